This design comes from an exercise in tuning for small area, a short achievable clock period and few clock cycles on the open sky130 flow, not from production work.
The RTL was checked by simulation tests, not by an equivalence proof against the original design.
Order is by start time. A run may have started before the one above it ended, and the first run may already hold edits.
The series may have gaps, and a smaller design here may also do less where the tests do not look.

--- flow/run.sh ---
#!/bin/bash
# synth_recipe.tcl (not shown) runs the flow's synth.tcl, then flattens the netlist and writes it again
# the make line also repeats each setting of config.mk as NAME=value (left out here)
make -C /OpenROAD-flow-scripts/flow DESIGN_CONFIG=/design/flow/config.mk WORK_HOME=/design/flow/orfs CLKGATE_MAP_FILE= SYNTH_SCRIPT=/design/flow/synth_recipe.tcl finish
--- flow/config.mk ---
export PLATFORM = sky130hd
export DESIGN_NAME = GSIM
export DESIGN_NICKNAME = GSIM
export VERILOG_FILES = /design/flow/design.v
export SDC_FILE = /design/flow/constraint.sdc
export NUM_CORES = 4
export LEC_CHECK = 0
export CAP_MARGIN = 20
export CORE_MARGIN = 2
export CORE_UTILIZATION = 25
export PLACE_DENSITY = 0.3
export SLEW_MARGIN = 20
--- flow/constraint.sdc ---
create_clock -name core_clock -period 20.0 [get_ports {clk}]
set_input_delay 4.0000 -clock core_clock [delete_from_list [all_inputs] [get_ports {clk}]]
set_output_delay 4.0000 -clock core_clock [all_outputs]
set_load 0.01 [all_outputs]
--- flow/design.v ---
`timescale 1ns/10ps
module calvalue(in_0, in_1, in_2, in_3, in_4, in_5, in_b, out_ans);
input  [63:0] in_0;
input  [63:0] in_1; 
input  [63:0] in_2; 
input  [63:0] in_3; 
input  [63:0] in_4; 
input  [63:0] in_5; 
input  [15:0] in_b; 
output [63:0] out_ans;
wire   [63:0] comb_0;
wire   [63:0] comb_1;
wire   [63:0] comb_2;
wire   [63:0] comb_3;
wire   [63:0] shi_11;
wire   [63:0] shi_12;
wire   [63:0] shi_22;
wire   [63:0] shi_23;
wire   [63:0] add_tmp;
wire   [95:0] add_ext;
wire   [95:0] tmp_ans;
assign comb_0 = in_0 + in_5;  
assign comb_1 = in_1 + in_4;  
assign comb_2 = in_2 + in_3;  
assign comb_3 = (in_b[15])? {16'hffff, in_b, 32'b0} : {16'h0, in_b, 32'b0};  
assign shi_11 = {comb_1[63], comb_1[61:0], 1'b0};
assign shi_12 = {comb_1[63], comb_1[60:0], 2'b0};
assign shi_22 = {comb_2[63], comb_2[60:0], 2'b0};
assign shi_23 = {comb_2[63], comb_2[59:0], 3'b0};
assign add_tmp = ((comb_0 + comb_2) + (shi_22 + shi_23)) + (comb_3 - (shi_11 + shi_12));
assign add_ext = (add_tmp[63])? {32'hffffffff, add_tmp} : {32'h0, add_tmp};
assign tmp_ans = add_ext * {64'b0, 32'h0CCCCCCD};  
assign out_ans = tmp_ans[95:32];
endmodule
module GSIM ( clk, reset, in_en, b_in, out_valid, x_out, iter_cnt);
input   clk ;
input   reset;
input   in_en;
output  out_valid;
input   [15:0]  b_in;
output  [31:0]  x_out;
output  [9:0]   iter_cnt;
reg   [3:0] count;
reg   [9:0] loop;
reg   [3:0] next_count;
reg   [9:0] next_loop;
reg         out_valid;
reg  [31:0] x_out;
reg         chg;
reg         next_chg;
reg         done;
reg         next_done;
wire        hold;
wire        row_chg;
assign hold     = done | loop[9];
assign iter_cnt = loop;
reg  [15:0] inb_0;
reg  [15:0] inb_1;
reg  [15:0] inb_2;
reg  [15:0] inb_3;
reg  [15:0] inb_4;
reg  [15:0] inb_5;
reg  [15:0] inb_6;
reg  [15:0] inb_7;
reg  [15:0] inb_8;
reg  [15:0] inb_9;
reg  [15:0] inb_10;
reg  [15:0] inb_11;
reg  [15:0] inb_12;
reg  [15:0] inb_13;
reg  [15:0] inb_14;
reg  [15:0] inb_15;
reg  [15:0] next_inb_0;
reg  [15:0] next_inb_1;
reg  [15:0] next_inb_2;
reg  [15:0] next_inb_3;
reg  [15:0] next_inb_4;
reg  [15:0] next_inb_5;
reg  [15:0] next_inb_6;
reg  [15:0] next_inb_7;
reg  [15:0] next_inb_8;
reg  [15:0] next_inb_9;
reg  [15:0] next_inb_10;
reg  [15:0] next_inb_11;
reg  [15:0] next_inb_12;
reg  [15:0] next_inb_13;
reg  [15:0] next_inb_14;
reg  [15:0] next_inb_15;
reg  [63:0] out_0;
reg  [63:0] out_1;
reg  [63:0] out_2;
reg  [63:0] out_3;
reg  [63:0] out_4;
reg  [63:0] out_5;
reg  [63:0] out_6;
reg  [63:0] out_7;
reg  [63:0] out_8;
reg  [63:0] out_9;
reg  [63:0] out_10;
reg  [63:0] out_11;
reg  [63:0] out_12;
reg  [63:0] out_13;
reg  [63:0] out_14;
reg  [63:0] out_15;
reg  [63:0] next_out_0;
reg  [63:0] next_out_1;
reg  [63:0] next_out_2;
reg  [63:0] next_out_3;
reg  [63:0] next_out_4;
reg  [63:0] next_out_5;
reg  [63:0] next_out_6;
reg  [63:0] next_out_7;
reg  [63:0] next_out_8;
reg  [63:0] next_out_9;
reg  [63:0] next_out_10;
reg  [63:0] next_out_11;
reg  [63:0] next_out_12;
reg  [63:0] next_out_13;
reg  [63:0] next_out_14;
reg  [63:0] next_out_15;
reg  [63:0] par_0;
reg  [63:0] par_1;
reg  [63:0] par_2;
reg  [63:0] par_3;
reg  [63:0] par_4;
reg  [63:0] par_5;
reg  [15:0] par_b;
wire [63:0] tmp_out;
reg  [63:0] cur_out;
assign row_chg = (tmp_out != cur_out);
calvalue cal0( .in_0(par_0),  .in_1(par_1),  .in_2(par_2),  .in_3(par_3),  .in_4(par_4),  .in_5(par_5),  .in_b(par_b),  .out_ans(tmp_out));
always @ (*) begin
    if (reset) begin
        next_count  =  4'b0;
        next_loop   = 10'b0;
        next_chg    =  1'b0;
        next_done   =  1'b0;
        cur_out     = 64'b0;
        next_inb_0  = 16'b0;
        next_inb_1  = 16'b0;
        next_inb_2  = 16'b0;
        next_inb_3  = 16'b0;
        next_inb_4  = 16'b0;
        next_inb_5  = 16'b0;
        next_inb_6  = 16'b0;
        next_inb_7  = 16'b0;
        next_inb_8  = 16'b0;
        next_inb_9  = 16'b0;
        next_inb_10 = 16'b0;
        next_inb_11 = 16'b0;
        next_inb_12 = 16'b0;
        next_inb_13 = 16'b0;
        next_inb_14 = 16'b0;
        next_inb_15 = 16'b0;
        next_out_0  = 64'b0;
        next_out_1  = 64'b0;
        next_out_2  = 64'b0;
        next_out_3  = 64'b0;
        next_out_4  = 64'b0;
        next_out_5  = 64'b0;
        next_out_6  = 64'b0;
        next_out_7  = 64'b0;
        next_out_8  = 64'b0;
        next_out_9  = 64'b0;
        next_out_10 = 64'b0;
        next_out_11 = 64'b0;
        next_out_12 = 64'b0;
        next_out_13 = 64'b0;
        next_out_14 = 64'b0;
        next_out_15 = 64'b0;
        par_0       = 64'b0;
        par_1       = 64'b0;
        par_2       = 64'b0;
        par_3       = 64'b0;
        par_4       = 64'b0;
        par_5       = 64'b0;
        par_b       = 16'b0;
        out_valid   =  1'b0;
        x_out       = 32'b0;
    end
    else begin
        next_count  = (in_en)? 4'b0   : count+4'b1;
        next_loop   = (in_en | hold)? loop : ((count == 4'hf)?  loop+10'b1: loop);
        next_chg    = (in_en | hold | (count == 4'hf))? 1'b0 : (chg | row_chg);
        next_done   = done | ((~in_en) & (~loop[9]) & (count == 4'hf) & (~chg) & (~row_chg));
        next_inb_0  = (in_en)? inb_1  : inb_0;
        next_inb_1  = (in_en)? inb_2  : inb_1;
        next_inb_2  = (in_en)? inb_3  : inb_2;
        next_inb_3  = (in_en)? inb_4  : inb_3;
        next_inb_4  = (in_en)? inb_5  : inb_4;
        next_inb_5  = (in_en)? inb_6  : inb_5;
        next_inb_6  = (in_en)? inb_7  : inb_6;
        next_inb_7  = (in_en)? inb_8  : inb_7;
        next_inb_8  = (in_en)? inb_9  : inb_8;
        next_inb_9  = (in_en)? inb_10 : inb_9;
        next_inb_10 = (in_en)? inb_11 : inb_10;
        next_inb_11 = (in_en)? inb_12 : inb_11;
        next_inb_12 = (in_en)? inb_13 : inb_12;
        next_inb_13 = (in_en)? inb_14 : inb_13;
        next_inb_14 = (in_en)? inb_15 : inb_14;
        next_inb_15 = (in_en)? b_in   : inb_15;
        next_out_0  = (in_en)? out_1  : ((~hold && count == 4'h0)? tmp_out : out_0);
        next_out_1  = (in_en)? out_2  : ((~hold && count == 4'h1)? tmp_out : out_1);
        next_out_2  = (in_en)? out_3  : ((~hold && count == 4'h2)? tmp_out : out_2);
        next_out_3  = (in_en)? out_4  : ((~hold && count == 4'h3)? tmp_out : out_3);
        next_out_4  = (in_en)? out_5  : ((~hold && count == 4'h4)? tmp_out : out_4);
        next_out_5  = (in_en)? out_6  : ((~hold && count == 4'h5)? tmp_out : out_5);
        next_out_6  = (in_en)? out_7  : ((~hold && count == 4'h6)? tmp_out : out_6);
        next_out_7  = (in_en)? out_8  : ((~hold && count == 4'h7)? tmp_out : out_7);
        next_out_8  = (in_en)? out_9  : ((~hold && count == 4'h8)? tmp_out : out_8);
        next_out_9  = (in_en)? out_10 : ((~hold && count == 4'h9)? tmp_out : out_9);
        next_out_10 = (in_en)? out_11 : ((~hold && count == 4'ha)? tmp_out : out_10);
        next_out_11 = (in_en)? out_12 : ((~hold && count == 4'hb)? tmp_out : out_11);
        next_out_12 = (in_en)? out_13 : ((~hold && count == 4'hc)? tmp_out : out_12);
        next_out_13 = (in_en)? out_14 : ((~hold && count == 4'hd)? tmp_out : out_13);
        next_out_14 = (in_en)? out_15 : ((~hold && count == 4'he)? tmp_out : out_14);
        next_out_15 = (in_en)? (b_in[15]? {20'hfffff, b_in[15:4], 32'b0} : {20'b0, b_in[15:4], 32'b0}) :
                     ((~hold && count == 4'hf)? tmp_out : out_15);
        case (count)
            4'h0: begin par_0 = 64'b0;  par_1 = 64'b0;  par_2 = 64'b0;  par_3 = out_1;  par_4 = out_2;  par_5 = out_3;  par_b = inb_0;  x_out = out_0[47:16]; cur_out = out_0;  end
            4'h1: begin par_0 = 64'b0;  par_1 = 64'b0;  par_2 = out_0;  par_3 = out_2;  par_4 = out_3;  par_5 = out_4;  par_b = inb_1;  x_out = out_1[47:16]; cur_out = out_1;  end
            4'h2: begin par_0 = 64'b0;  par_1 = out_0;  par_2 = out_1;  par_3 = out_3;  par_4 = out_4;  par_5 = out_5;  par_b = inb_2;  x_out = out_2[47:16]; cur_out = out_2;  end
            4'h3: begin par_0 = out_0;  par_1 = out_1;  par_2 = out_2;  par_3 = out_4;  par_4 = out_5;  par_5 = out_6;  par_b = inb_3;  x_out = out_3[47:16]; cur_out = out_3;  end
            4'h4: begin par_0 = out_1;  par_1 = out_2;  par_2 = out_3;  par_3 = out_5;  par_4 = out_6;  par_5 = out_7;  par_b = inb_4;  x_out = out_4[47:16]; cur_out = out_4;  end
            4'h5: begin par_0 = out_2;  par_1 = out_3;  par_2 = out_4;  par_3 = out_6;  par_4 = out_7;  par_5 = out_8;  par_b = inb_5;  x_out = out_5[47:16]; cur_out = out_5;  end
            4'h6: begin par_0 = out_3;  par_1 = out_4;  par_2 = out_5;  par_3 = out_7;  par_4 = out_8;  par_5 = out_9;  par_b = inb_6;  x_out = out_6[47:16]; cur_out = out_6;  end
            4'h7: begin par_0 = out_4;  par_1 = out_5;  par_2 = out_6;  par_3 = out_8;  par_4 = out_9;  par_5 = out_10; par_b = inb_7;  x_out = out_7[47:16]; cur_out = out_7;  end
            4'h8: begin par_0 = out_5;  par_1 = out_6;  par_2 = out_7;  par_3 = out_9;  par_4 = out_10; par_5 = out_11; par_b = inb_8;  x_out = out_8[47:16]; cur_out = out_8;  end
            4'h9: begin par_0 = out_6;  par_1 = out_7;  par_2 = out_8;  par_3 = out_10; par_4 = out_11; par_5 = out_12; par_b = inb_9;  x_out = out_9[47:16]; cur_out = out_9;  end
            4'ha: begin par_0 = out_7;  par_1 = out_8;  par_2 = out_9;  par_3 = out_11; par_4 = out_12; par_5 = out_13; par_b = inb_10; x_out = out_10[47:16]; cur_out = out_10; end
            4'hb: begin par_0 = out_8;  par_1 = out_9;  par_2 = out_10; par_3 = out_12; par_4 = out_13; par_5 = out_14; par_b = inb_11; x_out = out_11[47:16]; cur_out = out_11; end
            4'hc: begin par_0 = out_9;  par_1 = out_10; par_2 = out_11; par_3 = out_13; par_4 = out_14; par_5 = out_15; par_b = inb_12; x_out = out_12[47:16]; cur_out = out_12; end
            4'hd: begin par_0 = out_10; par_1 = out_11; par_2 = out_12; par_3 = out_14; par_4 = out_15; par_5 = 64'b0;  par_b = inb_13; x_out = out_13[47:16]; cur_out = out_13; end
            4'he: begin par_0 = out_11; par_1 = out_12; par_2 = out_13; par_3 = out_15; par_4 = 64'b0;  par_5 = 64'b0;  par_b = inb_14; x_out = out_14[47:16]; cur_out = out_14; end
            4'hf: begin par_0 = out_12; par_1 = out_13; par_2 = out_14; par_3 = 64'b0;  par_4 = 64'b0;  par_5 = 64'b0;  par_b = inb_15; x_out = out_15[47:16]; cur_out = out_15; end
        endcase
        out_valid = hold;
    end
end
always @ (posedge clk) begin
    if (reset) begin
        count  <=  4'b0;
        loop   <= 10'b0;
        chg    <=  1'b0;
        done   <=  1'b0;
        inb_0  <= 16'b0;
        inb_1  <= 16'b0;
        inb_2  <= 16'b0;
        inb_3  <= 16'b0;
        inb_4  <= 16'b0;
        inb_5  <= 16'b0;
        inb_6  <= 16'b0;
        inb_7  <= 16'b0;
        inb_8  <= 16'b0;
        inb_9  <= 16'b0;
        inb_10 <= 16'b0;
        inb_11 <= 16'b0;
        inb_12 <= 16'b0;
        inb_13 <= 16'b0;
        inb_14 <= 16'b0;
        inb_15 <= 16'b0;
        out_0  <= 64'b0;
        out_1  <= 64'b0;
        out_2  <= 64'b0;
        out_3  <= 64'b0;
        out_4  <= 64'b0;
        out_5  <= 64'b0;
        out_6  <= 64'b0;
        out_7  <= 64'b0;
        out_8  <= 64'b0;
        out_9  <= 64'b0;
        out_10 <= 64'b0;
        out_11 <= 64'b0;
        out_12 <= 64'b0;
        out_13 <= 64'b0;
        out_14 <= 64'b0;
        out_15 <= 64'b0;
    end
    else begin
        count  <= next_count;
        loop   <= next_loop;
        chg    <= next_chg;
        done   <= next_done;
        inb_0  <= next_inb_0;
        inb_1  <= next_inb_1;
        inb_2  <= next_inb_2;
        inb_3  <= next_inb_3;
        inb_4  <= next_inb_4;
        inb_5  <= next_inb_5;
        inb_6  <= next_inb_6;
        inb_7  <= next_inb_7;
        inb_8  <= next_inb_8;
        inb_9  <= next_inb_9;
        inb_10 <= next_inb_10;
        inb_11 <= next_inb_11;
        inb_12 <= next_inb_12;
        inb_13 <= next_inb_13;
        inb_14 <= next_inb_14;
        inb_15 <= next_inb_15;
        out_0  <= next_out_0;
        out_1  <= next_out_1;
        out_2  <= next_out_2;
        out_3  <= next_out_3;
        out_4  <= next_out_4;
        out_5  <= next_out_5;
        out_6  <= next_out_6;
        out_7  <= next_out_7;
        out_8  <= next_out_8;
        out_9  <= next_out_9;
        out_10 <= next_out_10;
        out_11 <= next_out_11;
        out_12 <= next_out_12;
        out_13 <= next_out_13;
        out_14 <= next_out_14;
        out_15 <= next_out_15;
    end
end
endmodule
==> results of run 1 <==
## tightest hold or removal path, cell delays in order (launching register included)
cell	delay, ns
dfxtp_1	0.32
mux2i_1	0.06
nor2_1	0.07
## worst max-delay path by stage
stage | startpoint | to
2_1_floorplan | reset | done$_SDFF_PP0_
3_3_place_gp | reset | chg$_SDFF_PP0_
3_5_place_dp | reset | chg$_SDFF_PP0_
4_1_cts | reset | chg$_SDFF_PP0_
5_1_grt | reset | chg$_SDFF_PP0_
6_report | reset | chg$_SDFF_PP0_
## flip-flops by register name (all words and copies together) (netlist names), 64 cells and up
register	count
out_1	64
out_11	64
out_10	64
out_12	64
out_4	64
out_14	64
out_0	64
out_9	64
out_7	64
out_15	64
out_8	64
out_2	64
out_13	64
out_5	64
out_6	64
out_3	64
## cells in the final DEF, fill, tap and decap left out, types with 189 or more instances in the layout
| cell | Yosys | final |
|---|---|---|
| a222oi_1 | 222 | 222 |
| a31oi_1 | 244 | 221 |
| nor3_1 | 253 | 231 |
| ha_1 | 666 | 647 |
| dfxtp_1 | 1296 | 1294 |
| fa_1 | 1133 | 1129 |
| clkbuf_16 | 0 | 189 |
| inv_1 | 1511 | 1506 |
| a21oi_1 | 2095 | 2064 |
| nor2_1 | 1060 | 1040 |
| a22oi_1 | 1061 | 1061 |
| mux2i_1 | 501 | 500 |
| nand2_1 | 913 | 898 |
| nand4_1 | 233 | 233 |
| a221oi_1 | 777 | 775 |
| a22o_1 | 518 | 518 |
| o21ai_0 | 1348 | 1313 |
| buf_4 | 10 | 2256 |
| xnor2_1 | 238 | 214 |
| nand3_1 | 256 | 255 |
## cells by family after synthesis
kind of cell               after synthesis  share of synthesized area [%]
buffers and inverters                 3705                           9.96
other                                    1                        0.00265
muxes                                  547                           3.93
xor gates and xnor gates               383                           2.38
adders and majority gates             1799                           22.0
AOI/OAI and AO/OA                     7159                           33.6
DFF                                   1296                           18.4
and+or+nand+nor                       3071                           9.77
## layer usage
layer  vias to the layer above  global-route usage [%]
met5                         -                       0
met3                      1966                    8.31
met2                      9126                    50.1
met4                        46                    15.2
li1                      66459                       -
met1                     79771                    45.9
## final cells by class
type	instances	area, sq um
timing repair buffer	2497	21100
clock inverter	75	1200
multi-input combinational	12960	103000
sequential	1296	26000
inverter	1515	5720
clock buffer	267	5450
fill	60432	392000
tap	7506	9390
antenna	47	118
## cells in the mapped netlist (all sizes together) (454+ instances only)
cell type	instances	area, sq um
clkbuf	1736	6520
o21ai	1368	6850
mux2i	501	5010
a22o	518	4540
nor2	1060	3980
fa	1133	22700
a221oi	778	6820
a22oi	1061	7970
dfxtp	1296	25900
buf	454	1870
inv	1513	5680
nand2	915	3440
a21oi	2097	10500
ha	666	8330
## per-stage QoR
stage,cell area (sq um),worst slack (ns),utilization [%],cells
global placement,164000,-1.76,29.1,25762
detailed placement,164000,-1.67,29.1,25764
finish,172000,0.441,30.5,26163
CTS,171000,0.00547,30.3,26108
global route,172000,-0.0241,30.5,26122
floorplan,141000,0.0135,-,17961
## repair_timing
action / 4_1_cts / 5_1_grt
hold buffers: 0 / 0
endpoints found under the hold margin: 0 / 0
buffers inserted: 2 / 8
resized for setup: 20 / 164
pin swaps: 1 / 31
setup endpoints to repair: 63 / 344
==> flow_metrics.env, run 1 <==
export IMPL_ys_ff_latch=1296
export IMPL_cpPeakStageDelay_ns=0.62
export IMPL_syn_avg_cell_area_sq_um=7.87
export IMPL_fp_dieW_um=756
export IMPL_grt_overflow=0
export IMPL_clk_pin_slew_ns=0.06
export IMPL_synthArstFlopShare_pct=0
export IMPL_first_iter_violations=22695
export IMPL_status="finished clean"
export IMPL_worst_r2r_startpoint="count[0]$_SDFF_PP0_"
export IMPL_dr_total_vias=157368
export IMPL_hold_viol_final=0
export IMPL_rr_endpoint="chg$_SDFF_PP0_"
export IMPL_drc=0
export IMPL_wl_um=1000000
export IMPL_routed_top_layer="met5"
export IMPL_critPathSlowestCell="fa_1"
export IMPL_slew_headroom_pct=15.5
export IMPL_ys_warn_count=1
export IMPL_grt_max_degree=155
export IMPL_worst_setup_path_type="input pin to flop"
export IMPL_hold_path_depth=2
export IMPL_syn_area_sq_um=141000
export IMPL_die_area_sq_um=571000
export IMPL_drv_cap=0
export IMPL_synth_edf_count=0
export IMPL_first_pass_iters=10
export IMPL_root_buffer="clkbuf_16"
export IMPL_grt_pass1_wl_um=1370000
export IMPL_critPathTopFamily="adder cells"
export IMPL_synthCells=17961
export IMPL_final_layout_size_suffix_gt1_share_pct=16.7
export IMPL_worstSkewPairLatency_ns=1.03
export IMPL_ant_nets=0
export IMPL_cp_num_buf_inv=24
export IMPL_crit_cells=68
export IMPL_finalNetCount=20277
export IMPL_h_tree_depth=4
export IMPL_routabilityCongestion=0.918
export IMPL_cts_tree="built"
export IMPL_synth_main_ff_cell="dfxtp_1"
export IMPL_reg2reg_depth=78
export IMPL_core_sq_um=564000
export IMPL_worst_pin_slew_ns=1.25
export IMPL_cp_arrival_ns=20.38
export IMPL_dr_wl_met3_um=91900
export IMPL_portBuffers=61
export IMPL_grt_pass1_vias=153214
export IMPL_slew_violations=0
export IMPL_start_kind="input pin"
export IMPL_wl_met2_um=423000
export IMPL_viasPerCell=6.01
export IMPL_num_rows=276
export IMPL_hold_end="inb_0[0]$_SDFFE_PP0P_"
export IMPL_wl_met1_um=434000
export IMPL_antenna_found_initial=100
export IMPL_numCtsBuffers=189
export IMPL_start_util_pct=25.1
export IMPL_setup_tns_ns=0
export IMPL_top_level_ports=62
export IMPL_hp_start="inb_0[0]$_SDFFE_PP0P_"
export IMPL_clock_sinks=1296
export IMPL_rrSetupSlack_ns=0.54
export IMPL_post_route_period_util_pct=97.8
export IMPL_clock_skew_ns=0.145
export IMPL_holdWs_ns=0.487
export IMPL_dp_hpwl_um=704000
export IMPL_end_kind="flop"
export IMPL_setup_viol=0
export IMPL_wire_per_inst_um=38.3
export IMPL_cp_max_fo=13
export IMPL_synth_distinct_cells=106
export IMPL_timing_critical_path_mode_cell="buf_4"
export IMPL_fmaxAchievable_mhz=51.1
export IMPL_required_ns=20.82
export IMPL_hp_class="flop to flop"
export IMPL_die_h_um=756
export IMPL_grt_usage_pct=33.7
export IMPL_areaGrowthSynthToFinish_pct=21.7
export IMPL_syn_nets=19779
export IMPL_fin_crit_ns=19.56
export IMPL_ys_seq_area_share_pct=18.4
export IMPL_clockBufferDepth=4
Testbench counts, summed over its fixed seeds: cycles 123,528.
Power of run 1 is not shown: default switching activity piles up to over one toggle a cycle in this logic, so the estimate is an artifact.
==> run 2, diff against run 1 <==
==> flow/design.v (replaced) <==
`timescale 1ns/10ps
module gs_csa #(parameter W = 8) (x, y, z, s, c);
input  [W-1:0] x, y, z;
output [W-1:0] s, c;
assign s = x ^ y ^ z;
assign c = {(x[W-2:0] & y[W-2:0]) | (x[W-2:0] & z[W-2:0]) | (y[W-2:0] & z[W-2:0]), 1'b0};
endmodule
module gs_pre (m3, m2, p1, p2, b, rs, rc);
input  [48:0] m3, m2, p1, p2;
input  [15:0] b;
output [54:0] rs, rc;
wire [54:0] e3 = {{6{m3[48]}}, m3};
wire [54:0] e1 = {{6{p1[48]}}, p1};
wire [54:0] f2 = {{6{m2[48]}}, m2};
wire [54:0] g2 = {{6{p2[48]}}, p2};
wire [54:0] q0 = e3;
wire [54:0] q1 = e1 << 3;
wire [54:0] q2 = e1 << 2;
wire [54:0] q3 = e1;
wire [54:0] q4 = {{7{b[15]}}, b, 32'b0} + {55'h1 << 52} + 55'd16;
wire [54:0] q5 = f2 << 1;
wire [54:0] q6 = {~f2[51:0], 3'b000};                  
wire [54:0] q7 = g2 << 1;
wire [54:0] q8 = {~g2[51:0], 3'b000};                  
wire [54:0] s1, c1, s2, c2, s3, c3, s4, c4, s5, c5, s6, c6, s7, c7;
gs_csa #(55) k1 (q0, q1, q2, s1, c1);
gs_csa #(55) k2 (q3, q4, q5, s2, c2);
gs_csa #(55) k3 (q6, q7, q8, s3, c3);
gs_csa #(55) k4 (s1, c1, s2, s4, c4);
gs_csa #(55) k5 (c2, s3, c3, s5, c5);
gs_csa #(55) k6 (s4, c4, s5, s6, c6);
gs_csa #(55) k7 (s6, c6, c5, s7, c7);
assign rs = s7;
assign rc = c7;
endmodule
module gs_row (rs, rc, m1, p3, v);
input  [54:0] rs, rc;
input  [48:0] m1, p3;
output [48:0] v;
wire [54:0] e1 = {{6{m1[48]}}, m1};
wire [54:0] e3 = {{6{p3[48]}}, p3};
wire [54:0] s1, c1, s2, c2, s3, c3, s4, c4, s5, c5, s6, c6;
gs_csa #(55) k1 (rs, rc, e1 << 3, s1, c1);
gs_csa #(55) k2 (e1 << 2, e1, e3, s2, c2);
gs_csa #(55) k3 (s1, c1, s2, s3, c3);
gs_csa #(55) k4 (s3, c3, c2, s4, c4);       
gs_csa #(55) k5 (s4, c4, s4 << 1, s5, c5);
gs_csa #(55) k6 (s5, c5, c4 << 1, s6, c6);  
wire [52:0] ab = s4[52:0] + c4[52:0];
wire [54:0] u  = s6 + c6;
wire [80:0] w0 = {28'b0, ab};
wire [80:0] w1 = {24'b0, u, 2'b0};
wire [80:0] w2 = {20'b0, u, 6'b0};
wire [80:0] w3 = {16'b0, u, 10'b0};
wire [80:0] w4 = {12'b0, u, 14'b0};
wire [80:0] w5 = { 8'b0, u, 18'b0};
wire [80:0] w6 = { 4'b0, u, 22'b0};
wire [80:0] w7 = {u, 26'b0};
wire [80:0] w8 = {29'h0 - 29'h0CCCCCCD, 52'b0};      
wire [80:0] t1, d1, t2, d2, t3, d3, t4, d4, t5, d5, t6, d6, t7, d7;
gs_csa #(81) m1_ (w0, w1, w2, t1, d1);
gs_csa #(81) m2_ (w3, w4, w5, t2, d2);
gs_csa #(81) m3_ (w6, w7, w8, t3, d3);
gs_csa #(81) m4_ (t1, d1, t2, t4, d4);
gs_csa #(81) m5_ (d2, t3, d3, t5, d5);
gs_csa #(81) m6_ (t4, d4, t5, t6, d6);
gs_csa #(81) m7_ (t6, d6, d5, t7, d7);
wire [80:0] pr = t7 + d7;
assign v = pr[80:32];
endmodule
module GSIM ( clk, reset, in_en, b_in, out_valid, x_out, iter_cnt);
input   clk ;
input   reset;
input   in_en;
output  out_valid;
input   [15:0]  b_in;
output  [31:0]  x_out;
output  [9:0]   iter_cnt;
localparam WS = 49;      
localparam WA = 55;      
reg  [WS*16-1:0] S;      
reg  [16*16-1:0] B;      
reg  [3:0]       ph;     
reg  [9:0]       nst;    
reg  [9:0]       ndone;  
reg              done;
reg  [1:0]       osel;   
reg  [3:0]       act;    
reg  [3:0]       fq;     
reg  [3:0]       acc;    
reg  [WA*4-1:0]  RS, RC; 
reg  [6*4-1:0]   msk;    
reg  [7*4-1:0]   grp;    
assign out_valid = done;
assign iter_cnt  = ndone;
wire gs = (ph[1:0] == 2'd0) && (ph[3:2] == nst[1:0] + 2'd1) && !nst[9] && !done;
wire [3:0] phn = reset ? 4'd0 : ph + 4'd1;
wire [WS*4-1:0] nv;
wire [WA*4-1:0] RS_n, RC_n;
wire [6*4-1:0]  msk_n;
wire [7*4-1:0]  grp_n;
wire [3:0] now_v, row15, row1, cq;
genvar g;
generate for (g = 0; g < 4; g = g + 1) begin : u
    wire [3:0] row = ph + 4*g;           
    wire [3:0] rn  = phn + 4*g;          
    wire [3:0] rnn = rn + 4'd1;          
    assign msk_n[6*g +: 6] = {rn >= 4'd1, rn <= 4'd12,
                              rnn >= 4'd3, rnn >= 4'd2, rnn <= 4'd14, rnn <= 4'd13};
    wire [WS-1:0] cur = S[WS*(4*g)             +: WS];
    wire [WS-1:0] sm2 = S[WS*((4*g + 14) % 16) +: WS];
    wire [WS-1:0] sm1 = S[WS*((4*g + 15) % 16) +: WS];
    wire [WS-1:0] sp2 = S[WS*((4*g + 2) % 16)  +: WS];
    wire [WS-1:0] sp3 = S[WS*((4*g + 3) % 16)  +: WS];
    wire [15:0]   bn  = B[16*((4*g + 1) % 16)  +: 16];
    wire [WS-1:0] m1  = sm1 & {WS{msk[6*g + 5]}};
    wire [WS-1:0] p3  = sp3 & {WS{msk[6*g + 4]}};
    gs_row ur (RS[WA*g +: WA], RC[WA*g +: WA], m1, p3, nv[WS*g +: WS]);
    wire [WS-1:0] m3n = sm2 & {WS{msk[6*g + 3]}};
    wire [WS-1:0] m2n = sm1 & {WS{msk[6*g + 2]}};
    wire [WS-1:0] p1n = sp2 & {WS{msk[6*g + 1]}};
    wire [WS-1:0] p2n = sp3 & {WS{msk[6*g + 0]}};
    gs_pre up (m3n, m2n, p1n, p2n, bn, RS_n[WA*g +: WA], RC_n[WA*g +: WA]);
    assign now_v[g] = act[g] | (gs & (row == 4'd0));
    assign row15[g] = (row == 4'd15);
    assign row1[g]  = (row == 4'd1);
    wire [WS-1:0] dif = nv[WS*g +: WS] ^ cur;
    genvar k;
    for (k = 0; k < 7; k = k + 1) begin : gr
        assign grp_n[7*g + k] = now_v[g] & (|dif[7*k +: 7]);
    end
    assign cq[g] = |grp[7*g +: 7];
end endgenerate
reg  [WS*16-1:0] S_n;
reg  [16*16-1:0] B_n;
integer p;
always @(*) begin
    for (p = 0; p < 15; p = p + 1) begin
        S_n[WS*p +: WS] = S[WS*(p + 1) +: WS];
        B_n[16*p +: 16] = B[16*(p + 1) +: 16];
    end
    S_n[WS*15 +: WS] = in_en  ? {{(WS-44){b_in[15]}}, b_in[15:4], 32'b0} :
                       now_v[0] ? nv[0 +: WS] : S[0 +: WS];
    B_n[16*15 +: 16] = in_en ? b_in : B[0 +: 16];
    if (now_v[1]) S_n[WS*3  +: WS] = nv[WS*1 +: WS];
    if (now_v[2]) S_n[WS*7  +: WS] = nv[WS*2 +: WS];
    if (now_v[3]) S_n[WS*11 +: WS] = nv[WS*3 +: WS];
end
wire       fin    = |fq;
wire       finchg = |(fq & (acc | cq));
wire [1:0] fint   = {fq[3] | fq[2], fq[3] | fq[1]};
always @(posedge clk) begin
    S   <= S_n;
    B   <= B_n;
    RS  <= RS_n;
    RC  <= RC_n;
    msk <= msk_n;
    grp <= grp_n;
    ph  <= phn;
    if (reset) begin
        nst   <= 10'd0;
        ndone <= 10'd0;
        done  <= 1'b0;
        osel  <= 2'd0;
        act   <= 4'd0;
        fq    <= 4'd0;
        acc   <= 4'd0;
    end else begin
        nst   <= nst + {9'd0, gs};
        act   <= now_v & ~row15;
        fq    <= now_v & row15;
        acc   <= (acc & ~row1) | cq;
        if (fin & !done) begin
            ndone <= ndone + 10'd1;
            if (!finchg || ndone == 10'd511) begin
                done <= 1'b1;
                osel <= fint;
            end
        end
    end
end
reg [31:0] xo;
always @(*) begin
    case (osel)
        2'd0: xo = S[WS*15 + 16 +: 32];
        2'd1: xo = S[WS*3  + 16 +: 32];
        2'd2: xo = S[WS*7  + 16 +: 32];
        default: xo = S[WS*11 + 16 +: 32];
    endcase
end
assign x_out = xo;
endmodule
--- a/flow/config.mk
+++ b/flow/config.mk
@@ -7,6 +7,6 @@
 export LEC_CHECK = 0
 export CAP_MARGIN = 20
 export CORE_MARGIN = 2
-export CORE_UTILIZATION = 25
-export PLACE_DENSITY = 0.3
+export CORE_UTILIZATION = 40
+export PLACE_DENSITY = 0.5
 export SLEW_MARGIN = 20
==> run 2 against run 1 <==
Effect of this change:
- still clean
- sequential share of layout area up 1.3 points
- sequential cell count up 263
- via count down 26%
- clock skew shrank 0.060 ns
- first-iteration DRC count decreased by 67%
- core utilization rose by 13 points
- critical path type is now flop to flop
==> flow_metrics.env, run 2 <==
export IMPL_status="finished clean"
export IMPL_h_tree_depth=4
export IMPL_first_iter_violations=7479
export IMPL_ys_ff_latch=1559
export IMPL_hold_viol_final=0
export IMPL_portBuffers=61
export IMPL_clk_pin_slew_ns=0.06
export IMPL_syn_area_sq_um=175000
export IMPL_num_rows=242
export IMPL_viasPerCell=4.96
export IMPL_fp_dieW_um=666
export IMPL_hp_class="flop to flop"
export IMPL_wl_um=571000
export IMPL_postLayoutCoreUtil_pct=43.9
export IMPL_clockBufferDepth=4
export IMPL_design_area_sq_um=191000
export IMPL_fillCellCount=42133
export IMPL_largest_reg_flops=784
export IMPL_rrSetupSlack_ns=5.22
export IMPL_worstSkewPairLatency_ns=0.94
export IMPL_fmaxAchievable_mhz=67.7
export IMPL_worst_pin_slew_ns=1.18
export IMPL_post_cts_setup_buffers=0
export IMPL_synth_edf_count=0
export IMPL_drv_cap=0
export IMPL_ant_nets=0
export IMPL_syn_nets=22170
export IMPL_final_common_cell="inv_1"
export IMPL_worst_setup_path_type="flop to flop"
export IMPL_synthTopCellsByArea="fa_1 41%, dfxtp_1 18%, ha_1 10%"
export IMPL_dr_wl_met3_um=30100
export IMPL_required_ns=20.79
export IMPL_routed_top_layer="met5"
export IMPL_ys_seq_area_share_pct=17.8
export IMPL_dr_total_vias=115970
export IMPL_cp_max_fo=36
export IMPL_grt_overflow=0
export IMPL_syn_avg_cell_area_sq_um=10.2
export IMPL_reg2reg_depth=46
export IMPL_grt_pass1_vias=127081
export IMPL_timing_critical_path_mode_cell="fa_1"
export IMPL_areaGrowthSynthToFinish_pct=9.00
export IMPL_yosysMostFrequentCell="inv_1"
export IMPL_finalNetCount=22427
export IMPL_rr_endpoint="grp[27]$_DFF_P_"
export IMPL_hold_end="B[16]$_DFF_P_"
export IMPL_setup_tns_ns=0
export IMPL_critPathSlowestCell="a2111oi_0"
export IMPL_placed_area_sq_um=184000
export IMPL_synth_distinct_cells=95
export IMPL_synthArstFlopShare_pct=0
export IMPL_hold_path_depth=0
export IMPL_synthTopCellsByCount="4403 x inv_1, 3564 x fa_1, 1559 x dfxtp_1"
export IMPL_cts_tree="built"
export IMPL_ys_warn_count=1
export IMPL_clock_sinks=1559
export IMPL_final_cell_mix="4403 x inv_1, 3564 x fa_1, 1538 x dfxtp_1, 1439 x ha_1, 1102 x nand2_1"
export IMPL_grt_usage_pct=26.2
export IMPL_synth_main_ff_cell="dfxtp_1"
export IMPL_yosys_area_top_type="fa_1"
export IMPL_hold_buffers=0
export IMPL_grt_setup_unrepaired="false"
export IMPL_routabilityCongestion=0.973
export IMPL_synth_top_cell_area_share_pct=40.7
export IMPL_wl_met1_um=255000
export IMPL_post_route_period_util_pct=73.9
export IMPL_synthCells=17148
export IMPL_die_area_sq_um=443000
export IMPL_worst_r2r_startpoint="msk[23]$_DFF_P_"
export IMPL_cpPeakStageDelay_ns=0.84
export IMPL_start_util_pct=40.2
export IMPL_core_sq_um=435000
export IMPL_reg_largest_list="S: 784 flops, B: 256 flops, RS: 220 flops"
export IMPL_cp_arrival_ns=15.57
export IMPL_grt_max_degree=55
export IMPL_die_h_um=666
export IMPL_top_level_ports=62
export IMPL_cts_resized=0
export IMPL_grt_pass1_wl_um=848000
export IMPL_clock_skew_ns=0.0851
export IMPL_wire_per_inst_um=24.4
export IMPL_numCtsBuffers=192
export IMPL_fin_crit_ns=14.78
export IMPL_wl_met2_um=264000
export IMPL_root_buffer="clkbuf_16"
export IMPL_slew_headroom_pct=21.1
export IMPL_start_kind="flop"
export IMPL_hp_start="B[32]$_DFF_P_"
export IMPL_slew_violations=0
export IMPL_regMostFlops="S"
export IMPL_first_pass_iters=8
export IMPL_dp_hpwl_um=503000
export IMPL_setup_viol=0
export IMPL_end_kind="flop"
export IMPL_drc=0
export IMPL_final_layout_size_suffix_gt1_share_pct=4.56
export IMPL_antenna_found_initial=76
==> run 2: per-layer routing <==
layer / up-vias / GRT usage (%)
met4: 2 / 8.19
met3: 602 / 3.43
met5: - / 0
li1: 52930 / -
met1: 59790 / 36.3
met2: 2646 / 42.5
==> run 2: how the worst max path moves through the flow <==
stage / endpoint / slack, ns / cells past startpoint / start
global route: grp[27]$_DFF_P_ / 4.64 / 46 / msk[23]$_DFF_P_
CTS: grp[27]$_DFF_P_ / 5.20 / 46 / msk[23]$_DFF_P_
floorplan: grp[27]$_DFF_P_ / 8.08 / 45 / msk[23]$_DFF_P_
detailed placement: grp[27]$_DFF_P_ / 5.24 / 46 / msk[23]$_DFF_P_
global placement: grp[20]$_DFF_P_ / 5.00 / 44 / msk[16]$_DFF_P_
finish: grp[27]$_DFF_P_ / 5.22 / 46 / msk[23]$_DFF_P_
==> run 2: critical path, delay by kind of cell (launching register included) <==
kind | cells | cell delay [ns]
buf+inv | 7 | 1.11
simple gates | 10 | 2.82
compound gates | 15 | 4.28
fa+ha+maj | 11 | 5.29
flops | 1 | 0.32
xor+xnor | 3 | 0.74
==> run 2: layout make-up <==
cell class                 instances  area (sq um)  area share (%)
antenna                           88           220           0.115
clock buffer                     241          5290            2.77
clock inverter                   110          1240           0.651
inverter                        4403         16500            8.66
multi-input combinational      10949        127000            66.4
sequential                      1559         31200            16.4
tap                             5734          7170            3.76
timing repair buffer             300          2390            1.25
==> run 2: per-stage QoR <==
stage | hold slack (ns) | instances | worst slack, ns
after global routing | 0.276 | 23341 | 4.64
after floorplan | 0.310 | 17148 | 8.08
final | 0.266 | 23384 | 5.22
after detailed placement | 0.312 | 22945 | 5.24
after CTS | 0.259 | 23296 | 5.20
after global placement | 0.310 | 22943 | 5.00
==> run 2: cells by family after synthesis <==
logic type / share of synthesized area, %
simple gates: 7.77
buf+inv: 9.95
mux: 0.993
fa+ha+maj: 51.1
compound gates: 7.67
xor+xnor: 4.69
flops: 17.8
Testbench counts for the RTL of run 2, summed over its fixed seeds: cycles 32,524.
Power of run 2 is left out for the same reason.
==> run 3, diff against run 2 <==
--- a/flow/design.v
+++ b/flow/design.v
@@ -81,6 +81,8 @@
 reg  [WS*16-1:0] S;      
 reg  [16*16-1:0] B;      
 reg  [3:0]       ph;     
+reg  [3:0]       phb, phc;  
+reg  [3*2*4-1:0] mkc;    
 reg  [9:0]       nst;    
 reg  [9:0]       ndone;  
 reg              done;
@@ -95,6 +97,9 @@
 assign iter_cnt  = ndone;
 wire gs = (ph[1:0] == 2'd0) && (ph[3:2] == nst[1:0] + 2'd1) && !nst[9] && !done;
 wire [3:0] phn = reset ? 4'd0 : ph + 4'd1;
+wire [3:0] phbn = reset ? 4'd0 : phb + 4'd1;
+wire [3:0] phcn = reset ? 4'd0 : phc + 4'd1;
+wire [3*2*4-1:0] mkc_n;
 wire [WS*4-1:0] nv;
 wire [WA*4-1:0] RS_n, RC_n;
 wire [6*4-1:0]  msk_n;
@@ -105,16 +110,20 @@
     wire [3:0] row = ph + 4*g;           
     wire [3:0] rn  = phn + 4*g;          
     wire [3:0] rnn = rn + 4'd1;          
-    assign msk_n[6*g +: 6] = {rn >= 4'd1, rn <= 4'd12,
-                              rnn >= 4'd3, rnn >= 4'd2, rnn <= 4'd14, rnn <= 4'd13};
+    assign msk_n[6*g +: 6] = {2'b00, rnn >= 4'd3, rnn >= 4'd2, rnn <= 4'd14, rnn <= 4'd13};
     wire [WS-1:0] cur = S[WS*(4*g)             +: WS];
     wire [WS-1:0] sm2 = S[WS*((4*g + 14) % 16) +: WS];
     wire [WS-1:0] sm1 = S[WS*((4*g + 15) % 16) +: WS];
     wire [WS-1:0] sp2 = S[WS*((4*g + 2) % 16)  +: WS];
     wire [WS-1:0] sp3 = S[WS*((4*g + 3) % 16)  +: WS];
     wire [15:0]   bn  = B[16*((4*g + 1) % 16)  +: 16];
-    wire [WS-1:0] m1  = sm1 & {WS{msk[6*g + 5]}};
-    wire [WS-1:0] p3  = sp3 & {WS{msk[6*g + 4]}};
+    wire [3:0] rnb = phbn + 4*g;
+    wire [3:0] rnc = phcn + 4*g;
+    assign mkc_n[6*g +: 6] = {rnc >= 4'd1, rnc <= 4'd12, rnb >= 4'd1, rnb <= 4'd12, rn >= 4'd1, rn <= 4'd12};
+    wire [WS-1:0] e1  = {{17{mkc[6*g + 5]}}, {16{mkc[6*g + 3]}}, {16{mkc[6*g + 1]}}};
+    wire [WS-1:0] e3  = {{17{mkc[6*g + 4]}}, {16{mkc[6*g + 2]}}, {16{mkc[6*g + 0]}}};
+    wire [WS-1:0] m1  = sm1 & e1;
+    wire [WS-1:0] p3  = sp3 & e3;
     gs_row ur (RS[WA*g +: WA], RC[WA*g +: WA], m1, p3, nv[WS*g +: WS]);
     wire [WS-1:0] m3n = sm2 & {WS{msk[6*g + 3]}};
     wire [WS-1:0] m2n = sm1 & {WS{msk[6*g + 2]}};
@@ -155,6 +164,9 @@
     RS  <= RS_n;
     RC  <= RC_n;
     msk <= msk_n;
+    mkc <= mkc_n;
+    phb <= phbn;
+    phc <= phcn;
     grp <= grp_n;
     ph  <= phn;
     if (reset) begin
==> flow/flow/run.sh (new file) <==
#!/bin/bash
# Layout flow: the standard synthesis and layout, with two changes.
# 1. After the standard synthesis, fixinv.py flips the polarity of full-adder
#    cells where that removes inverters (a full adder is self-dual); the logic
#    function and every register stay as they are.
# 2. The layout's timing repair aims for extra setup slack (SETUP_SLACK_MARGIN 8)
#    so that the achieved period shrinks; constraints are unchanged.
# Each tool's output goes to a log file of its own in this folder.
set -euo pipefail
R=orfs/results/${FLOW_PLATFORM:-sky130hd}/GSIM/base
bash standard.sh synth > synth.log 2>&1
python3 flow/fixinv.py $R/1_2_yosys.v $R/1_2_yosys_fixinv.v > fixinv.log 2>&1
cp $R/1_2_yosys.v $R/1_2_yosys_orig.v
cp $R/1_2_yosys_fixinv.v $R/1_2_yosys.v
touch $R/1_2_yosys.v
bash standard.sh finish SETUP_SLACK_MARGIN=8 > layout.log 2>&1
==> flow/flow/fixinv.py (new file) <==
#!/usr/bin/env python3
"""Remove inverters around full adders in a flat sky130 netlist.

A full adder is self-dual: FA(~a, ~b, ~c) = (~sum, ~cout).  Synthesis maps
carry-save trees onto fa cells with arbitrary polarity and puts inverters
between them.  This flips the polarity of a full adder whenever that lowers
the inverter count, repeating until nothing improves.  The logic function of
the netlist does not change; registers and ports are left as they are.

usage: fixinv.py IN.v OUT.v
"""
import re, sys

src = open(sys.argv[1]).read()
m = re.search(r'^\s*sky130_fd_sc_hd__\w+\s+\S+\s*\(', src, re.M)
head = src[:m.start()]
tail_i = src.rindex('endmodule')
body = src[m.start():tail_i]
tail = src[tail_i:]

cell_re = re.compile(r'\s*(sky130_fd_sc_hd__\w+)\s+(\S+)\s*\((.*?)\);', re.S)
pin_re = re.compile(r'\.(\w+)\(\s*(.*?)\s*\)\s*(?:,|$)', re.S)
OUTS = {'X', 'Y', 'Q', 'Q_N', 'SUM', 'COUT'}

cells = {}      # name -> [type, {pin: net}]
order = []
pos = 0
for cm in cell_re.finditer(body):
    assert body[pos:cm.start()].strip() == '', body[pos:cm.start()][:200]
    pos = cm.end()
    typ, name, pins = cm.group(1), cm.group(2), cm.group(3)
    pd = {}
    for pm in pin_re.finditer(pins.strip()):
        pd[pm.group(1)] = pm.group(2).strip()
    cells[name] = [typ, pd]
    order.append(name)
assert body[pos:].strip() == ''

# port nets (anything named in the port list) count as fixed loads/drivers
ports = set()
for pm in re.finditer(r'^\s*(input|output)\s+(\[[^\]]*\]\s*)?(\S+);', head, re.M):
    ports.add(pm.group(3))
def is_port(net):
    return net.split('[')[0].lstrip('\\').strip() in {p.lstrip('\\') for p in ports} and not net.startswith('_')

drv = {}
loads = {}
def add_load(net, c, p):
    loads.setdefault(net, set()).add((c, p))
def rm_load(net, c, p):
    loads[net].discard((c, p))
for c in order:
    typ, pd = cells[c]
    for p, n in pd.items():
        if p in OUTS:
            drv[n] = (c, p)
        else:
            add_load(n, c, p)

def is_inv(c):
    return c in cells and cells[c][0].startswith('sky130_fd_sc_hd__inv_')
def is_fa(c):
    return c in cells and cells[c][0].startswith('sky130_fd_sc_hd__fa_')

inv_of = {}     # net -> an inverter whose input is net
for c in order:
    if is_inv(c):
        inv_of.setdefault(cells[c][1]['A'], set()).add(c)

cnt = [0]
newwires = []
def newnet():
    cnt[0] += 1
    n = '_fixinv_n%d_' % cnt[0]
    newwires.append(n)
    return n
def newinv(a):
    cnt[0] += 1
    c = '_fixinv_c%d_' % cnt[0]
    y = newnet()
    cells[c] = ['sky130_fd_sc_hd__inv_1', {'A': a, 'Y': y}]
    order.append(c)
    drv[y] = (c, 'Y')
    add_load(a, c, 'A')
    inv_of.setdefault(a, set()).add(c)
    return c, y
def delcell(c):
    typ, pd = cells.pop(c)
    for p, n in pd.items():
        if p in OUTS:
            del drv[n]
        else:
            rm_load(n, c, p)
    if typ.startswith('sky130_fd_sc_hd__inv_'):
        inv_of[pd['A']].discard(c)

def inv_out_ok(j):
    # an inverter on an FA output can be bypassed if its output is not a port
    return not is_port(cells[j][1]['Y'])

def gain(f):
    pd = cells[f][1]
    g = 0
    seen = {}
    for p in ('A', 'B', 'CIN'):
        n = pd[p]
        d = drv.get(n)
        if d and is_inv(d[0]):
            seen[d[0]] = seen.get(d[0], 0) + 1
        else:
            if not inv_of.get(n):
                g -= 1
    for i, k in seen.items():
        if len(loads[cells[i][1]['Y']]) == k:
            g += 1
    for p in ('SUM', 'COUT'):
        n = pd[p]
        other = is_port(n)
        for (c, q) in loads.get(n, ()):
            if is_inv(c) and inv_out_ok(c):
                g += 1
            else:
                other = True
        if other:
            g -= 1
    return g

def flip(f):
    pd = cells[f][1]
    for p in ('A', 'B', 'CIN'):
        n = pd[p]
        d = drv.get(n)
        if d and is_inv(d[0]):
            i = d[0]
            m_ = cells[i][1]['A']
            rm_load(n, f, p)
            pd[p] = m_
            add_load(m_, f, p)
            if not loads[n]:
                delcell(i)
        else:
            js = inv_of.get(n)
            if js:
                y = cells[next(iter(js))][1]['Y']
            else:
                _, y = newinv(n)
            rm_load(n, f, p)
            pd[p] = y
            add_load(y, f, p)
    for p in ('SUM', 'COUT'):
        n = pd[p]
        o2 = newnet()
        del drv[n]
        pd[p] = o2
        drv[o2] = (f, p)
        other = is_port(n)
        for (c, q) in list(loads.get(n, ())):
            if is_inv(c) and inv_out_ok(c):
                k = cells[c][1]['Y']
                for (c2, q2) in list(loads.get(k, ())):
                    rm_load(k, c2, q2)
                    cells[c2][1][q2] = o2
                    add_load(o2, c2, q2)
                delcell(c)
            else:
                other = True
        if other:
            # regenerate n = ~o2 with a new inverter driving n itself
            cnt[0] += 1
            c = '_fixinv_c%d_' % cnt[0]
            cells[c] = ['sky130_fd_sc_hd__inv_1', {'A': o2, 'Y': n}]
            order.append(c)
            drv[n] = (c, 'Y')
            add_load(o2, c, 'A')
            inv_of.setdefault(o2, set()).add(c)

before = sum(1 for c in cells if is_inv(c))
for it in range(50):
    changed = 0
    for f in list(order):
        if is_fa(f) and gain(f) > 0:
            flip(f)
            changed += 1
    if not changed:
        break
after = sum(1 for c in cells if is_inv(c))
sys.stderr.write('fixinv: inverters %d -> %d after %d passes\n' % (before, after, it + 1))

out = [head.rstrip('\n') + '\n']
for n in newwires:
    out.append('  wire %s;\n' % n)
for c in order:
    if c not in cells:
        continue
    typ, pd = cells[c]
    out.append('  %s %s (\n' % (typ, c))
    out.append(',\n'.join('    .%s(%s)' % (p, n if not n.startswith('\\') else n + ' ') for p, n in pd.items()))
    out.append('\n  );\n')
out.append(tail)
open(sys.argv[2], 'w').write(''.join(out))
==> flow/standard.sh (new file) <==
#!/bin/bash
# synth_recipe.tcl (not shown) runs the flow's synth.tcl, then flattens the netlist and writes it again
# the make line also repeats each setting of config.mk as NAME=value (left out here)
make -C /OpenROAD-flow-scripts/flow DESIGN_CONFIG=/design/flow/config.mk WORK_HOME=/design/flow/orfs CLKGATE_MAP_FILE= SYNTH_SCRIPT=/design/flow/synth_recipe.tcl "${@:-finish}"
removed: flow/run.sh
==> run 3 against run 2 <==
Effect of this change:
- global-route usage increased by 0.27 points
- via count decreased by 7.7%
- final area decreased by 1.8%
- fmax increased by 23%
- cell count decreased by 13%
- synthesized cell count decreased by 17%
- register-to-register slack improved by 2.8 ns
- core utilization increased by 1.6 points
- highest routed layer unchanged
- still clean
- die area decreased by 5.6%
==> flow_metrics.env, run 3 <==
export IMPL_fmaxAchievable_mhz=83.6
export IMPL_hold_viol_final=0
export IMPL_grt_max_degree=88
export IMPL_antenna_found_initial=10
export IMPL_grt_pass1_vias=116191
export IMPL_largest_reg_flops=784
export IMPL_root_buffer="clkbuf_16"
export IMPL_regMostFlops="S"
export IMPL_worst_setup_path_type="flop to flop"
export IMPL_final_common_cell="fa_1"
export IMPL_clock_sinks=1583
export IMPL_ys_warn_count=1
export IMPL_final_layout_size_suffix_gt1_share_pct=12.9
export IMPL_timing_critical_path_mode_cell="fa_1"
export IMPL_start_util_pct=40.1
export IMPL_required_ns=20.78
export IMPL_top_level_ports=62
export IMPL_h_tree_depth=4
export IMPL_first_pass_iters=6
export IMPL_start_kind="flop"
export IMPL_syn_avg_cell_area_sq_um=11.6
export IMPL_drc=0
export IMPL_worstSkewPairLatency_ns=0.96
export IMPL_cts_tree="built"
export IMPL_setup_slack_ns=8.03
export IMPL_grt_overflow=0
export IMPL_wire_per_inst_um=26.4
export IMPL_areaGrowthSynthToFinish_pct=13.5
export IMPL_dp_hpwl_um=471000
export IMPL_status="finished clean"
export IMPL_core_sq_um=412000
export IMPL_end_kind="flop"
export IMPL_die_h_um=647
export IMPL_post_route_period_util_pct=59.8
export IMPL_grt_usage_pct=26.4
export IMPL_slew_headroom_pct=20.8
export IMPL_worst_pin_slew_ns=1.18
export IMPL_fillCellCount=38828
export IMPL_setup_viol=0
export IMPL_portBuffers=61
export IMPL_cp_arrival_ns=12.74
export IMPL_setup_tns_ns=0
export IMPL_ant_nets=0
export IMPL_num_rows=236
export IMPL_hold_buffers=0
export IMPL_die_area_sq_um=418000
export IMPL_cp_max_fo=11
export IMPL_final_cell_mix="3476 x fa_1, 1476 x dfxtp_1, 1322 x inv_1, 1314 x ha_1, 1112 x nand2_1"
export IMPL_slew_violations=0
export IMPL_synthCells=14300
export IMPL_syn_nets=19324
export IMPL_wl_um=540000
export IMPL_fp_dieW_um=647
export IMPL_reg_largest_list="S: 784 flops, B: 256 flops, RS: 220 flops"
export IMPL_cpPeakStageDelay_ns=0.59
export IMPL_viasPerCell=5.24
export IMPL_finalNetCount=19824
export IMPL_postLayoutCoreUtil_pct=45.5
export IMPL_critPathSlowestCell="fa_1"
export IMPL_clk_pin_slew_ns=0.07
export IMPL_dr_total_vias=106997
export IMPL_clockBufferDepth=4
export IMPL_first_iter_violations=7424
export IMPL_fin_crit_ns=11.97
export IMPL_routabilityCongestion=0.952
export IMPL_grt_pass1_wl_um=803000
export IMPL_clock_skew_ns=0.111
export IMPL_syn_area_sq_um=165000
export IMPL_place_ws_ns=5.06
export IMPL_drv_cap=0
export IMPL_hp_class="flop to flop"
export IMPL_numCtsBuffers=182
export IMPL_grt_setup_unrepaired="true"
run 3: cell types whose count changed in the layout (fill, tap and decap cells not counted), moves of 62 or more:
cell / previous run / this run
buf_4: 237 / 471
dfxtp_1: 1538 / 1476
diode_2: 88 / 14
fa_1: 3564 / 3476
fa_2: 0 / 88
ha_1: 1439 / 1314
ha_4: 0 / 71
inv_1: 4403 / 1322
o21ai_0: 408 / 344
xnor2_1: 548 / 465
xnor2_2: 18 / 85
run 3: repair_timing:
item | 4_1_cts | 5_1_grt
resized for setup | 556 | 592
buffers inserted | 87 | 163
cloned | 0 | 1
pin swaps | 91 | 276
setup endpoints to repair | 207 | 133
run 3: cell type report:
| type | instances | area, sq um | area share [%] |
|---|---|---|---|
| well taps | 5474 | 6850 | 3.65 |
| inverters | 1393 | 5260 | 2.81 |
| clock buffers | 230 | 5040 | 2.69 |
| multi-input cells | 11068 | 132000 | 70.6 |
| flip-flops and latches | 1583 | 31900 | 17.0 |
| clock inverters | 103 | 1310 | 0.700 |
| repair buffers | 572 | 4710 | 2.51 |
| diodes | 14 | 35.0 | 0.0187 |
run 3: final timing paths:
kind,from,endpoint,slack [ns],cells past startpoint
worst min register to register,B[126]$_DFF_P_,B[110]$_DFF_P_,0.27,0
worst max-delay path,mkc[19]$_DFF_P_,grp[25]$_DFF_P_,8.03,42
worst min-delay path,B[126]$_DFF_P_,B[110]$_DFF_P_,0.27,0
worst max register to register,mkc[19]$_DFF_P_,grp[25]$_DFF_P_,8.03,42
run 3: through the flow:
step / instance area (sq um) / std cells / hold slack (ns)
3_3_place_gp: 174000 / 19838 / 0.310
2_1_floorplan: 165000 / 14300 / 0.310
4_1_cts: 183000 / 20258 / 0.271
5_1_grt: 187000 / 20424 / 0.277
6_report: 188000 / 20437 / 0.268
3_5_place_dp: 174000 / 19838 / 0.312
run 3: layer usage:
| metal | up-vias | part of all wire, % | GRT usage (%) |
|---|---|---|---|
| met4 | 2 | 4.7 | 9.58 |
| met3 | 564 | 4.3 | 2.84 |
| met5 | - | 0.0024 | 0 |
| met2 | 2495 | 47 | 43.2 |
| li1 | 47912 | - | - |
| met1 | 56024 | 44 | 36.4 |
run 3: worst max-delay path: cells and delay by family (launching register included):
family                   cells  cell delay (ns)
XOR/XNOR                     3             0.94
buffers and inverters        6             0.96
AO/OA/AOI/OAI               18             3.74
adder cells (fa/ha/maj)     11             5.27
AND/OR/NAND/NOR              4             0.54
flip-flops                   1             0.35
Testbench counts for the RTL of run 3, summed over its fixed seeds: cycles 32,524.
Power of run 3 is left out for the same reason.
==> run 4, diff against run 3 <==
--- a/flow/design.v
+++ b/flow/design.v
@@ -33,10 +33,12 @@
 assign rs = s7;
 assign rc = c7;
 endmodule
-module gs_row (rs, rc, m1, p3, v);
+module gs_row (rs, rc, m1, p3, old, v, ne);
 input  [54:0] rs, rc;
 input  [48:0] m1, p3;
+input  [48:0] old;
 output [48:0] v;
+output [6:0]  ne;    
 wire [54:0] e1 = {{6{m1[48]}}, m1};
 wire [54:0] e3 = {{6{p3[48]}}, p3};
 wire [54:0] s1, c1, s2, c2, s3, c3, s4, c4, s5, c5, s6, c6;
@@ -67,6 +69,15 @@
 gs_csa #(81) m7_ (t6, d6, d5, t7, d7);
 wire [80:0] pr = t7 + d7;
 assign v = pr[80:32];
+wire [32:0] lo = {1'b0, t7[31:0]} + {1'b0, d7[31:0]};
+wire [48:0] ht = t7[80:32];
+wire [48:0] hd = d7[80:32];
+wire [48:0] kc = {(ht[47:0] & hd[47:0]) | ((ht[47:0] ^ hd[47:0]) & ~old[47:0]), lo[32]};
+wire [48:0] df = ht ^ hd ^ old ^ kc;
+genvar k;
+generate for (k = 0; k < 7; k = k + 1) begin : gr
+    assign ne[k] = |df[7*k +: 7];
+end endgenerate
 endmodule
 module GSIM ( clk, reset, in_en, b_in, out_valid, x_out, iter_cnt);
 input   clk ;
@@ -124,7 +135,8 @@
     wire [WS-1:0] e3  = {{17{mkc[6*g + 4]}}, {16{mkc[6*g + 2]}}, {16{mkc[6*g + 0]}}};
     wire [WS-1:0] m1  = sm1 & e1;
     wire [WS-1:0] p3  = sp3 & e3;
-    gs_row ur (RS[WA*g +: WA], RC[WA*g +: WA], m1, p3, nv[WS*g +: WS]);
+    wire [6:0] ne;
+    gs_row ur (RS[WA*g +: WA], RC[WA*g +: WA], m1, p3, cur, nv[WS*g +: WS], ne);
     wire [WS-1:0] m3n = sm2 & {WS{msk[6*g + 3]}};
     wire [WS-1:0] m2n = sm1 & {WS{msk[6*g + 2]}};
     wire [WS-1:0] p1n = sp2 & {WS{msk[6*g + 1]}};
@@ -133,11 +145,7 @@
     assign now_v[g] = act[g] | (gs & (row == 4'd0));
     assign row15[g] = (row == 4'd15);
     assign row1[g]  = (row == 4'd1);
-    wire [WS-1:0] dif = nv[WS*g +: WS] ^ cur;
-    genvar k;
-    for (k = 0; k < 7; k = k + 1) begin : gr
-        assign grp_n[7*g + k] = now_v[g] & (|dif[7*k +: 7]);
-    end
+    assign grp_n[7*g +: 7] = ne & {7{now_v[g]}};
     assign cq[g] = |grp[7*g +: 7];
 end endgenerate
 reg  [WS*16-1:0] S_n;
--- a/flow/flow/run.sh
+++ b/flow/flow/run.sh
@@ -3,7 +3,7 @@
 # 1. After the standard synthesis, fixinv.py flips the polarity of full-adder
 #    cells where that removes inverters (a full adder is self-dual); the logic
 #    function and every register stay as they are.
-# 2. The layout's timing repair aims for extra setup slack (SETUP_SLACK_MARGIN 8)
+# 2. The layout's timing repair aims for extra setup slack (SETUP_SLACK_MARGIN 10)
 #    so that the achieved period shrinks; constraints are unchanged.
 # Each tool's output goes to a log file of its own in this folder.
 set -euo pipefail
@@ -13,4 +13,4 @@
 cp $R/1_2_yosys.v $R/1_2_yosys_orig.v
 cp $R/1_2_yosys_fixinv.v $R/1_2_yosys.v
 touch $R/1_2_yosys.v
-bash standard.sh finish SETUP_SLACK_MARGIN=8 > layout.log 2>&1
+bash standard.sh finish SETUP_SLACK_MARGIN=10 > layout.log 2>&1
==> run 4 against run 3 <==
Effect of this change:
- cell count rose by 5.6%
- synthesized cell count up 4.0%
- hold slack lost 0.042 ns
==> flow_metrics.env, run 4 <==
export IMPL_status="finished clean"
export IMPL_grt_usage_pct=28.4
export IMPL_num_rows=239
export IMPL_slew_violations=0
export IMPL_wire_per_inst_um=28.0
export IMPL_die_area_sq_um=432000
export IMPL_drc=0
export IMPL_use_met3_pct=4.29
export IMPL_numCtsBuffers=190
export IMPL_use_met2_pct=45.0
export IMPL_multi_input_area_sq_um=142000
export IMPL_portBuffers=61
export IMPL_synthCells=14879
export IMPL_fillCellCount=39172
export IMPL_largest_reg_flops=784
export IMPL_clk_pin_slew_ns=0.06
export IMPL_critPathLaunch="mkc[13]$_DFF_P_"
export IMPL_worst_r2r_startpoint="mkc[13]$_DFF_P_"
export IMPL_syn_nets=20126
export IMPL_first_iter_violations=8290
export IMPL_worst_pin_slew_ns=1.26
export IMPL_grt_setup_unrepaired="true"
export IMPL_final_cell_mix="3558 x fa_1, 1686 x inv_1, 1452 x dfxtp_1, 1218 x ha_1, 965 x nand2_1"
export IMPL_top_usage_layer="met2"
export IMPL_core_sq_um=424000
export IMPL_critPathSlowestCell="fa_2"
export IMPL_dr_total_vias=114329
export IMPL_timing_critical_path_mode_cell="fa_2"
export IMPL_fmaxAchievable_mhz=89.0
export IMPL_final_common_cell="fa_1"
export IMPL_cts_tree="built"
export IMPL_drv_cap=0
export IMPL_worstSkewPairLatency_ns=0.94
export IMPL_hold_end="S[24]$_DFF_P_"
export IMPL_worst_setup_path_type="flop to flop"
export IMPL_rr_endpoint="S[375]$_DFF_P_"
export IMPL_hold_viol_final=0
export IMPL_ys_warn_count=1
export IMPL_grt_met1_usage_pct=39.9
export IMPL_final_layout_size_suffix_gt1_share_pct=19.3
export IMPL_grt_max_degree=55
export IMPL_grt_pass1_vias=123382
export IMPL_root_buffer="clkbuf_16"
export IMPL_required_ns=20.75
export IMPL_clock_skew_ns=0.134
export IMPL_setup_tns_ns=0
export IMPL_hp_class="flop to flop"
export IMPL_clockBufferDepth=4
export IMPL_slew_headroom_pct=16.0
export IMPL_antenna_found_initial=33
export IMPL_cpPeakStageDelay_ns=0.60
export IMPL_h_tree_depth=4
export IMPL_start_kind="flop"
export IMPL_finalNetCount=20994
export IMPL_grt_pass1_wl_um=886000
export IMPL_dp_hpwl_um=519000
export IMPL_post_route_period_util_pct=56.2
export IMPL_cp_arrival_ns=11.99
export IMPL_rrSetupSlack_ns=8.76
export IMPL_wl_um=604000
export IMPL_hold_path_depth=0
export IMPL_setup_viol=0
export IMPL_hp_start="S[73]$_DFF_P_"
export IMPL_regArea_sq_um=32000
export IMPL_start_util_pct=40.2
export IMPL_hold_buffers=0
export IMPL_viasPerCell=5.30
export IMPL_reg2reg_depth=44
export IMPL_first_pass_iters=9
export IMPL_ant_nets=0
export IMPL_fp_dieW_um=657
export IMPL_regMostFlops="S"
export IMPL_syn_avg_cell_area_sq_um=11.5
export IMPL_die_h_um=657
export IMPL_routabilityCongestion=0.968
export IMPL_cp_max_fo=4
export IMPL_clock_sinks=1583
export IMPL_end_kind="flop"
export IMPL_grt_overflow=0
export IMPL_top_level_ports=62
export IMPL_fin_crit_ns=11.24
export IMPL_syn_area_sq_um=171000
export IMPL_reg_largest_list="S: 784 flops, B: 256 flops, RS: 220 flops"
export IMPL_areaGrowthSynthToFinish_pct=18.9
## run 4: how the worst max path moves through the flow
stage / endpoint / slack, ns
floorplan: S[391]$_DFF_P_ / 9.60
global placement: S[391]$_DFF_P_ / 6.43
detailed placement: S[391]$_DFF_P_ / 6.66
CTS: S[375]$_DFF_P_ / 8.84
global route: S[391]$_DFF_P_ / 8.50
finish: S[375]$_DFF_P_ / 8.76
## run 4: critical path: cells and delay by family (launching register included)
kind / cells / cell delay [ns]
buffers and inverters: 7 / 0.91
xor gates and xnor gates: 1 / 0.27
adders and majority gates: 12 / 5.17
DFF: 1 / 0.36
and+or+nand+nor: 5 / 1.08
AOI/OAI and AO/OA: 19 / 3.28
## run 4: per-stage QoR
stage / area [sq um] / setup slack, ns / std cells / utilization [%] / hold slack (ns)
floorplan: 172000 / 9.60 / 14879 / - / 0.310
global placement: 180000 / 6.43 / 20546 / 42.5 / 0.310
detailed placement: 180000 / 6.66 / 20550 / 42.5 / 0.312
CTS: 198000 / 8.84 / 21322 / 46.6 / 0.219
global route: 203000 / 8.50 / 21560 / 47.8 / 0.236
finish: 203000 / 8.76 / 21576 / 47.8 / 0.225
## run 4: layout make-up
type / count / share of cell area, %
Antenna cell: 19 / 0.0235
Clock buffer: 250 / 2.67
Clock inverter: 89 / 0.675
Inverter: 1814 / 3.42
Multi-Input combinational cell: 11221 / 69.9
Sequential cell: 1583 / 15.8
Tap cell: 5663 / 3.50
Timing Repair Buffer: 937 / 4.07
## run 4: routing by layer
layer	wire [um]	vias to the layer above	part of all wire (%)
met2	278000	3212	46
li1	-	50027	-
met1	264000	60356	44
met5	126	-	0.021
met4	26300	18	4.4
met3	35600	716	5.9
## run 4: what timing repair did
item / CTS / global route
endpoints found under the setup margin: 223 / 210
resized for setup: 1671 / 688
pin swaps: 578 / 542
cloned: 0 / 0
setup buffers: 433 / 235
Testbench counts for the RTL of run 4, summed over its fixed seeds: cycles 32,524.
Power of run 4 is left out for the same reason.
==> run 5, diff against run 4 <==
--- a/flow/design.v
+++ b/flow/design.v
@@ -4,6 +4,40 @@
 output [W-1:0] s, c;
 assign s = x ^ y ^ z;
 assign c = {(x[W-2:0] & y[W-2:0]) | (x[W-2:0] & z[W-2:0]) | (y[W-2:0] & z[W-2:0]), 1'b0};
+endmodule
+module gs_bk #(parameter W = 8, parameter L = 3) (x, y, s);
+input  [W-1:0] x, y;
+output [W-1:0] s;
+wire [W-1:0] gu [0:L];
+wire [W-1:0] pu [0:L];
+wire [W-1:0] gd [0:L];
+assign gu[0] = x & y;
+assign pu[0] = x ^ y;
+genvar l, i;
+generate
+    for (l = 1; l <= L; l = l + 1) begin : up
+        for (i = 0; i < W; i = i + 1) begin : b
+            if ((i + 1) % (1 << l) == 0) begin : n
+                assign gu[l][i] = gu[l-1][i] | (pu[l-1][i] & gu[l-1][i - (1 << (l-1))]);
+                assign pu[l][i] = pu[l-1][i] & pu[l-1][i - (1 << (l-1))];
+            end else begin : w
+                assign gu[l][i] = gu[l-1][i];
+                assign pu[l][i] = pu[l-1][i];
+            end
+        end
+    end
+    assign gd[L] = gu[L];
+    for (l = L; l >= 1; l = l - 1) begin : dn
+        for (i = 0; i < W; i = i + 1) begin : b
+            if ((i + 1) % (1 << l) == (1 << (l-1)) && i >= (1 << l)) begin : n
+                assign gd[l-1][i] = gd[l][i] | (pu[l-1][i] & gd[l][i - (1 << (l-1))]);
+            end else begin : w
+                assign gd[l-1][i] = gd[l][i];
+            end
+        end
+    end
+endgenerate
+assign s = pu[0] ^ {gd[0][W-2:0], 1'b0};
 endmodule
 module gs_pre (m3, m2, p1, p2, b, rs, rc);
 input  [48:0] m3, m2, p1, p2;
@@ -48,7 +82,8 @@
 gs_csa #(55) k4 (s3, c3, c2, s4, c4);       
 gs_csa #(55) k5 (s4, c4, s4 << 1, s5, c5);
 gs_csa #(55) k6 (s5, c5, c4 << 1, s6, c6);  
-wire [52:0] ab = s4[52:0] + c4[52:0];
+wire [52:0] ab;
+gs_bk #(53, 6) kab (s4[52:0], c4[52:0], ab);
 wire [54:0] u  = s6 + c6;
 wire [80:0] w0 = {28'b0, ab};
 wire [80:0] w1 = {24'b0, u, 2'b0};
--- a/flow/flow/run.sh
+++ b/flow/flow/run.sh
@@ -3,7 +3,7 @@
 # 1. After the standard synthesis, fixinv.py flips the polarity of full-adder
 #    cells where that removes inverters (a full adder is self-dual); the logic
 #    function and every register stay as they are.
-# 2. The layout's timing repair aims for extra setup slack (SETUP_SLACK_MARGIN 10)
+# 2. The layout's timing repair aims for extra setup slack (SETUP_SLACK_MARGIN 9)
 #    so that the achieved period shrinks; constraints are unchanged.
 # Each tool's output goes to a log file of its own in this folder.
 set -euo pipefail
@@ -13,4 +13,4 @@
 cp $R/1_2_yosys.v $R/1_2_yosys_orig.v
 cp $R/1_2_yosys_fixinv.v $R/1_2_yosys.v
 touch $R/1_2_yosys.v
-bash standard.sh finish SETUP_SLACK_MARGIN=10 > layout.log 2>&1
+bash standard.sh finish SETUP_SLACK_MARGIN=9 > layout.log 2>&1
--- a/flow/config.mk
+++ b/flow/config.mk
@@ -8,5 +8,6 @@
 export CAP_MARGIN = 20
 export CORE_MARGIN = 2
 export CORE_UTILIZATION = 40
+export CTS_BUF_LIST = sky130_fd_sc_hd__clkbuf_8
 export PLACE_DENSITY = 0.5
 export SLEW_MARGIN = 20
==> run 5 against run 4 <==
Effect of this change:
- still clean
- clock skew is 0.018 ns higher
- first-iteration DRC count is 11% lower
- register-to-register slack worse by 0.10 ns
- hold slack better by 0.058 ns
- synthesized cell count is 3.9% lower
- cell count is 2.0% lower
- wire length is 1.2% higher
- die area is 1.1% lower
- highest routed layer unchanged
==> flow_metrics.env, run 5 <==
export IMPL_fp_dieW_um=653
export IMPL_start_util_pct=40.2
export IMPL_numCtsBuffers=312
export IMPL_grt_setup_unrepaired="true"
export IMPL_areaGrowthSynthToFinish_pct=17.1
export IMPL_grt_pass1_wl_um=884000
export IMPL_die_h_um=653
export IMPL_grt_max_degree=105
export IMPL_dp_hpwl_um=526000
export IMPL_timing_critical_path_mode_cell="fa_1"
export IMPL_synthCells=14304
export IMPL_wire_per_inst_um=28.9
export IMPL_hold_path_depth=0
export IMPL_final_cell_mix="3628 x fa_1, 1624 x inv_1, 1427 x dfxtp_1, 1233 x ha_1, 977 x nand2_1"
export IMPL_critPathSlowestCell="fa_2"
export IMPL_syn_avg_cell_area_sq_um=11.8
export IMPL_slew_violations=0
export IMPL_start_kind="flop"
export IMPL_setup_tns_ns=0
export IMPL_ant_nets=0
export IMPL_ys_warn_count=2
export IMPL_required_ns=20.84
export IMPL_reg_largest_list="S: 784 flops, B: 256 flops, RS: 220 flops"
export IMPL_final_layout_size_suffix_gt1_share_pct=18.4
export IMPL_dr_total_vias=111421
export IMPL_h_tree_depth=5
export IMPL_worstSkewPairLatency_ns=1.12
export IMPL_drv_cap=0
export IMPL_end_kind="flop"
export IMPL_hp_class="flop to flop"
export IMPL_cts_tree="built"
export IMPL_fmaxAchievable_mhz=88.2
export IMPL_die_area_sq_um=427000
export IMPL_core_sq_um=420000
export IMPL_top_level_ports=62
export IMPL_hold_viol_final=0
export IMPL_finalNetCount=20620
export IMPL_cp_max_fo=6
export IMPL_viasPerCell=5.27
export IMPL_final_common_cell="fa_1"
export IMPL_routabilityCongestion=0.968
export IMPL_post_route_period_util_pct=56.7
export IMPL_syn_nets=19640
export IMPL_grt_usage_pct=29.0
export IMPL_grt_pass1_vias=124194
export IMPL_setup_viol=0
export IMPL_syn_area_sq_um=169000
export IMPL_first_pass_iters=6
export IMPL_slew_headroom_pct=17.4
export IMPL_fin_crit_ns=11.34
export IMPL_antenna_found_initial=101
export IMPL_drc=0
export IMPL_regMostFlops="S"
export IMPL_wl_um=611000
export IMPL_placed_area_sq_um=177000
export IMPL_num_rows=238
export IMPL_cpPeakStageDelay_ns=0.61
export IMPL_largest_reg_flops=784
export IMPL_first_iter_violations=7393
export IMPL_portBuffers=61
export IMPL_clock_skew_ns=0.152
export IMPL_cp_arrival_ns=12.18
export IMPL_design_area_sq_um=197000
export IMPL_root_buffer="clkbuf_8"
export IMPL_clock_sinks=1583
export IMPL_grt_overflow=0
export IMPL_status="finished clean"
export IMPL_clockBufferDepth=4
export IMPL_worst_pin_slew_ns=1.23
export IMPL_reg2reg_depth=41
export IMPL_worst_setup_path_type="flop to flop"
export IMPL_clk_pin_slew_ns=0.06
## run 5: path summary, 6_finish.rpt
kind                    endpoint  slack (ns)      startpoint
hold reg to reg    S[41]$_DFF_P_        0.28   S[90]$_DFF_P_
setup reg to reg  S[587]$_DFF_P_        8.66  S[562]$_DFF_P_
setup / recovery  S[587]$_DFF_P_        8.66  S[562]$_DFF_P_
hold / removal     S[41]$_DFF_P_        0.28   S[90]$_DFF_P_
## run 5: repair_timing
item                                    4_1_cts  5_1_grt
gates cloned                                  0        1
buffers inserted                            295      318
hold buffers                                  0        0
endpoints found under the setup margin      216      158
resized for setup                          1240      757
pin swaps                                   309      590
## run 5: layer usage
metal / wire length (um) / up-vias / share of wire (%) / global-route usage, %
li1: - / 48353 / - / -
met2: 279000 / 3188 / 46 / 45.9
met3: 37300 / 918 / 6.1 / 4.78
met4: 29700 / 10 / 4.9 / 11.4
met5: 72 / - / 0.012 / 0
met1: 265000 / 58952 / 43 / 39.8
## run 5: worst max-delay path, delay by kind of cell, from the launching register on
family / cells / cell delay [ns]
buf+inv: 7 / 0.94
fa+ha+maj: 11 / 5.11
xor+xnor: 1 / 0.14
flops: 1 / 0.29
compound gates: 17 / 3.20
simple gates: 5 / 1.44
## run 5: layout make-up
cell class	count	area (sq um)
Antenna cell	83	208
Clock buffer	375	5160
Clock inverter	192	1780
Fill cell	38656	222000
Inverter	1644	6270
Multi-Input combinational cell	10828	137000
Sequential cell	1583	32100
Tap cell	5520	6910
Timing Repair Buffer	915	7790
## run 5: stage by stage
| step | setup WS, ns | utilization (%) | hold slack [ns] | cells |
|---|---|---|---|---|
| detailed placement | 6.16 | 42.2 | 0.312 | 19876 |
| floorplan | 9.13 | - | 0.310 | 14304 |
| CTS | 8.59 | 45.6 | 0.263 | 20738 |
| global route | 8.36 | 47.0 | 0.282 | 21107 |
| global placement | 5.85 | 42.2 | 0.310 | 19874 |
| finish | 8.66 | 47.0 | 0.283 | 21140 |
Testbench counts for the RTL of run 5, summed over its fixed seeds: cycles 32,524.
Power of run 5 is left out for the same reason.
==> run 6, diff against run 5 <==
--- a/flow/flow/run.sh
+++ b/flow/flow/run.sh
@@ -3,7 +3,7 @@
 # 1. After the standard synthesis, fixinv.py flips the polarity of full-adder
 #    cells where that removes inverters (a full adder is self-dual); the logic
 #    function and every register stay as they are.
-# 2. The layout's timing repair aims for extra setup slack (SETUP_SLACK_MARGIN 9)
+# 2. The layout's timing repair aims for extra setup slack (SETUP_SLACK_MARGIN 8)
 #    so that the achieved period shrinks; constraints are unchanged.
 # Each tool's output goes to a log file of its own in this folder.
 set -euo pipefail
@@ -13,4 +13,4 @@
 cp $R/1_2_yosys.v $R/1_2_yosys_orig.v
 cp $R/1_2_yosys_fixinv.v $R/1_2_yosys.v
 touch $R/1_2_yosys.v
-bash standard.sh finish SETUP_SLACK_MARGIN=9 > layout.log 2>&1
+bash standard.sh finish SETUP_SLACK_MARGIN=8 > layout.log 2>&1
--- a/flow/config.mk
+++ b/flow/config.mk
@@ -8,6 +8,5 @@
 export CAP_MARGIN = 20
 export CORE_MARGIN = 2
 export CORE_UTILIZATION = 40
-export CTS_BUF_LIST = sky130_fd_sc_hd__clkbuf_8
 export PLACE_DENSITY = 0.5
 export SLEW_MARGIN = 20
==> run 6 against run 5 <==
Effect of this change:
- register-to-register slack worse by 0.42 ns
- fmax is 3.6% lower
- die area stayed put
- synthesized cell count stayed put
- critical path type unchanged
==> flow_metrics.env, run 6 <==
export IMPL_grt_setup_unrepaired="true"
export IMPL_dr_total_vias=107864
export IMPL_rr_endpoint="S[162]$_DFF_P_"
export IMPL_worst_pin_slew_ns=1.10
export IMPL_fp_dieW_um=653
export IMPL_start_kind="flop"
export IMPL_drc=0
export IMPL_rrSetupSlack_ns=8.24
export IMPL_grt_max_degree=84
export IMPL_cts_tree="built"
export IMPL_core_sq_um=420000
export IMPL_required_ns=20.65
export IMPL_grt_overflow=0
export IMPL_regArea_sq_um=31900
export IMPL_regMostFlops="S"
export IMPL_setup_tns_ns=0
export IMPL_viasPerCell=5.29
export IMPL_grt_pass1_vias=120951
export IMPL_worst_r2r_startpoint="S[151]$_DFF_P_"
export IMPL_antenna_found_initial=114
export IMPL_synthCells=14304
export IMPL_final_cell_mix="3854 x fa_1, 1634 x inv_1, 1469 x dfxtp_1, 1427 x ha_1, 993 x nand2_1"
export IMPL_largest_reg_flops=784
export IMPL_cpPeakStageDelay_ns=0.79
export IMPL_hold_path_depth=0
export IMPL_clockBufferDepth=4
export IMPL_num_rows=238
export IMPL_fin_crit_ns=11.76
export IMPL_areaGrowthSynthToFinish_pct=10.4
export IMPL_hold_viol_final=0
export IMPL_post_route_period_util_pct=58.8
export IMPL_drv_cap=0
export IMPL_critPathSlowestCell="xnor2_1"
export IMPL_syn_nets=19640
export IMPL_portBuffers=61
export IMPL_start_util_pct=40.2
export IMPL_slew_headroom_pct=26.0
export IMPL_routabilityCongestion=0.980
export IMPL_clock_skew_ns=0.0820
export IMPL_ys_warn_count=2
export IMPL_numCtsBuffers=194
export IMPL_die_area_sq_um=427000
export IMPL_holdWs_ns=0.311
export IMPL_slew_violations=0
export IMPL_worst_setup_path_type="flop to flop"
export IMPL_first_iter_violations=7895
export IMPL_status="finished clean"
export IMPL_fillCellCount=39299
export IMPL_syn_area_sq_um=169000
export IMPL_dp_hpwl_um=513000
export IMPL_grt_usage_pct=27.8
export IMPL_root_buffer="clkbuf_16"
export IMPL_reg_largest_list="S: 784 flops, B: 256 flops, RS: 220 flops"
export IMPL_clk_pin_slew_ns=0.06
export IMPL_timing_critical_path_mode_cell="fa_1"
export IMPL_final_layout_size_suffix_gt1_share_pct=7.70
export IMPL_end_kind="flop"
export IMPL_h_tree_depth=4
export IMPL_finalNetCount=19963
export IMPL_multi_input_area_sq_um=131000
export IMPL_final_common_cell="fa_1"
export IMPL_critPathLaunch="S[151]$_DFF_P_"
export IMPL_reg2reg_depth=34
export IMPL_grt_pass1_wl_um=850000
export IMPL_hold_buffers=0
export IMPL_clock_sinks=1583
export IMPL_cp_arrival_ns=12.41
export IMPL_wl_um=580000
export IMPL_top_level_ports=62
export IMPL_hp_class="flop to flop"
export IMPL_ant_nets=0
export IMPL_die_h_um=653
export IMPL_fmaxAchievable_mhz=85.0
export IMPL_cp_max_fo=7
export IMPL_syn_avg_cell_area_sq_um=11.8
export IMPL_worstSetupEndpoint="S[162]$_DFF_P_"
export IMPL_first_pass_iters=5
export IMPL_wire_per_inst_um=28.5
export IMPL_setup_viol=0
export IMPL_worstSkewPairLatency_ns=0.93
-- run 6: changes by cell type in the layout (fill, tap and decap cells not counted), sizes merged, moves of 3 or more --
cell / change
buf: -539
clkbuf: -126
inv: -66
diode: -13
bufinv: -10
clkinvlp: -9
clkinv: -3
-- run 6: cell type report --
type	count	share of cell area, %
Clock buffer	250	2.89
Sequential cell	1583	17.1
Timing Repair Buffer	376	1.62
Multi-Input combinational cell	10828	70.6
Clock inverter	104	0.677
Antenna cell	70	0.0941
Inverter	1644	3.32
Tap cell	5520	3.71
-- run 6: through the flow --
step	cell area, sq um	utilization (%)	worst slack (ns)	instances
2_1_floorplan	169000	-	8.99	14304
3_3_place_gp	177000	42.2	6.23	19892
3_5_place_dp	177000	42.2	6.21	19893
4_1_cts	185000	44.1	8.01	20269
5_1_grt	186000	44.3	7.94	20327
6_report	186000	44.3	8.24	20375
-- run 6: how the worst min path moves through the flow --
stage                   start              to
6_report        B[66]$_DFF_P_   B[50]$_DFF_P_
4_1_cts         B[66]$_DFF_P_   B[50]$_DFF_P_
3_5_place_dp   S[454]$_DFF_P_  S[405]$_DFF_P_
3_3_place_gp   B[251]$_DFF_P_  B[235]$_DFF_P_
2_1_floorplan  B[116]$_DFF_P_  B[100]$_DFF_P_
5_1_grt        B[178]$_DFF_P_  B[162]$_DFF_P_
-- run 6: critical path: cells and delay by family, from the launching register on --
family          cells  cell delay [ns]
fa+ha+maj          11             5.48
compound gates     10             2.36
simple gates        8             1.52
xor+xnor            2             1.05
buf+inv             3             0.67
flops               1             0.46
-- run 6: layer usage --
metal | vias up | track usage [%] | share of wire [%]
met4 | 2 | 9.84 | 4.3
met3 | 741 | 4.98 | 6.7
li1 | 47010 | - | -
met1 | 56804 | 38.2 | 43
met2 | 3307 | 43.9 | 46
met5 | - | 0.374 | 0.0016
-- run 6: repair_timing --
item,4_1_cts,5_1_grt
setup buffers,22,36
resized for setup,186,234
setup endpoints to repair,168,117
pin swaps,15,32
Power of run 6 is left out for the same reason.
==> run 7, diff against run 6 <==
--- a/flow/config.mk
+++ b/flow/config.mk
@@ -7,6 +7,6 @@
 export LEC_CHECK = 0
 export CAP_MARGIN = 20
 export CORE_MARGIN = 2
-export CORE_UTILIZATION = 40
-export PLACE_DENSITY = 0.5
+export CORE_UTILIZATION = 50
+export PLACE_DENSITY = 0.6
 export SLEW_MARGIN = 20
==> run 7 against run 6 <==
Effect of this change:
- critical path depth grew 2
- clock-buffer cell count shrank 16
- synthesized cell count is the same
- cell count shrank 4.8%
==> flow_metrics.env, run 7 <==
export IMPL_status="finished clean"
export IMPL_core_sq_um=336000
export IMPL_hold_buffers=0
export IMPL_fin_crit_ns=11.71
export IMPL_grt_usage_pct=33.0
export IMPL_grt_overflow=0
export IMPL_cp_max_fo=6
export IMPL_placed_area_sq_um=176000
export IMPL_place_ws_ns=6.75
export IMPL_dr_wl_met3_um=43800
export IMPL_ys_warn_count=2
export IMPL_wl_met1_um=232000
export IMPL_worst_pin_slew_ns=1.14
export IMPL_slew_violations=0
export IMPL_worstSkewPairLatency_ns=0.91
export IMPL_numCtsBuffers=183
export IMPL_slew_headroom_pct=23.6
export IMPL_end_kind="flop"
export IMPL_wire_per_inst_um=28.2
export IMPL_routed_top_layer="met5"
export IMPL_dp_hpwl_um=477000
export IMPL_first_pass_iters=6
export IMPL_post_route_period_util_pct=58.6
export IMPL_start_util_pct=50.2
export IMPL_num_rows=213
export IMPL_ant_nets=0
export IMPL_h_tree_depth=4
export IMPL_grt_pass1_wl_um=810000
export IMPL_cpPeakStageDelay_ns=0.59
export IMPL_clock_sinks=1583
export IMPL_largest_reg_flops=784
export IMPL_routabilityCongestion=0.999
export IMPL_timing_critical_path_mode_cell="fa_1"
export IMPL_portBuffers=61
export IMPL_synthCells=14304
export IMPL_wl_met2_um=239000
export IMPL_syn_avg_cell_area_sq_um=11.8
export IMPL_die_h_um=585
export IMPL_finalNetCount=19983
export IMPL_syn_nets=19640
export IMPL_fp_dieW_um=585
export IMPL_regMostFlops="S"
export IMPL_root_buffer="clkbuf_16"
export IMPL_final_layout_size_suffix_gt1_share_pct=7.14
export IMPL_antenna_found_initial=108
export IMPL_syn_area_sq_um=169000
export IMPL_hold_viol_final=0
export IMPL_die_area_sq_um=342000
export IMPL_drc=0
export IMPL_clock_skew_ns=0.0741
export IMPL_viasPerCell=5.62
export IMPL_setup_slack_ns=8.29
export IMPL_first_iter_violations=9137
export IMPL_setup_tns_ns=0
export IMPL_drv_cap=0
export IMPL_final_cell_mix="3863 x fa_1, 1636 x inv_1, 1513 x dfxtp_1, 1432 x ha_1, 995 x nand2_1"
export IMPL_required_ns=20.74
export IMPL_cp_arrival_ns=12.46
export IMPL_clk_pin_slew_ns=0.08
export IMPL_grt_pass1_vias=117570
export IMPL_start_kind="flop"
export IMPL_grt_setup_unrepaired="true"
export IMPL_fmaxAchievable_mhz=85.4
export IMPL_cts_tree="built"
export IMPL_final_common_cell="fa_1"
export IMPL_setup_viol=0
export IMPL_clockBufferDepth=4
export IMPL_top_level_ports=62
export IMPL_critPathSlowestCell="fa_1"
export IMPL_grt_max_degree=66
export IMPL_hp_class="flop to flop"
export IMPL_areaGrowthSynthToFinish_pct=9.53
export IMPL_reg_largest_list="S: 784 flops, B: 256 flops, RS: 220 flops"
export IMPL_wl_um=547000
export IMPL_worst_setup_path_type="flop to flop"
export IMPL_dr_total_vias=108945
export IMPL_design_area_sq_um=185000
## run 7: changes by cell type in the layout (fill, tap and decap cells not counted), sizes merged
cell,delta
buf,+31
bufinv,+7
clkbuf,-16
clkinv,-19
clkinvlp,+2
diode,+15
inv,+4
## run 7: layout make-up
type	count	area, sq um
antenna	85	213
clock buffer	234	5030
clock inverter	98	1380
fill	28933	151000
inverter	1644	6190
multi-input combinational	10828	131000
sequential	1583	31800
tap	4515	5650
timing repair buffer	407	3270
## run 7: repair_timing
item / 4_1_cts / 5_1_grt
buffers inserted: 6 / 54
setup endpoints to repair: 139 / 136
pin swaps: 8 / 30
endpoints found under the hold margin: 0 / 0
resized for setup: 106 / 226
## run 7: worst paths after layout
kind / from / end / slack, ns / cells after the start
min reg2reg: S[66]$_DFF_P_ / S[17]$_DFF_P_ / 0.30 / 0
min: S[66]$_DFF_P_ / S[17]$_DFF_P_ / 0.30 / 0
max reg2reg: S[556]$_DFF_P_ / S[587]$_DFF_P_ / 8.29 / 36
max: S[556]$_DFF_P_ / S[587]$_DFF_P_ / 8.29 / 36
## run 7: layer usage
layer | up-vias | GRT usage (%)
li1 | 47043 | -
met1 | 57037 | 46.8
met2 | 3958 | 48.7
met3 | 887 | 6.69
met4 | 20 | 15.8
met5 | - | 0
## run 7: per-stage QoR
stage                     hold slack (ns)  util, %  instances
after global routing                0.320     54.9      19313
after floorplan                     0.310        -      14304
after global placement              0.310     52.4      18917
after CTS                           0.309     54.5      19255
after detailed placement            0.312     52.4      18917
final                               0.302     55.0      19394
## run 7: critical path: cells and delay by family (launching register included)
kind,cells,cell delay [ns]
buffers and inverters,2,0.31
flip-flops,1,0.32
XOR/XNOR,2,0.52
AND/OR/NAND/NOR,4,1.48
adder cells (fa/ha/maj),11,5.19
AO/OA/AOI/OAI,17,3.69
Power of run 7 is left out for the same reason.
==> run 8, diff against run 7 <==
--- a/flow/config.mk
+++ b/flow/config.mk
@@ -7,6 +7,6 @@
 export LEC_CHECK = 0
 export CAP_MARGIN = 20
 export CORE_MARGIN = 2
-export CORE_UTILIZATION = 50
-export PLACE_DENSITY = 0.6
+export CORE_UTILIZATION = 55
+export PLACE_DENSITY = 0.65
 export SLEW_MARGIN = 20
==> run 8 against run 7 <==
Effect of this change:
- still clean on timing, DRC and antenna
- hold slack got worse by 0.0094 ns
- global-route usage up 3.4 points
- synthesized cell count unchanged
- critical path depth increased by 1
- clock-buffer cell count rose by 13
- core utilization up 5.5 points
- setup slack lost 0.026 ns
- non-clock buffer count shrank 53
- clock skew down 0.0050 ns
- critical endpoint unchanged
==> flow_metrics.env, run 8 <==
export IMPL_holdWs_ns=0.292
export IMPL_clockBufferDepth=4
export IMPL_place_ws_ns=6.20
export IMPL_first_iter_violations=7809
export IMPL_crit_cells=37
export IMPL_drc=0
export IMPL_grt_usage_pct=36.4
export IMPL_clock_skew_ns=0.0690
export IMPL_syn_avg_cell_area_sq_um=11.8
export IMPL_viasPerCell=5.76
export IMPL_status="finished clean"
export IMPL_areaGrowthSynthToFinish_pct=9.61
export IMPL_synthCells=14304
export IMPL_fin_crit_ns=11.74
export IMPL_clock_sinks=1583
export IMPL_numCtsBuffers=192
export IMPL_dp_hpwl_um=479000
export IMPL_critPathSlowestCell="fa_1"
export IMPL_first_pass_iters=8
export IMPL_worst_pin_slew_ns=1.31
export IMPL_required_ns=20.73
export IMPL_fmaxAchievable_mhz=85.2
export IMPL_reg2reg_depth=37
export IMPL_dr_total_vias=109387
export IMPL_syn_nets=19640
export IMPL_wire_per_inst_um=28.9
export IMPL_fp_dieW_um=558
export IMPL_multi_input_area_sq_um=132000
export IMPL_final_cell_mix="3855 x fa_1, 1631 x inv_1, 1473 x dfxtp_1, 1418 x ha_1, 996 x nand2_1"
export IMPL_drv_cap=0
export IMPL_cp_max_fo=6
export IMPL_die_area_sq_um=311000
export IMPL_regMostFlops="S"
export IMPL_end_kind="flop"
export IMPL_root_buffer="clkbuf_16"
export IMPL_grt_overflow=0
export IMPL_slew_violations=0
export IMPL_hold_path_depth=0
export IMPL_hold_buffers=0
export IMPL_portBuffers=61
export IMPL_start_kind="flop"
export IMPL_hold_viol_final=0
export IMPL_core_sq_um=306000
export IMPL_ys_warn_count=2
export IMPL_grt_pass1_wl_um=810000
export IMPL_final_common_cell="fa_1"
export IMPL_clk_pin_slew_ns=0.07
export IMPL_grt_pass1_vias=121526
export IMPL_cp_arrival_ns=12.47
export IMPL_die_h_um=558
export IMPL_wl_um=548000
export IMPL_setup_viol=0
export IMPL_cpPeakStageDelay_ns=0.57
export IMPL_h_tree_depth=4
export IMPL_cp_num_buf_inv=3
export IMPL_post_route_period_util_pct=58.7
export IMPL_final_layout_size_suffix_gt1_share_pct=7.92
export IMPL_fillCellCount=25415
export IMPL_critPathTopFamily="adder cells"
export IMPL_hp_class="flop to flop"
export IMPL_placed_area_sq_um=175000
export IMPL_ant_nets=0
export IMPL_design_area_sq_um=185000
export IMPL_routabilityCongestion=1.02
export IMPL_start_util_pct=55.2
export IMPL_regArea_sq_um=31900
export IMPL_syn_area_sq_um=169000
export IMPL_top_level_ports=62
export IMPL_worst_setup_path_type="flop to flop"
export IMPL_setup_slack_ns=8.26
export IMPL_largest_reg_flops=784
export IMPL_grt_setup_unrepaired="false"
export IMPL_setup_tns_ns=0
export IMPL_grt_max_degree=68
export IMPL_worstSkewPairLatency_ns=0.92
export IMPL_reg_largest_list="S: 784 flops, B: 256 flops, RS: 220 flops"
export IMPL_cts_tree="built"
export IMPL_finalNetCount=19939
export IMPL_timing_critical_path_mode_cell="fa_1"
export IMPL_slew_headroom_pct=12.4
export IMPL_antenna_found_initial=93
export IMPL_num_rows=203
-- run 8: final cells by class --
class | count | area share [%]
tap | 4100 | 2.78
multi-input combinational | 10828 | 71.2
inverter | 1644 | 3.34
clock inverter | 105 | 0.793
clock buffer | 247 | 2.88
timing repair buffer | 354 | 1.55
antenna | 127 | 0.172
sequential | 1583 | 17.2
-- run 8: worst paths after layout --
path / from / to / slack [ns]
setup / recovery: S[543]$_DFF_P_ / S[587]$_DFF_P_ / 8.26
hold / removal: S[85]$_DFF_P_ / S[36]$_DFF_P_ / 0.29
setup reg to reg: S[543]$_DFF_P_ / S[587]$_DFF_P_ / 8.26
hold reg to reg: S[85]$_DFF_P_ / S[36]$_DFF_P_ / 0.29
-- run 8: repair_timing --
action / in CTS / in global routing
hold endpoints to repair: 0 / 0
pin swaps: 24 / 48
setup endpoints to repair: 169 / 111
resized for setup: 188 / 302
gates cloned: 0 / 0
setup buffers: 28 / 39
-- run 8: per-stage QoR --
step	instances	util, %
after floorplan	14304	-
after global placement	18442	57.4
after CTS	18822	60.0
after global routing	18936	60.5
final	18988	60.5
after detailed placement	18442	57.4
-- run 8: per-layer routing --
metal | vias up | GRT usage [%] | routed length, um | part of all wire [%]
li1 | 46951 | - | - | -
met1 | 57537 | 47.1 | 216000 | 39
met2 | 3825 | 57.6 | 254000 | 46
met3 | 1062 | 8.25 | 43700 | 8.0
met4 | 12 | 18.7 | 34400 | 6.3
met5 | - | 0 | 90 | 0.016
Power of run 8 is left out for the same reason.
==> run 9, diff against run 8 <==
--- a/flow/flow/run.sh
+++ b/flow/flow/run.sh
@@ -3,7 +3,7 @@
 # 1. After the standard synthesis, fixinv.py flips the polarity of full-adder
 #    cells where that removes inverters (a full adder is self-dual); the logic
 #    function and every register stay as they are.
-# 2. The layout's timing repair aims for extra setup slack (SETUP_SLACK_MARGIN 8)
+# 2. The layout's timing repair aims for extra setup slack (SETUP_SLACK_MARGIN 8.5)
 #    so that the achieved period shrinks; constraints are unchanged.
 # Each tool's output goes to a log file of its own in this folder.
 set -euo pipefail
@@ -13,4 +13,4 @@
 cp $R/1_2_yosys.v $R/1_2_yosys_orig.v
 cp $R/1_2_yosys_fixinv.v $R/1_2_yosys.v
 touch $R/1_2_yosys.v
-bash standard.sh finish SETUP_SLACK_MARGIN=8 > layout.log 2>&1
+bash standard.sh finish SETUP_SLACK_MARGIN=8.5 > layout.log 2>&1
--- a/flow/config.mk
+++ b/flow/config.mk
@@ -7,6 +7,6 @@
 export LEC_CHECK = 0
 export CAP_MARGIN = 20
 export CORE_MARGIN = 2
-export CORE_UTILIZATION = 55
-export PLACE_DENSITY = 0.65
+export CORE_UTILIZATION = 50
+export PLACE_DENSITY = 0.6
 export SLEW_MARGIN = 20
==> run 9 against run 8 <==
Effect of this change:
- fmax up 2.6%
- setup slack better by 0.29 ns
- clock skew up 0.049 ns
==> flow_metrics.env, run 9 <==
export IMPL_final_common_cell="fa_1"
export IMPL_grt_pass1_vias=121295
export IMPL_cts_tree="built"
export IMPL_status="finished clean"
export IMPL_first_pass_iters=6
export IMPL_fp_dieW_um=585
export IMPL_grt_setup_unrepaired="true"
export IMPL_syn_area_sq_um=169000
export IMPL_hold_buffers=0
export IMPL_routabilityCongestion=1.01
export IMPL_hp_class="flop to flop"
export IMPL_syn_avg_cell_area_sq_um=11.8
export IMPL_required_ns=20.79
export IMPL_cp_num_buf_inv=6
export IMPL_use_met3_pct=5.89
export IMPL_grt_usage_pct=32.9
export IMPL_die_h_um=585
export IMPL_die_area_sq_um=342000
export IMPL_ys_warn_count=2
export IMPL_grt_met1_usage_pct=44.9
export IMPL_final_layout_size_suffix_gt1_share_pct=11.1
export IMPL_slew_headroom_pct=21.7
export IMPL_synthCells=14304
export IMPL_critPathSlowestCell="fa_1"
export IMPL_numCtsBuffers=191
export IMPL_clk_pin_slew_ns=0.07
export IMPL_num_rows=213
export IMPL_dp_hpwl_um=476000
export IMPL_top_level_ports=62
export IMPL_dr_total_vias=109729
export IMPL_grt_pass1_wl_um=811000
export IMPL_core_sq_um=336000
export IMPL_drc=0
export IMPL_start_kind="flop"
export IMPL_top_usage_layer="met2"
export IMPL_largest_reg_flops=784
export IMPL_post_route_period_util_pct=57.2
export IMPL_regMostFlops="S"
export IMPL_critPathTopFamily="adder cells"
export IMPL_wire_per_inst_um=28.1
export IMPL_fin_crit_ns=11.45
export IMPL_clock_sinks=1583
export IMPL_hold_viol_final=0
export IMPL_fmaxAchievable_mhz=87.4
export IMPL_final_cell_mix="3768 x fa_1, 1602 x inv_1, 1470 x dfxtp_1, 1347 x ha_1, 991 x nand2_1"
export IMPL_worst_setup_path_type="flop to flop"
export IMPL_first_iter_violations=8190
export IMPL_setup_viol=0
export IMPL_antenna_found_initial=98
export IMPL_drv_cap=0
export IMPL_grt_overflow=0
export IMPL_setup_tns_ns=0
export IMPL_grt_max_degree=75
export IMPL_slew_violations=0
export IMPL_wl_um=547000
export IMPL_ant_nets=0
export IMPL_cpPeakStageDelay_ns=0.60
export IMPL_reg_largest_list="S: 784 flops, B: 256 flops, RS: 220 flops"
export IMPL_clockBufferDepth=4
export IMPL_start_util_pct=50.2
export IMPL_finalNetCount=20086
export IMPL_worstSkewPairLatency_ns=0.96
export IMPL_viasPerCell=5.63
export IMPL_cp_arrival_ns=12.24
export IMPL_worst_pin_slew_ns=1.17
export IMPL_cp_max_fo=6
export IMPL_use_met2_pct=51.7
export IMPL_clock_skew_ns=0.118
export IMPL_root_buffer="clkbuf_16"
export IMPL_timing_critical_path_mode_cell="fa_1"
export IMPL_h_tree_depth=4
export IMPL_syn_nets=19640
export IMPL_portBuffers=61
export IMPL_end_kind="flop"
export IMPL_areaGrowthSynthToFinish_pct=11.6
## run 9: routing by layer
| metal | routed length [um] | vias to the layer above |
|---|---|---|
| met4 | 29500 | 18 |
| met1 | 226000 | 57792 |
| met2 | 251000 | 3773 |
| met3 | 40400 | 955 |
| li1 | - | 47191 |
| met5 | 122 | - |
## run 9: area by class of cell
class	instances	area, sq um
Timing Repair Buffer	502	4110
Fill cell	28963	148000
Clock buffer	248	5350
Tap cell	4515	5650
Sequential cell	1583	31900
Antenna cell	62	155
Inverter	1644	6200
Multi-Input combinational cell	10828	133000
Clock inverter	97	1370
## run 9: worst reg2reg max path, delay by kind of cell, from the launching register on
| kind | cells | cell delay [ns] |
|---|---|---|
| adders and majority gates | 11 | 5.42 |
| AOI/OAI and AO/OA | 16 | 3.40 |
| buffers and inverters | 6 | 0.96 |
| and+or+nand+nor | 3 | 0.77 |
| DFF | 1 | 0.40 |
| xor gates and xnor gates | 2 | 0.38 |
## run 9: path summary, 6_finish.rpt
check	start	to	slack, ns	depth (start not counted)
max	mkc[19]$_DFF_P_	S[587]$_DFF_P_	8.55	38
min	S[466]$_DFF_P_	S[417]$_DFF_P_	0.25	0
max reg2reg	mkc[19]$_DFF_P_	S[587]$_DFF_P_	8.55	38
min reg2reg	S[466]$_DFF_P_	S[417]$_DFF_P_	0.25	0
## run 9: repair_timing
| item | 4_1_cts | 5_1_grt |
|---|---|---|
| resized for setup | 456 | 524 |
| setup endpoints to repair | 193 | 125 |
| pin swaps | 63 | 154 |
| buffers inserted | 63 | 132 |
## run 9: per-stage QoR
| step | cells | setup slack (ns) | instance area [sq um] | hold WS [ns] | utilization, % |
|---|---|---|---|---|---|
| finish | 19479 | 8.55 | 188000 | 0.253 | 56.0 |
| global placement | 18877 | 6.07 | 176000 | 0.310 | 52.4 |
| floorplan | 14304 | 8.99 | 169000 | 0.310 | - |
| detailed placement | 18877 | 6.13 | 176000 | 0.312 | 52.4 |
| global route | 19445 | 8.36 | 188000 | 0.259 | 56.0 |
| CTS | 19285 | 8.49 | 185000 | 0.259 | 55.1 |
Power of run 9 is left out for the same reason.

-- re-timing with driven ports --
In the flow no input, the clock included, has a driving cell. The finished layouts below were timed again as built, in two steps. Step 1 sets driving cells, clkbuf_16 on the clock port and buf_2 on the other inputs (assumed; they add their load-dependent delay and slew). Step 2 also shifts input and output timing later by t, the mid clock arrival at the registers, as if the neighbouring blocks saw the same clock. Three values: no drivers, after step 1, after step 2; two values: the first two.
| run | t (ns) | setup WS [ns] | worst setup path at the end |
|---|---|---|---|
| run 1 | 1.083 | 0.441 / 0.532 / -0.551 | input to register |
| run 2 | 1.012 | 5.225 / 5.225 / 5.225 | register to register |
| run 3 | 1.006 | 8.033 / 8.033 / 8.033 | register to register |
| run 4 | 0.982 | 8.764 / 8.764 / 8.764 | register to register |
| run 5 | 1.157 | 8.663 / 8.663 / 8.663 | register to register |
| run 6 | 1.004 | 8.240 / 8.240 / 8.240 | register to register |
| run 7 | 0.969 | 8.286 / 8.286 / 8.286 | register to register |
| run 8 | 0.995 | 8.259 / 8.259 / 8.259 | register to register |
| run 9 | 0.999 | 8.553 / 8.553 / 8.553 | register to register |
With both steps, setup timing fails in run 1, where it was met with ideal ports. For run 1, which loses most, drivers alone change the setup slack by +0.091 ns; drivers and shift together by -0.992 ns.
